Source: an optimization exercise on an open RTL-to-GDS flow (aim: small area). Production flows keep margins and buffers that such runs may drop.
Where RTL was checked, it was by simulation tests only, not by an equivalence proof against the original.
The runs stand in the order in which they began. Some may have run side by side, so a run need not build on the results above it, and the first need not be the original design.
Not every run is shown, and edits may drop behaviour that the tests do not exercise.
Only the layout flow was run in runs 2 to 4; the RTL was not checked for function there.
The clock cells of runs 4 to 10 come from the design's own scripts or RTL, not from TritonCTS.
The flow treats the clock pin as an ideal source. Dropping or thinning the clock tree relies on that and would not hold on a real chip.
Power is estimated from default activity; no workload was simulated.

**flow/run.sh**
```bash
#!/bin/bash
# synth_recipe.tcl (not shown) runs the flow's synth.tcl, then flattens the netlist and writes it again
# the make line also repeats each setting of config.mk as NAME=value (left out here)
make -C /OpenROAD-flow-scripts/flow DESIGN_CONFIG=/design/flow/config.mk WORK_HOME=/design/flow/orfs CLKGATE_MAP_FILE= SYNTH_SCRIPT=/design/flow/synth_recipe.tcl finish
```
**flow/config.mk**
```make
export PLATFORM = sky130hd
export DESIGN_NAME = keypad_entry
export DESIGN_NICKNAME = keypad_entry
export VERILOG_FILES = /design/flow/design.v
export SDC_FILE = /design/flow/constraint.sdc
export NUM_CORES = 4
export LEC_CHECK = 0
export CAP_MARGIN = 20
export CORE_MARGIN = 2
export CORE_UTILIZATION = 40
export SLEW_MARGIN = 20
```
**flow/constraint.sdc**
```tcl
create_clock -name core_clock -period 10.0 [get_ports {clk}]
set_input_delay 2.0000 -clock core_clock [delete_from_list [all_inputs] [get_ports {clk}]]
set_output_delay 2.0000 -clock core_clock [all_outputs]
set_load 0.01 [all_outputs]
```
**flow/design.v**
```verilog
module LFSR25000(
    input Clock,
    input Reset,
    output reg Out
);
    reg [8:0] counter;
    always @(posedge Clock or negedge Reset) begin
        if (Reset == 0) begin
            Out <= 0;
            counter <= 9'd0;
        end else begin
            if (counter == 9'd249) begin
                Out <= 1;
                counter <= 9'd0;
            end else begin
                Out <= 0;
                counter <= counter + 1'b1;
            end
        end
    end
endmodule
module KeyPadScanner(
input Reset,
input Clock, 
input [3:0] RowIn, 
output [3:0] ColOut, 
output reg LFSRReset, 
input LFSRFlg, 
output reg [3:0] RowColVector, 
output reg KeyRdy, 
input KeyRd
);
parameter Scan=2'b00, Calculate=2'b01, Analyize=2'b10, WaitForRead=2'b11;
reg [1:0] State;
reg [2:0] Counter;
reg [15:0] Data;
reg [3:0] Col;
reg [3:0] Sum;
reg ZeroChecker;
reg waitbit;
assign ColOut = Col;
always @(posedge Clock, negedge Reset) begin
	if (Reset == 0) begin
		State <= Scan;
		Col <= 4'b0111;
		LFSRReset <= 0;
		KeyRdy <= 0;
		RowColVector <= 4'b1101;
		Counter <= 0;
		Data <= 16'hFFFF;
		Sum <= 0;
		ZeroChecker <= 0;
		waitbit <= 0;
	end
	else begin
		case(State)
			Scan: begin
				if(LFSRFlg == 1) begin
					case(Col)
						4'b0111: begin 
							if(waitbit == 1) begin
								Data[15:12] <= RowIn;
								Col <= 4'b1011;
								waitbit <= 0;
							end
							else waitbit <= 1;
						end
						4'b1011: begin
							if(waitbit == 1) begin
								Data[11:8] <= RowIn;
								Col <= 4'b1101;
								waitbit <= 0;
							end
							else waitbit <= 1;
						end
						4'b1101: begin
							if(waitbit == 1) begin
								Data[7:4] <= RowIn;
								Col <= 4'b1110;
								waitbit <= 0;
							end
							else waitbit <= 1;
						end
						4'b1110: begin
							if(waitbit == 1) begin
								Data[3:0] <= RowIn;
								Col <= 4'b0111;
								State <= Calculate;	
								waitbit <= 0;
							end
							else waitbit <= 1;
						end
						default: begin
							Col <= 4'b1110;
							Counter <= 0;
						end
					endcase
					LFSRReset <= 0;
				end
				else begin
					LFSRReset <= 1;
				end
			end
			Calculate: begin
				Sum <= ~Data[0] + ~Data[1] + ~Data[2] + ~Data[3]
					 + ~Data[4] + ~Data[5] + ~Data[6] + ~Data[7]
					 + ~Data[8] + ~Data[9] + ~Data[10] + ~Data[11]
					 + ~Data[12] + ~Data[13] + ~Data[14] + ~Data[15]; 
				State <= Analyize;
			end
			Analyize: begin
				if (ZeroChecker== 1'b1) begin
					if(Sum == 4'b0001) begin
						Counter <= Counter + 1'b1;
						if(Counter == 3'b100) begin
							case(Data)
								16'hFFFE : RowColVector <= 4'b0000; 
								16'hFFFD : RowColVector <= 4'b0100; 
								16'hFFFB : RowColVector <= 4'b1000; 
								16'hFFF7 : RowColVector <= 4'b1100; 
								16'hFFEF : RowColVector <= 4'b0001; 
								16'hFFDF : RowColVector <= 4'b0101; 
								16'hFFBF : RowColVector <= 4'b1001; 
								16'hFF7F : RowColVector <= 4'b1101; 
								16'hFEFF : RowColVector <= 4'b0010; 
								16'hFDFF : RowColVector <= 4'b0110; 
								16'hFBFF : RowColVector <= 4'b1010; 
								16'hF7FF : RowColVector <= 4'b1110; 
								16'hEFFF : RowColVector <= 4'b0011; 
								16'hDFFF : RowColVector <= 4'b0111; 
								16'hBFFF : RowColVector <= 4'b1011; 
								16'h7FFF : RowColVector <= 4'b1111; 
								default  : RowColVector <= 4'b0000; 
							endcase
							KeyRdy <= 1;
							State <= WaitForRead;
							Counter <= 0;
							ZeroChecker <= 0;
						end
					end
					else if (Sum == 4'b0000) begin 
						Counter <= 0;
						State <= Scan;
					end
					else begin 
						ZeroChecker <= 1'b0; 
						Counter <= 0; 
						State <= Scan;
					end
				end
				else if (Sum == 4'b0000) begin
					ZeroChecker <= 1'b1;
					State <= Scan;
				end
				else State <= Scan;
			end
			WaitForRead: begin
				if(KeyRd == 1) begin
					KeyRdy <= 0;
					LFSRReset <= 0;
					State <= Scan;
				end
			end 
			default: begin 
				State <= Scan;
				Col <= 4'b1110;
				LFSRReset <= 0;
				KeyRdy <= 1;
				RowColVector <= 4'b1111;
				Counter <= 0;
				Data <= 16'hFFFF;
				Sum <= 0;
			end
		endcase
	end
end
endmodule
module PulseCounter(
input Reset,
input Clock,
input In, 
output [3:0] Out
);
reg [3:0] Counter;
reg toggle;
always @(posedge Clock, negedge Reset) begin
	if ( Reset == 0 ) 
		Counter <= 4'b0000;
	else begin
		if ((In==1) & (toggle==0)) begin
			Counter <= Counter + 1'b1;
			toggle <= 1;
	    end
		else if (In==0) begin
			toggle <= 0;
		end
	end
end
assign Out = Counter;
endmodule
module KeyPadDecoder(
input [3:0] In, 
output reg [3:0] Out
);
always @(In) begin
	case (In)
		4'b0000: Out = 4'h1;
		4'b0001: Out = 4'h2;
		4'b0010: Out = 4'h3;
		4'b0011: Out = 4'hA;
		4'b0100: Out = 4'h4;
		4'b0101: Out = 4'h5;
		4'b0110: Out = 4'h6;
		4'b0111: Out = 4'hB;
		4'b1000: Out = 4'h7;
		4'b1001: Out = 4'h8;
		4'b1010: Out = 4'h9;
		4'b1011: Out = 4'hC;
		4'b1100: Out = 4'hF;
		4'b1101: Out = 4'h0;
		4'b1110: Out = 4'hE;
		4'b1111: Out = 4'hD;
     default: Out = 4'h1;
	endcase
end
endmodule
module KeyPadInterpreter(
    input  Clock, 
    input  ResetButton,
    input  KeyRead, 			
    input  [3:0] RowDataIn,
    output KeyReady,			
    output [3:0] DataOut,
    output [3:0] ColDataOut,
    output [3:0] PressCount
);
    wire [3:0] KeyCode;
    wire LFSRRst;
    wire LFSRFlg;
    LFSR25000       LFSR     (Clock, LFSRRst, LFSRFlg);
    KeyPadScanner   Scanner  (ResetButton, Clock, RowDataIn, ColDataOut, LFSRRst, LFSRFlg, KeyCode, KeyReady, KeyRead);
    PulseCounter    Count    (ResetButton, Clock, KeyReady, PressCount);
    KeyPadDecoder   Decoder  (KeyCode, DataOut);
endmodule
module mod_lecturaTeclado (
    input        Clock,
    input        Reset_n,
    input  [3:0] KeyData,
    input        KeyReady,
    output reg   KeyRead,
    output reg [9:0] Num1_value,
    output reg [9:0] Num2_value,
    output reg        Num1_done,
    output reg        Num2_done,
    output reg        Sum_ready,
    output reg [3:0] disp_hundreds,
    output reg [3:0] disp_tens,
    output reg [3:0] disp_units,
    output reg [1:0] active_field
);
    localparam S_IDLE=3'd0, S_INPUT1=3'd1, S_INPUT2=3'd2, S_DONE=3'd3;
    reg [2:0] state;
    reg [3:0] n1_d2,n1_d1,n1_d0,n2_d2,n2_d1,n2_d0;
    reg keyready_q;
    wire keyready_rise = (KeyReady && !keyready_q);
    always @(posedge Clock or negedge Reset_n) begin
        if (!Reset_n) begin
            state<=S_IDLE; keyready_q<=0; KeyRead<=0;
            n1_d2<=0; n1_d1<=0; n1_d0<=0; n2_d2<=0; n2_d1<=0; n2_d0<=0;
            Num1_value<=0; Num2_value<=0;
            Num1_done<=0; Num2_done<=0; Sum_ready<=0;
            disp_hundreds<=0; disp_tens<=0; disp_units<=0;
            active_field<=0;
        end else begin
            keyready_q<=KeyReady;
            KeyRead<=0;
            case(state)
                S_IDLE: begin
                    Num1_done<=0; Num2_done<=0; Sum_ready<=0;
                    n1_d2<=0; n1_d1<=0; n1_d0<=0;
                    n2_d2<=0; n2_d1<=0; n2_d0<=0;
                    active_field<=2'd1;
                    state<=S_INPUT1;
                end
                S_INPUT1: if (keyready_rise) begin
                    if (KeyData<=4'h9) begin
                        n1_d2<=n1_d1; n1_d1<=n1_d0; n1_d0<=KeyData;
                        disp_hundreds<=n1_d1; disp_tens<=n1_d0; disp_units<=KeyData;
                        KeyRead<=1;
                    end else if (KeyData==4'hF) begin
                        Num1_done<=1; Num1_value<=(n1_d2*100)+(n1_d1*10)+n1_d0;
                        KeyRead<=1; active_field<=2'd2; state<=S_INPUT2;
                    end else KeyRead<=1;
                end
                S_INPUT2: if (keyready_rise) begin
                    if (KeyData<=4'h9) begin
                        n2_d2<=n2_d1; n2_d1<=n2_d0; n2_d0<=KeyData;
                        disp_hundreds<=n2_d1; disp_tens<=n2_d0; disp_units<=KeyData;
                        KeyRead<=1;
                    end else if (KeyData==4'hE) begin
                        Num2_done<=1; Num2_value<=(n2_d2*100)+(n2_d1*10)+n2_d0;
                        KeyRead<=1; active_field<=2'd3; state<=S_DONE;
                    end else KeyRead<=1;
                end
                S_DONE: Sum_ready<=(Num1_done & Num2_done);
            endcase
        end
    end
endmodule
module keypad_entry (
    input        clk,
    input        rst_n,
    input  [3:0] row,
    output [3:0] col,
    output       key_ready,
    output [3:0] key_data,
    output [3:0] press_count,
    output       key_read,
    output [9:0] num1,
    output [9:0] num2,
    output       num1_done,
    output       num2_done,
    output       sum_ready,
    output [3:0] disp_hundreds,
    output [3:0] disp_tens,
    output [3:0] disp_units,
    output [1:0] active_field
);
    KeyPadInterpreter u_keypad (
        .Clock(clk),
        .ResetButton(rst_n),
        .KeyRead(key_read),
        .RowDataIn(row),
        .KeyReady(key_ready),
        .DataOut(key_data),
        .ColDataOut(col),
        .PressCount(press_count)
    );
    mod_lecturaTeclado u_lectura (
        .Clock(clk),
        .Reset_n(rst_n),
        .KeyData(key_data),
        .KeyReady(key_ready),
        .KeyRead(key_read),
        .Num1_value(num1),
        .Num2_value(num2),
        .Num1_done(num1_done),
        .Num2_done(num2_done),
        .Sum_ready(sum_ready),
        .disp_hundreds(disp_hundreds),
        .disp_tens(disp_tens),
        .disp_units(disp_units),
        .active_field(active_field)
    );
endmodule
```
==> results.json, run 1 <==
{
  "rsz0062_at_grt": "false",
  "via_per_inst": 5.229,
  "num_io_pins": 57,
  "cts_hold_buf": 0,
  "arrival_ns": 2.59,
  "die_area_sq_mm": 0.01930,
  "drc": 0,
  "hold_viol": 0,
  "critPathLaunchType": "flop",
  "synthArstFlopShare": 0.9913,
  "synth_area_sq_mm": 0.007282,
  "slew_violations": 0,
  "fin_crit_ns": 4.589,
  "synth_area_per_cell_sq_um": 10.21,
  "setup_violations": 0,
  "firstDrtPassIters": 5,
  "antenna_found_initial": 0,
  "grt_max_degree": 61,
  "cp.required_ns": 8.00,
  "drtIter0Drc": 291,
  "slew-limit-headroom": 0.3458,
  "start_util": 0.4068,
  "grt_overflow": 0,
  "numCtsBuffers": 17,
  "core_sq_mm": 0.01790,
  "placementRows": 49,
  "clock_sinks": 115,
  "setup_slack_ns": 5.411,
  "clock_skew_ns": 0.007850,
  "syn2layout_area_growth_pct": 18.06,
  "preCtsSetupSlack_ns": 5.816,
  "grt_pass1_vias": 5351,
  "p_per_area_mw_per_mm2": 134.8,
  "leakagePower_nw": 4.064,
  "drv_cap": 0,
  "fmax_mhz": 217.9,
  "placed_area_sq_mm": 0.008000,
  "worst-slew-pin-transition_ns": 0.9802,
  "yosysWarnings": 5,
  "grt_use_total": 0.1643,
  "cts_tree": "built",
  "ys_seq_area_frac": 0.3997,
  "crit_fanout": 6,
  "period_share": 0.4589,
  "routabilityCongestion": 0.8634,
  "hp-class": "reg -> async",
  "die_w_um": 138.9,
  "status": "complete, no violations",
  "antenna_cells": 0,
  "cts.clk_slew.worst_paths_ns": 0.05,
  "postRouteAntennaNets": 0,
  "clock_path_buffers": 2,
  "peakVddDrop_mv": 0.1142,
  "dp_hpwl_um": 11130,
  "root_buffer": "clkbuf_16",
  "postRouteWirelength_um": 15020,
  "synth_edf_count": 1,
  "htree_levels": 4,
  "synth_nets": 808,
  "cp-end-kind": "primary output",
  "reg2regPathDepth": 12,
  "finish.instance_area_sq_mm": 0.008597,
  "final.setup.tns_ns": 0,
  "ctsResizeCount": 0,
  "die_y_um": 138.9,
  "clkLatencyLatePin_ns": 0.42,
  "ys_types": 61,
  "dr_total_vias": 5255,
  "wl_per_cell_um": 14.94,
  "portBuffers": 56,
  "cts_setup_buffers": 0,
  "layout-drive-gt1-share": 0.1263,
  "synth_cells": 713,
  "ys.flop_type": "dfrtp_1",
  "ys_seq_elements": 115,
  "nets": 858,
  "critPathKind": "reg -> out",
  "grt_pass1_wl_um": 26100
}
[layer usage]
layer	wire length, um	global-route usage	up-vias
li1	-	-	2550
met1	6729	0.2079	2583
met2	7455	0.2805	99
met3	528	0.03591	23
met4	305	0.05369	0
met5	0	0	-
[cells in the final DEF, fill, tap and decap left out, types with 6 or more instances in the layout]
master / netlist / final
o31ai_1: 9 / 9
o21ai_0: 35 / 35
mux2_2: 32 / 32
a31oi_1: 6 / 6
inv_1: 75 / 75
nor2b_1: 11 / 11
nor3_1: 12 / 12
nand4_1: 6 / 6
dfstp_2: 22 / 22
clkdlybuf4s50_1: 0 / 55
xnor2_1: 21 / 21
nand2_1: 67 / 67
nor2_1: 34 / 34
nand2b_1: 11 / 11
clkbuf_8: 0 / 6
dfrtp_1: 92 / 92
clkbuf_16: 0 / 17
nand3_1: 35 / 35
o221ai_1: 6 / 6
xor2_1: 13 / 13
mux2_1: 9 / 9
mux2i_1: 11 / 11
a21oi_1: 29 / 29
ha_1: 69 / 69
fa_1: 20 / 20
[Yosys cell counts, types with 2 or more instances]
cell       number  area [sq um]
and2_1          4         25.02
dfrtp_1        92          2302
fa_1           20         400.4
o41ai_1         2         17.52
mux2i_1        11         110.1
xnor2_1        21         183.9
ha_1           69         863.3
o211ai_1        2         15.01
and3_1          5         31.28
nor4_1          2         12.51
buf_2           2         10.01
buf_6           5         56.30
nor2_1         34         127.6
a21oi_1        29         145.1
o2111ai_1       3         26.28
nand2_1        67         251.5
a32o_1          2         20.02
o21a_1          5         37.54
nand3_1        35         175.2
o21bai_1        2         15.01
mux2_2         32         360.4
nor3_1         12         60.06
mux2_4          3         45.04
nand2b_1       11         68.82
clkbuf_1       19         71.32
nor2b_1        11         68.82
o21ai_0        35         175.2
inv_1          75         281.5
nand4b_1        2         17.52
a31oi_1         6         37.54
mux2_1          9         101.4
a21o_1          2         15.01
o311ai_0        2         17.52
nor3b_1         2         15.01
dfstp_2        22         578.1
o31ai_1         9         67.56
a21boi_0        2         15.01
xor2_1         13         113.9
o221ai_1        6         52.55
nand4_1         6         37.54
or3_1           2         12.51
[critical path, cell delays in order, from the launching register on]
cell	delay (ns)
dfstp_2	0.57
inv_1	0.09
ha_1	0.31
nand2b_1	0.17
a31o_2	0.29
inv_1	0.17
clkdlybuf4s50_1	0.58
[layout make-up]
class                      count  area [sq um]
clock buffer                  28         526.8
clock inverter                 4         70.07
fill                        1655          9305
inverter                      75         281.5
multi-input combinational    495          3941
sequential                   115          2910
tap                          229         286.5
timing repair buffer          59         580.6
[path summary, 6_finish.rpt]
path	startpoint	slack, ns	end
min in group core_clock	u_keypad.Count.Counter[3]	0.47	u_keypad.Count.Counter[3]
max in group asynchronous	rst_n	7.17	u_lectura.n2_d0[3]
worst min register to register	u_keypad.Scanner.LFSRReset	0.19	u_keypad.LFSR.counter[7]
worst max register to register	u_keypad.Scanner.Data[14]	6.27	u_keypad.Scanner.Sum[3]
worst min-delay path	u_keypad.Scanner.LFSRReset	0.19	u_keypad.LFSR.counter[7]
worst max-delay path	u_keypad.Scanner.RowColVector[0]	5.41	key_data[0]
[logic make-up after synthesis]
kind of cell | synth area share
simple gates | 0.1351
compound gates | 0.1070
flops | 0.3997
buf+inv | 0.05911
fa+ha+maj | 0.1735
mux | 0.08471
xor+xnor | 0.04089
[power by group]
| group | internal (mW) | total, mW | switching (mW) |
|---|---|---|---|
| combinational | 0.0295 | 0.0698 | 0.0403 |
| sequential | 0.471 | 0.476 | 0.00438 |
| clock | 0.406 | 0.613 | 0.207 |
| total | 0.907 | 1.16 | 0.252 |
[sequential cells by signal, indices dropped and copies added, names as in the netlist, 2 cells and up]
name / flops
u_lectura.Num1_value: 10
u_keypad.Scanner.Sum: 4
u_keypad.Scanner.RowColVector: 4
u_lectura.n1_d2: 4
u_keypad.LFSR.counter: 9
u_lectura.n2_d2: 4
u_keypad.Scanner.State: 2
u_keypad.Scanner.Counter: 3
u_keypad.Count.Counter: 4
u_keypad.Scanner.Data: 16
u_lectura.state: 2
u_lectura.disp_hundreds: 4
u_lectura.disp_tens: 4
u_keypad.Scanner.Col: 4
u_lectura.n1_d1: 4
u_lectura.disp_units: 4
u_lectura.n2_d1: 4
u_lectura.Num2_value: 10
u_lectura.n1_d0: 4
u_lectura.n2_d0: 4
[through the flow]
step | hold WS [ns] | power, mW | util | std cells
detailed placement | 0.1953 | 0.5524 | 0.4469 | 973
floorplan | 0.1382 | 0.5283 | - | 713
global route | 0.2461 | 1.207 | 0.4802 | 1005
finish | 0.1855 | 1.159 | 0.4802 | 1005
global placement | 0.1772 | 0.5481 | 0.4469 | 973
CTS | 0.2064 | 1.174 | 0.4802 | 1005
==> inputs of run 2 (changes only) <==
==> flow/design.v (replaced) <==
module keypad_entry (
    input        clk,
    input        rst_n,
    input  [3:0] row,
    output [3:0] col,
    output       key_ready,
    output [3:0] key_data,
    output [3:0] press_count,
    output       key_read,
    output [9:0] num1,
    output [9:0] num2,
    output       num1_done,
    output       num2_done,
    output       sum_ready,
    output [3:0] disp_hundreds,
    output [3:0] disp_tens,
    output [3:0] disp_units,
    output [1:0] active_field
);
    reg [7:0] t;
    reg [2:0] k;
    reg       zc;        
    reg [4:0] tr;        
    reg [3:0] kd;
    reg [3:0] pc;
    reg [1:0] af;
    reg       f2dig;     
    reg       sr;
    reg [3:0] dh, dt, du;
    reg [9:0] n1;
    wire scan  = |t[7:2];
    wire tmax  = &t;
    wire [2:0] n = {k[0], t[1:0]};
    wire an0   = ~scan & (n == 3'd1);
    wire an4   = ~scan & (n == 3'd5);
    wire rise  = ~scan & (n == 3'd6);
    wire wait2 = ~scan & (n == 3'd7);
    assign key_ready = ~scan & k[0] & t[1];
    assign key_read  = wait2 & ~sr;
    wire [1:0] idx = k[2:1];
    assign col = {idx != 2'd0, idx != 2'd1, idx != 2'd2, idx != 2'd3};
    function [3:0] code_of(input [1:0] ci, input [3:0] r);
        reg [1:0] ri;
        begin
            ri = ~r[0] ? 2'd0 : ~r[1] ? 2'd1 : ~r[2] ? 2'd2 : 2'd3;
            case ({ri, ci})
                4'b00_00: code_of = 4'hA; 4'b00_01: code_of = 4'h3;
                4'b00_10: code_of = 4'h2; 4'b00_11: code_of = 4'h1;
                4'b01_00: code_of = 4'hB; 4'b01_01: code_of = 4'h6;
                4'b01_10: code_of = 4'h5; 4'b01_11: code_of = 4'h4;
                4'b10_00: code_of = 4'hC; 4'b10_01: code_of = 4'h9;
                4'b10_10: code_of = 4'h8; 4'b10_11: code_of = 4'h7;
                4'b11_00: code_of = 4'hD; 4'b11_01: code_of = 4'hE;
                4'b11_10: code_of = 4'h0; default:  code_of = 4'hF;
            endcase
        end
    endfunction
    wire [2:0] z = {2'b0, ~row[0]} + {2'b0, ~row[1]} + {2'b0, ~row[2]} + {2'b0, ~row[3]};
    wire [4:0] base = (idx == 2'd0) ? 5'b0_0000 : tr;
    reg  [4:0] tr_n;
    always @(*) begin
        if (base[4])
            tr_n = (z == 3'd0) ? base : 5'b0_0001;
        else if (base[1:0] == 2'b00) begin
            if (z == 3'd0)      tr_n = 5'b0_0000;
            else if (z == 3'd1) tr_n = {1'b1, code_of(idx, row)};
            else if (z == 3'd4 && idx == 2'd0) tr_n = 5'b0_0010;
            else                tr_n = 5'b0_0001;
        end else if (base[1:0] == 2'b10)
            tr_n = (z == 3'd4) ? 5'b0_0010 : 5'b0_0001;
        else
            tr_n = 5'b0_0001;
    end
    wire one     = tr[4];
    wire zero    = ~tr[4] & ~tr[0];
    wire go_scan = (an0 & ~(zc & one)) | (wait2 & key_read);
    wire hold    = wait2 & ~key_read;
    wire [2:0] n_inc = n + 3'd1;
    always @(posedge clk or negedge rst_n) begin
        if (!rst_n) begin
            t  <= 8'd4;
            k  <= 3'd0;
            zc <= 1'b0;
            tr <= 5'd0;
            kd <= 4'd0;
        end else begin
            if (scan) begin
                if (tmax) begin
                    k <= k + 3'd1;
                    t <= (k == 3'd7) ? 8'd0 : 8'd4;
                    if (k[0]) tr <= tr_n;
                end else
                    t <= t + 8'd1;
            end else if (go_scan) begin
                k <= 3'd0;
                t <= 8'd4;
            end else if (!hold) begin
                k[0] <= n_inc[2];
                t[1:0] <= n_inc[1:0];
            end
            if (an0) zc <= zero;
            if (an4) kd <= tr[3:0];
        end
    end
    assign key_data = kd;
    always @(posedge clk or negedge rst_n) begin
        if (!rst_n) pc <= 4'd0;
        else if (rise) pc <= pc + 4'd1;
    end
    assign press_count = pc;
    wire [9:0] conv = {dh, 6'b0} + {dh, 5'b0} + {dh, 2'b0} + {dt, 3'b0} + {dt, 1'b0} + du;
    wire is_digit = (kd <= 4'h9);
    wire keep = (af == 2'd1) | f2dig;      
    always @(posedge clk or negedge rst_n) begin
        if (!rst_n) begin
            af <= 2'd0; f2dig <= 1'b0; sr <= 1'b0;
            dh <= 4'd0; dt <= 4'd0; du <= 4'd0;
            n1 <= 10'd0;
        end else begin
            if (af == 2'd0) af <= 2'd1;
            if (af == 2'd3) sr <= 1'b1;
            if (rise & (af == 2'd1 || af == 2'd2)) begin
                if (is_digit) begin
                    dh <= keep ? dt : 4'd0;
                    dt <= keep ? du : 4'd0;
                    du <= kd;
                    if (af == 2'd2) f2dig <= 1'b1;
                end else if (af == 2'd1 && kd == 4'hF) begin
                    n1 <= conv;
                    af <= 2'd2;
                end else if (af == 2'd2 && kd == 4'hE) begin
                    af <= 2'd3;
                end
            end
        end
    end
    assign num1 = n1;
    assign num2 = conv & {10{(af == 2'd3) & f2dig}};
    assign num1_done = af[1];
    assign num2_done = af[1] & af[0];
    assign sum_ready = sr;
    assign disp_hundreds = dh;
    assign disp_tens = dt;
    assign disp_units = du;
    assign active_field = af;
endmodule
==> run 2 against run 1 <==
Still clean on timing, DRC and antenna. Combinational power fell by 74%. Cell area is 53% lower. Clock power down 77%. Via count down 53%. Hold slack improved by 0.28 ns.
==> results.json, run 2 <==
{
  "min_from": "pc[3]",
  "wl_met2_um": 3324,
  "placed_area_sq_mm": 0.003961,
  "grt_pass1_vias": 2444,
  "yosysMostFrequentCell": "dfrtp_1",
  "cts_hold_buf": 0,
  "ys_seq_area_frac": 0.3844,
  "fin_hold_ws_ns": 0.4694,
  "numCtsBuffers": 5,
  "fmax_mhz": 171.3,
  "crit-reg2reg-launch": "dh[1]",
  "critPathKind": "reg -> out",
  "dr_total_vias": 2468,
  "leakagePower_nw": 1.958,
  "clock_skew_ns": 0.01071,
  "crit_fanout": 4,
  "worst-slew-pin-transition_ns": 0.6841,
  "grt_overflow": 0,
  "htree_levels": 2,
  "cts.clk_slew.worst_paths_ns": 0.09,
  "portBuffers": 56,
  "cts_setup_buffers": 0,
  "drtIter0Drc": 71,
  "grt_use_total": 0.1615,
  "core_sq_mm": 0.008134,
  "final.setup.tns_ns": 0,
  "synth_nets": 384,
  "synth_area_leaders": "dfrtp_1, ha_1, fa_1, mux2_2, nand2_1",
  "antenna_found_initial": 0,
  "root_buffer": "clkbuf_8",
  "grt_max_degree": 52,
  "wl_per_cell_um": 13.58,
  "clock_path_buffers": 2,
  "clkPwrFrac": 0.386,
  "num_io_pins": 57,
  "die_area_sq_mm": 0.009054,
  "drc": 0,
  "via_per_inst": 4.976,
  "largest_register_ffs": 10,
  "fin_util": 0.5008,
  "ys_seq_elements": 51,
  "cpMostUsedCell": "fa_1",
  "synth_cells": 334,
  "antenna_cells": 0,
  "final.fill_count": 755,
  "ys_types": 54,
  "peakVddDrop_mv": 0.06020,
  "layout-drive-gt1-share": 0.1049,
  "p_comb_frac": 0.050,
  "cp_top_family": "adder cells",
  "p_per_area_mw_per_mm2": 89.87,
  "largest_register": "n1",
  "path_cells": "inv_1, fa_1, inv_1, fa_1, ha_1, fa_1, a211oi_1, o21bai_1, a21oi_1, xnor2_1, nor2_1, clkdlybuf4s50_1",
  "dp_hpwl_um": 5367,
  "clock_sinks": 51,
  "die_y_um": 95.15,
  "clkLatencyLatePin_ns": 0.30,
  "synth.cells.most_frequent": "dfrtp_1, nand2_1, ha_1, inv_1, o21ai_0",
  "postRouteWirelength_um": 6738,
  "arrival_ns": 3.84,
  "placementRows": 33,
  "cp-end-kind": "primary output",
  "nets": 440,
  "postRouteAntennaNets": 0,
  "die_w_um": 95.15,
  "synth_area_sq_mm": 0.003323,
  "drv_cap": 0,
  "fin_crit_ns": 5.836,
  "synthArstFlopShare": 1.000,
  "crit_path_top_delay_cell": "fa_1",
  "setup_slack_ns": 4.164,
  "yosys.area.top_type_share": 0.3765,
  "setup_violations": 0,
  "period_share": 0.5836,
  "rsz0062_at_grt": "false",
  "start_util": 0.4086,
  "instances_no_fill": 496,
  "final_common_cell": "clkdlybuf4s50_1",
  "detail_route.wirelength.met1_um": 3090,
  "firstDrtPassIters": 4,
  "top_regs": "n1: 10 flops, t: 8 flops, tr: 5 flops",
  "slowest_delay_ns": 0.54,
  "wl_met3_um": 261,
  "hold_viol": 0,
  "slew_violations": 0,
  "cts_tree": "built",
  "preCtsSetupSlack_ns": 4.528,
  "seqPwrFrac": 0.564,
  "dr.max_layer_used": "met4",
  "final_cell_mix": "clkdlybuf4s50_1, dfrtp_1, nand2_1",
  "synth_edf_count": 0,
  "grt_pass1_wl_um": 11630,
  "yosysWarnings": 1,
  "synth.largest_area_cell": "dfrtp_1",
  "syn2layout_area_growth_pct": 22.59,
  "power_switching_mw": 0.07825,
  "worstSetupStartpoint": "dh[1]",
  "finish.instance_area_sq_mm": 0.004074,
  "hp-class": "reg -> reg",
  "slew-limit-headroom": 0.5426,
  "switching_share": 0.2137,
  "intPower_mw": 0.2879,
  "cp.required_ns": 8.00,
  "ys.flop_type": "dfrtp_1",
  "routabilityCongestion": 0.8432,
  "ctsResizeCount": 0,
  "place_inst": 488,
  "critPathLaunchType": "flop",
  "total_power_mw": 0.3661,
  "synth_area_per_cell_sq_um": 9.950,
  "status": "complete, no violations",
  "crit_buf_inv": 3
}
==> run 2: area by class of cell <==
| class | instances | area, sq um | area share |
|---|---|---|---|
| Inverter | 36 | 135.1 | 0.03317 |
| Multi-Input combinational cell | 239 | 1854 | 0.4552 |
| Sequential cell | 51 | 1277 | 0.3136 |
| Clock buffer | 5 | 68.82 | 0.01689 |
| Clock inverter | 3 | 43.79 | 0.01075 |
| Timing Repair Buffer | 57 | 563.0 | 0.1382 |
| Tap cell | 105 | 131.4 | 0.03225 |
==> run 2: routing by layer <==
metal | track usage | vias up
met5 | 0 | -
met4 | 0.03623 | 0
met3 | 0.03083 | 7
met2 | 0.2870 | 46
met1 | 0.2031 | 1158
li1 | - | 1257
==> run 2: worst reg2reg max path, cell delays in order, from the launching register on <==
cell and delay (ns):
dfrtp_1 0.40, inv_1 0.11, fa_1 0.54, inv_1 0.05, fa_1 0.45, ha_1 0.25, fa_1 0.43, a211oi_1 0.28
o21bai_1 0.11, a21oi_1 0.18, xnor2_1 0.17, o21ai_1 0.10
==> run 2: path summary, 6_finish.rpt <==
check	endpoint	slack, ns	cells past startpoint
worst max-delay path	num2[9]	4.16	12
worst min-delay path	pc[3]	0.47	1
worst max register to register	n1[9]	6.82	11
worst min register to register	pc[3]	0.47	1
max in group asynchronous	t[4]	7.76	2
min in group asynchronous	n1[6]	1.78	2
==> run 2: power by group through the flow <==
stage	clock network, mW	logic [mW]	registers [mW]
finish	0.141	0.0183	0.206
global route	0.156	0.0216	0.207
CTS	0.147	0.0187	0.206
detailed placement	0	0.0186	0.211
global placement	0	0.0186	0.211
floorplan	0	0.00980	0.211
==> run 2: cell families after synthesis <==
family	Yosys count	share of synthesized area
mux	16	0.05723
fa+ha+maj	44	0.1837
compound gates	61	0.1111
buf+inv	44	0.05760
xor+xnor	14	0.03690
flops	51	0.3844
simple gates	104	0.1691
==> inputs of run 3 (changes only) <==
==> flow/flow/run.sh (new file) <==
#!/bin/bash
set -euo pipefail
bash standard.sh \
  BUFFER_PORTS_ARGS="-buffer_cell sky130_fd_sc_hd__buf_1" \
  CTS_ARGS="-sink_clustering_enable -repair_clock_nets -dont_use_dummy_load -buf_list {sky130_fd_sc_hd__clkbuf_2 sky130_fd_sc_hd__clkbuf_4 sky130_fd_sc_hd__clkbuf_8}" \
  finish > standard_flow.log 2>&1
==> flow/standard.sh (new file) <==
#!/bin/bash
# synth_recipe.tcl (not shown) runs the flow's synth.tcl, then flattens the netlist and writes it again
# the make line also repeats each setting of config.mk as NAME=value (left out here)
make -C /OpenROAD-flow-scripts/flow DESIGN_CONFIG=/design/flow/config.mk WORK_HOME=/design/flow/orfs CLKGATE_MAP_FILE= SYNTH_SCRIPT=/design/flow/synth_recipe.tcl "${@:-finish}"
removed: flow/run.sh
==> run 3 against run 2 <==
Non-clock buffer count unchanged. Global-route usage down 0.27 points. Fmax is 7.2% higher. Cell count is 0.60% lower. Clock power decreased by 25%. Count of clock-buffer cells in the layout did not move. Critical endpoint unchanged. Largest cell class unchanged.
==> results.json, run 3 <==
{
  "status": "complete, no violations",
  "detail_route.wirelength.met1_um": 3068,
  "start_util": 0.4086,
  "dp_hpwl_um": 5352,
  "portBuffers": 56,
  "rsz0062_at_grt": "false",
  "reg2reg_slack_ns": 6.83,
  "synth_compound_area_frac": 0.1111,
  "postRouteAntennaNets": 0,
  "wl_met2_um": 3332,
  "cts_setup_buffers": 0,
  "placementRows": 33,
  "yosysWarnings": 1,
  "largest_register_ffs": 10,
  "syn2layout_area_growth_pct": 10.92,
  "synth_cells": 334,
  "core_sq_mm": 0.008134,
  "postRouteWirelength_um": 6763,
  "crit_fanout": 4,
  "drtIter0Drc": 57,
  "synth_edf_count": 0,
  "synth_area_sq_mm": 0.003323,
  "clkLatencyLatePin_ns": 0.30,
  "setup_violations": 0,
  "grt_pass1_wl_um": 11470,
  "synth-simple-area-share": 0.1691,
  "root_buffer": "clkbuf_8",
  "firstDrtPassIters": 5,
  "routabilityCongestion": 0.8290,
  "clock_skew_ns": 0.02440,
  "final.fill_count": 830,
  "drc": 0,
  "synth_nets": 384,
  "cp-end-kind": "primary output",
  "dr.max_layer_used": "met4",
  "synth.cells.most_frequent": "dfrtp_1, nand2_1, ha_1, inv_1, o21ai_0",
  "die_w_um": 95.15,
  "synth_area_per_cell_sq_um": 9.950,
  "grt_pass1_vias": 2459,
  "finish.instance_area_sq_mm": 0.003686,
  "die_area_sq_mm": 0.009054,
  "dr_total_vias": 2473,
  "placed_area_sq_mm": 0.003617,
  "nets": 440,
  "cp.required_ns": 8.00,
  "p_per_area_mw_per_mm2": 89.53,
  "cts_tree": "built",
  "muxShareOfSynthArea": 0.05723,
  "grt_use_total": 0.1588,
  "drv_cap": 0,
  "num_io_pins": 57,
  "fin_util": 0.4532,
  "htree_levels": 2,
  "wl_per_cell_um": 13.72,
  "die_y_um": 95.15,
  "period_share": 0.5445,
  "synth_xor_area_frac": 0.03690,
  "synth_area_leaders": "dfrtp_1, ha_1, fa_1, mux2_2, nand2_1",
  "fmax_mhz": 183.7,
  "clock_sinks": 51,
  "hold_viol": 0,
  "total_power_mw": 0.3300,
  "hp-class": "reg -> reg",
  "ys_types": 54,
  "synthArstFlopShare": 1.000,
  "critPathLaunchType": "flop",
  "leakagePower_nw": 1.808,
  "clock_path_buffers": 2,
  "synth.largest_area_cell": "dfrtp_1",
  "critPathKind": "reg -> out",
  "worst-slew-pin-transition_ns": 0.6804,
  "ys_seq_elements": 51,
  "yosysMostFrequentCell": "dfrtp_1",
  "ys_seq_area_frac": 0.3844,
  "grt_max_degree": 52,
  "final.setup.tns_ns": 0,
  "cts.clk_slew.worst_paths_ns": 0.08,
  "ctsResizeCount": 0,
  "synth-adder-area-share": 0.1837,
  "largest_register": "n1",
  "slew_violations": 0,
  "antenna_cells": 0,
  "numCtsBuffers": 5,
  "top_regs": "n1: 10 flops, t: 8 flops, tr: 5 flops",
  "fin_crit_ns": 5.445,
  "peakVddDrop_mv": 0.04941,
  "grt_overflow": 0,
  "antenna_found_initial": 0,
  "cts_hold_buf": 0,
  "via_per_inst": 5.016,
  "final_cell_mix": "buf_1, dfrtp_1, nand2_1",
  "synth_top_family_by_area": "adder cells",
  "final_common_cell": "buf_1",
  "ys.flop_type": "dfrtp_1",
  "arrival_ns": 3.44,
  "yosys.area.top_type_share": 0.3765,
  "wl_met3_um": 293,
  "layout-drive-gt1-share": 0.09794,
  "slew-limit-headroom": 0.5451
}
run 3: cell counts after synthesis:
No cell type changed its count.
run 3: area by class of cell:
| cell class | instances | area (sq um) | share of cell area |
|---|---|---|---|
| sequential | 51 | 1277 | 0.3466 |
| clock buffer | 5 | 68.82 | 0.01867 |
| inverter | 36 | 135.1 | 0.03666 |
| tap | 105 | 131.4 | 0.03564 |
| multi-input combinational | 239 | 1854 | 0.5031 |
| timing repair buffer | 57 | 219.0 | 0.05940 |
run 3: cells by family (layout without fill, tap and decap cells):
kind of cell               Yosys count  count (layout)
AOI/OAI and AO/OA                   61              61
xor gates and xnor gates            14              14
adders and majority gates           44              44
muxes                               16              16
DFF                                 51              51
and+or+nand+nor                    104             104
buffers and inverters               44              98
run 3: worst max-delay path, cell delays in order (launching register included):
cell,delay [ns]
dfrtp_1,0.39
inv_1,0.11
fa_1,0.56
inv_1,0.06
fa_1,0.45
ha_1,0.25
fa_1,0.44
a211oi_1,0.27
o21bai_1,0.10
a21oi_1,0.18
xnor2_1,0.10
nor2_1,0.09
buf_1,0.15
run 3: power by group:
group / switching [mW] / total, mW / internal (mW)
Clock: 0.0609 / 0.106 / 0.0453
Sequential: 0.000235 / 0.206 / 0.206
Combinational: 0.0112 / 0.0174 / 0.00614
run 3: worst paths after layout:
path,endpoint,from,cells after the start
worst min register to register,pc[3],pc[3],1
worst min-delay path,pc[3],pc[3],1
min in group asynchronous,n1[5],rst_n,2
worst max-delay path,num2[9],dh[1],12
max in group asynchronous,pc[1],rst_n,2
worst max register to register,n1[9],dh[1],11
run 3: stage by stage:
| stage | hold slack, ns | worst slack, ns | instances |
|---|---|---|---|
| after global placement | 0.4602 | 4.953 | 488 |
| after floorplan | 0.4767 | 5.060 | 334 |
| final | 0.4707 | 4.555 | 493 |
| after detailed placement | 0.4626 | 4.888 | 488 |
| after global routing | 0.4895 | 4.312 | 493 |
| after CTS | 0.4771 | 4.536 | 493 |
run 3: routing by layer:
metal,GRT usage,up-vias
met3,0.03162,9
met4,0.03623,0
met1,0.1976,1173
li1,-,1246
met5,0,-
met2,0.2835,45
==> inputs of run 4 (changes only) <==
==> flow/flow/run.sh (replaced) <==
#!/bin/bash
# The standard layout with three changes:
#  1. the standard synthesis's combinational gates are re-mapped for area by
#     ABC (flow/resyn.ys, flow/resyn.abc); its flip-flops are kept as they are;
#  2. the ports are buffered with the smallest buffer (buf_1);
#  3. a hand-built one-level clock tree (flow/pre_cts.tcl) replaces TritonCTS.
# Each tool's output goes to a log file of its own in this folder.
set -euo pipefail
here=$(pwd)
R=$here/orfs/results/$FLOW_PLATFORM/keypad_entry/base
LIB=$FLOW_HOME/platforms/$FLOW_PLATFORM/lib/sky130_fd_sc_hd__tt_025C_1v80.lib
YOSYS=${YOSYS_EXE:-$FLOW_HOME/../tools/install/yosys/bin/yosys}
DONT_USE=$(sed -n '/DONT_USE_CELLS += /,/^#/p' $FLOW_HOME/platforms/$FLOW_PLATFORM/config.mk \
  | grep -o 'sky130_fd_sc_hd__[a-z0-9_]*' | sed 's/^/-dont_use /' | tr '\n' ' ')

bash standard.sh synth > standard_synth.log 2>&1

cp $R/1_2_yosys.v $here/standard_1_2_yosys.v
sed -e "s#{LIB}#$LIB#g" -e "s#{NETLIST}#$here/standard_1_2_yosys.v#" -e "s#{TOP}#$FLOW_TOP#g" \
    -e "s#{DONT_USE}#$DONT_USE#" -e "s#{ABC_SCRIPT}#$here/flow/resyn.abc#" -e "s#{OUT}#$R/1_2_yosys.v#" \
    flow/resyn.ys > resyn_run.ys
$YOSYS -s resyn_run.ys > resyn.log 2>&1
sed -e "s#{LIB}#$LIB#g" -e "s#{TOP}#$FLOW_TOP#g" -e "s#{OUT}#$R/1_2_yosys.v#" flow/check.ys > check_run.ys
$YOSYS -s check_run.ys > resyn_check.log 2>&1
rm -f $R/1_synth.odb

MY_CLKBUF=sky130_fd_sc_hd__clkbuf_8 bash standard.sh \
  BUFFER_PORTS_ARGS="-buffer_cell sky130_fd_sc_hd__buf_1" \
  PRE_CTS_TCL="$here/flow/pre_cts.tcl" \
  finish > standard_flow.log 2>&1
==> flow/flow/check.ys (new file) <==
# The re-mapped netlist must be made of library cells only.
read_liberty -lib {LIB}
read_verilog {OUT}
hierarchy -check -top {TOP}
check -assert -mapped
==> flow/flow/pre_cts.tcl (new file) <==
# Manual clock tree: the clock port drives NGRP clock buffers, each driving
# the clock pins of one group of nearby flip-flops (groups split at the
# median x, then at the median y).  TritonCTS is skipped.
set cbuf [expr {[info exists ::env(MY_CLKBUF)] ? $::env(MY_CLKBUF) : "sky130_fd_sc_hd__clkbuf_8"}]
set block [ord::get_db_block]
set master [[ord::get_db] findMaster $cbuf]
set clknet [$block findNet clk]
set sinks {}
foreach it [$clknet getITerms] {
  set loc [[$it getInst] getLocation]
  lappend sinks [list $it [lindex $loc 0] [lindex $loc 1]]
}
proc halves {lst idx} {
  set s [lsort -real -index $idx $lst]
  set h [expr {[llength $s] / 2}]
  return [list [lrange $s 0 [expr {$h - 1}]] [lrange $s $h end]]
}
set groups {}
foreach half [halves $sinks 1] {
  foreach q [halves $half 2] { lappend groups $q }
}
set g 0
foreach grp $groups {
  set inst [odb::dbInst_create $block $master clkbuf_leaf_$g]
  set net [odb::dbNet_create $block clknet_leaf_$g]
  $net setSigType CLOCK
  set sx 0.0; set sy 0.0
  foreach s $grp {
    set it [lindex $s 0]
    set sx [expr {$sx + [lindex $s 1]}]
    set sy [expr {$sy + [lindex $s 2]}]
    $it disconnect
    $it connect $net
  }
  [$inst findITerm A] connect $clknet
  [$inst findITerm X] connect $net
  $inst setLocation [expr {int($sx / [llength $grp])}] [expr {int($sy / [llength $grp])}]
  $inst setPlacementStatus PLACED
  puts "manual clock buffer $g: $cbuf drives [llength $grp] clock pins"
  incr g
}
rename clock_tree_synthesis tritoncts_unused
proc clock_tree_synthesis {args} { set_propagated_clock [all_clocks] }
==> flow/flow/resyn.abc (new file) <==
strash
&get -n
&deepsyn -T 60
&put
dch -f
amap
==> flow/flow/resyn.ys (new file) <==
# Re-map the combinational logic of the standard synthesis for area.  The
# flip-flops stay as the standard synthesis made them (same instances, names
# and cells); only the gates between them are re-optimised by ABC.
read_liberty -ignore_miss_func {LIB}
blackbox sky130_fd_sc_hd__df* sky130_fd_sc_hd__sdf* sky130_fd_sc_hd__edf* sky130_fd_sc_hd__dl* sky130_fd_sc_hd__sdl*
read_verilog {NETLIST}
hierarchy -top {TOP}
flatten -wb
opt -purge
abc -liberty {LIB} {DONT_USE} -script {ABC_SCRIPT}
opt_clean -purge
splitnets
opt_clean -purge
hilomap -singleton -hicell sky130_fd_sc_hd__conb_1 HI -locell sky130_fd_sc_hd__conb_1 LO
insbuf -buf sky130_fd_sc_hd__buf_4 A X
select {TOP}
stat -liberty {LIB}
write_verilog -noattr -nohex -nodec -selected {OUT}
==> run 4 against run 3 <==
Cell count down 2.8%. Worst setup slack got worse by 0.60 ns. Sequential power barely moved. Clock skew fell by 0.020 ns. Hold slack got worse by 0.0013 ns. Register-to-register slack got worse by 0.79 ns. Flip-flop and latch count unchanged. Critical endpoint unchanged. Still clean on timing, DRC and antenna.
==> results.json, run 4 <==
{
  "crit_fanout": 7,
  "postRouteAntennaNets": 0,
  "crit_path_top_delay_cell": "dfrtp_1",
  "grt_overflow": 0,
  "peakVddDrop_mv": 0.05466,
  "path_cells": "clkinv_1, o22ai_1, nor2_1, a21oi_1, nor2b_1, o21bai_1, nor2_1, o21a_1, nor2_1, nor2_1, o21ai_0, o21ai_0, nor2_1, nor2b_1, or2_0, o21a_1, o221ai_1, nor2b_1, nor2_1, nand2_1, clkinv_1, o32ai_1, nor2_1, buf_1",
  "finish.instance_area_sq_mm": 0.002974,
  "crit_buf_inv": 3,
  "placementRows": 30,
  "fmax_mhz": 165.4,
  "setup_slack_ns": 3.955,
  "largest_register": "n1",
  "fin_crit_ns": 6.045,
  "worst-slew-pin-transition_ns": 0.9009,
  "dp_hpwl_um": 4673,
  "crit-reg2reg-launch": "dh[1]",
  "cts.clk_slew.worst_paths_ns": 0.08,
  "rsz0062_at_grt": "false",
  "synth_nets": 360,
  "preCtsSetupSlack_ns": 4.158,
  "slowest_delay_ns": 0.42,
  "core_sq_mm": 0.006794,
  "firstDrtPassIters": 4,
  "critPathKind": "reg -> out",
  "placed_area_sq_mm": 0.002919,
  "synth_area_per_cell_sq_um": 7.967,
  "syn2layout_area_growth_pct": 5.457,
  "nets": 391,
  "worstHoldPathCells": 1,
  "layout-drive-gt1-share": 0.01828,
  "p_per_area_mw_per_mm2": 102.9,
  "portBuffers": 56,
  "cp.required_ns": 8.00,
  "min_to": "pc[3]",
  "largest_register_ffs": 10,
  "via_per_inst": 4.919,
  "slew-limit-headroom": 0.3930,
  "num_io_pins": 57,
  "leakagePower_nw": 1.225,
  "r2r_end": "n1[9]",
  "cts_hold_buf": 0,
  "die_area_sq_mm": 0.007738,
  "setup_violations": 0,
  "die_w_um": 87.97,
  "final_cell_mix": "nor2_1, buf_1, dfrtp_1",
  "final.fill_count": 704,
  "die_y_um": 87.97,
  "grt_use_total": 0.1584,
  "grt_max_degree": 52,
  "wl_per_cell_um": 12.34,
  "reg2regPathDepth": 23,
  "synth_area_sq_mm": 0.002820,
  "hp-class": "reg -> reg",
  "cp-end-kind": "primary output",
  "cp_top_family": "compound AO/OA/AOI/OAI gates",
  "arrival_ns": 4.04,
  "period_share": 0.6045,
  "final_common_cell": "nor2_1",
  "grt_pass1_vias": 2202,
  "synth_cells": 354,
  "antenna_found_initial": 0,
  "drv_cap": 0,
  "routabilityCongestion": 0.8620,
  "critPathLaunchType": "flop",
  "ctsResizeCount": 0,
  "dr_total_vias": 2356,
  "final.setup.tns_ns": 0,
  "cts_setup_buffers": 0,
  "reg2reg_slack_ns": 6.04,
  "hold_viol": 0,
  "cpMostUsedCell": "nor2_1",
  "top_regs": "n1: 10 flops, t: 8 flops, tr: 5 flops",
  "clock_skew_ns": 0.004550,
  "slew_violations": 0,
  "min_from": "pc[3]",
  "drc": 0,
  "status": "complete, no violations",
  "grt_pass1_wl_um": 10100,
  "yosysWarnings": 1,
  "total_power_mw": 0.3061,
  "antenna_cells": 0,
  "clkLatencyLatePin_ns": 0.14,
  "drtIter0Drc": 109,
  "postRouteWirelength_um": 5913,
  "start_util": 0.4151
}
[run 4: per-layer routing]
metal	global-route usage	vias up	share of wire	wire length, um
met3	0.01979	9	0.045	266
li1	-	1231	-	-
met1	0.2172	1073	0.46	2699
met4	0.02657	0	0.018	105
met2	0.2734	43	0.48	2842
met5	0	-	0	0
[run 4: metrics by stage]
stage,hold WS (ns),util,std cells
3_5_place_dp,0.4620,0.4297,475
6_report,0.4695,0.4378,479
4_1_cts,0.4720,0.4378,479
2_1_floorplan,0.4408,-,354
5_1_grt,0.5173,0.4378,479
3_3_place_gp,0.4519,0.4297,475
[run 4: how the worst max path moves through the flow]
stage | startpoint | endpoint | slack, ns | depth (start not counted)
after detailed placement | dh[1] | num2[9] | 4.16 | 24
final | dh[1] | num2[9] | 3.96 | 24
after floorplan | dh[1] | num2[9] | 4.66 | 23
after CTS | dh[1] | num2[9] | 3.96 | 24
after global placement | dh[1] | num2[9] | 4.28 | 24
after global routing | dh[1] | num2[9] | 3.31 | 24
[run 4: cell type report]
| class | instances | area, sq um | share of cell area |
|---|---|---|---|
| Sequential cell | 51 | 1277 | 0.4295 |
| Multi-Input combinational cell | 223 | 1122 | 0.3774 |
| Inverter | 48 | 180.2 | 0.06058 |
| Timing Repair Buffer | 57 | 219.0 | 0.07362 |
| Tap cell | 96 | 120.1 | 0.04039 |
| Buffer | 4 | 55.05 | 0.01851 |
[run 4: power by group]
group	total, mW	internal (mW)	switching (mW)
clock	0.0879	0.0367	0.0511
sequential	0.208	0.207	0.000961
combinational	0.00987	0.00250	0.00737
==> inputs of run 5 (changes only) <==
==> flow/design.v (replaced) <==
module keypad_entry (
    input        clk,
    input        rst_n,
    input  [3:0] row,
    output [3:0] col,
    output       key_ready,
    output [3:0] key_data,
    output [3:0] press_count,
    output       key_read,
    output [9:0] num1,
    output [9:0] num2,
    output       num1_done,
    output       num2_done,
    output       sum_ready,
    output [3:0] disp_hundreds,
    output [3:0] disp_tens,
    output [3:0] disp_units,
    output [1:0] active_field
);
    reg [7:0] t;
    reg [2:0] k;
    reg       zc;        
    reg [4:0] tr;        
    reg [3:0] kd;
    reg [3:0] pc;
    reg [1:0] af;
    reg       f2dig;     
    reg [3:0] dh, dt, du;
    reg [9:0] n1;
    wire scan  = |t[7:2];
    wire tmax  = &t;
    wire [2:0] n = {k[0], t[1:0]};
    wire an0   = ~scan & (n == 3'd1);
    wire an4   = ~scan & (n == 3'd5);
    wire rise  = ~scan & (n == 3'd6);
    wire wait2 = ~scan & (n == 3'd7) & ~k[1];
    wire stuck = ~scan & k[1];
    assign key_ready = ~scan & k[0] & t[1];
    assign key_read  = wait2;
    wire [1:0] idx = k[2:1];
    assign col = {scan & (idx != 2'd0), ~scan | (idx != 2'd1), idx != 2'd2, idx != 2'd3};
    function [3:0] code_of(input [3:0] pos);
        case (pos)
            4'b00_00: code_of = 4'hA; 4'b00_01: code_of = 4'hB;
            4'b00_10: code_of = 4'hC; 4'b00_11: code_of = 4'hD;
            4'b01_00: code_of = 4'h3; 4'b01_01: code_of = 4'h6;
            4'b01_10: code_of = 4'h9; 4'b01_11: code_of = 4'hE;
            4'b10_00: code_of = 4'h2; 4'b10_01: code_of = 4'h5;
            4'b10_10: code_of = 4'h8; 4'b10_11: code_of = 4'h0;
            4'b11_00: code_of = 4'h1; 4'b11_01: code_of = 4'h4;
            4'b11_10: code_of = 4'h7; default:  code_of = 4'hF;
        endcase
    endfunction
    wire c0 = &row;                                    
    wire c4 = ~|row;                                   
    wire c1 = (row == 4'b1110) | (row == 4'b1101) | (row == 4'b1011) | (row == 4'b0111);
    wire [1:0] ri = {~row[2] | ~row[3], ~row[1] | ~row[3]};
    wire [4:0] base = (idx == 2'd0) ? 5'b0_0000 : tr;
    reg  [4:0] tr_n;
    always @(*) begin
        if (base[4])
            tr_n = c0 ? base : 5'b0_0001;
        else if (base[1:0] == 2'b00) begin
            if (c0)      tr_n = 5'b0_0000;
            else if (c1) tr_n = {1'b1, idx, ri};
            else if (c4 && idx == 2'd0) tr_n = 5'b0_0010;
            else         tr_n = 5'b0_0001;
        end else if (base[1:0] == 2'b10)
            tr_n = c4 ? 5'b0_0010 : 5'b0_0001;
        else
            tr_n = 5'b0_0001;
    end
    wire one     = tr[4];
    wire zero    = ~tr[4] & ~tr[0];
    wire go_scan = (an0 & ~(zc & one)) | wait2;
    wire [2:0] n_inc = n + 3'd1;
    always @(posedge clk) begin
        if (scan & tmax & k[0]) tr <= tr_n;
    end
    always @(posedge clk or negedge rst_n) begin
        if (!rst_n) begin
            t  <= 8'd4;
            k  <= 3'd0;
            zc <= 1'b0;
            kd <= 4'd0;
        end else begin
            if (scan) begin
                if (tmax) begin
                    k <= k + 3'd1;
                    t <= (k == 3'd7) ? 8'd0 : 8'd4;
                end else
                    t <= t + 8'd1;
            end else if (go_scan) begin
                k <= 3'd0;
                t <= 8'd4;
            end else if (!stuck) begin
                k[0] <= n_inc[2];
                t[1:0] <= n_inc[1:0];
                if (rise && af == 2'd3) k[1] <= 1'b1;
            end
            if (an0) zc <= zero;
            if (an4) kd <= code_of(tr[3:0]);
        end
    end
    assign key_data = kd;
    always @(posedge clk or negedge rst_n) begin
        if (!rst_n) pc <= 4'd0;
        else if (rise) pc <= pc + 4'd1;
    end
    assign press_count = pc;
    wire [9:0] conv = {dh, 6'b0} + {dh, 5'b0} + {dh, 2'b0} + {dt, 3'b0} + {dt, 1'b0} + du;
    wire is_digit = (kd <= 4'h9);
    wire keep = (af == 2'd1) | f2dig;      
    always @(posedge clk or negedge rst_n) begin
        if (!rst_n) begin
            af <= 2'd0; f2dig <= 1'b0;
            dh <= 4'd0; dt <= 4'd0; du <= 4'd0;
            n1 <= 10'd0;
        end else begin
            if (af == 2'd0) af <= 2'd1;
            if (rise & (af == 2'd1 || af == 2'd2)) begin
                if (is_digit) begin
                    dh <= keep ? dt : 4'd0;
                    dt <= keep ? du : 4'd0;
                    du <= kd;
                    if (af == 2'd2) f2dig <= 1'b1;
                end else if (af == 2'd1 && kd == 4'hF) begin
                    n1 <= conv;
                    af <= 2'd2;
                end else if (af == 2'd2 && kd == 4'hE) begin
                    af <= 2'd3;
                end
            end
        end
    end
    assign num1 = n1;
    assign num2 = conv & {10{(af == 2'd3) & f2dig}};
    assign num1_done = af[1];
    assign num2_done = af[1] & af[0];
    assign sum_ready = (af == 2'd3) & ~wait2;
    assign disp_hundreds = dh;
    assign disp_tens = dt;
    assign disp_units = du;
    assign active_field = af;
endmodule
==> run 5 against run 4 <==
First-iteration DRC count decreased by 35%. Hold slack improved by 0.00063 ns. Via count increased by 0.30%. Critical endpoint is now num2[8]. Flip-flop and latch count decreased by 1. Power decreased by 1.5%. Combinational power decreased by 19%. Fmax increased by 8.7%. Wire length decreased by 3.9%.
==> results.json, run 5 <==
{
  "postRouteWirelength_um": 5681,
  "ctsResizeCount": 0,
  "start_util": 0.4140,
  "layout.area.seq_sq_mm": 0.001277,
  "synth_cells": 356,
  "multi_input_area_sq_mm": 0.001134,
  "worst-slew-pin-transition_ns": 0.9233,
  "setup_slack_ns": 4.439,
  "syn2layout_area_growth_pct": 5.738,
  "status": "complete, no violations",
  "nets": 394,
  "leakagePower_nw": 1.196,
  "die_area_sq_mm": 0.007719,
  "final_common_cell": "nor2_1",
  "synth_nets": 362,
  "preCtsSetupSlack_ns": 4.631,
  "peakVddDrop_mv": 0.06443,
  "firstDrtPassIters": 6,
  "place_inst": 478,
  "cts_setup_buffers": 0,
  "synth_area_sq_mm": 0.002813,
  "drv_cap": 0,
  "layout-drive-gt1-share": 0.02073,
  "drtIter0Drc": 71,
  "final_cell_mix": "nor2_1, buf_1, dfrtp_1",
  "critPathKind": "reg -> out",
  "yosysWarnings": 1,
  "via_per_inst": 4.902,
  "wl_per_cell_um": 11.79,
  "placementRows": 30,
  "cp.required_ns": 8.00,
  "clock_skew_ns": 0.004834,
  "final.fill_count": 727,
  "finish.instance_area_sq_mm": 0.002974,
  "grt_pass1_vias": 2123,
  "clkLatencyLatePin_ns": 0.14,
  "num_io_pins": 57,
  "routabilityCongestion": 0.8759,
  "fmax_mhz": 179.8,
  "critPathLaunchType": "flop",
  "core_sq_mm": 0.006794,
  "grt_max_degree": 46,
  "synth_area_per_cell_sq_um": 7.901,
  "hp-class": "reg -> reg",
  "antenna_cells": 0,
  "die_y_um": 87.86,
  "arrival_ns": 3.56,
  "setup_violations": 0,
  "antenna_found_initial": 0,
  "slew_violations": 0,
  "portBuffers": 56,
  "grt_pass1_wl_um": 9446,
  "postRouteAntennaNets": 0,
  "placed_area_sq_mm": 0.002919,
  "fin_crit_ns": 5.561,
  "p_per_area_mw_per_mm2": 101.4,
  "hold_viol": 0,
  "grt_use_total": 0.1475,
  "largest_register_ffs": 10,
  "rsz0062_at_grt": "false",
  "final.setup.tns_ns": 0,
  "instances_no_fill": 482,
  "period_share": 0.5561,
  "crit_fanout": 7,
  "top_regs": "n1: 10 flops, t: 8 flops, tr: 5 flops",
  "cts.clk_slew.worst_paths_ns": 0.08,
  "dp_hpwl_um": 4403,
  "largest_register": "n1",
  "cts_hold_buf": 0,
  "cp-end-kind": "primary output",
  "slew-limit-headroom": 0.3780,
  "drc": 0,
  "dr_total_vias": 2363,
  "grt_overflow": 0,
  "die_w_um": 87.86
}
[run 5: final timing paths]
| kind | startpoint | endpoint | slack [ns] | cells after the start |
|---|---|---|---|---|
| setup / recovery | dh[0] | num2[8] | 4.44 | 22 |
| setup reg to reg | t[3] | n1[3] | 6.57 | 13 |
| hold / removal | pc[3] | pc[3] | 0.47 | 1 |
| hold reg to reg | pc[3] | pc[3] | 0.47 | 1 |
| max in group asynchronous | rst_n | t[2] | 7.68 | 2 |
| min in group asynchronous | rst_n | n1[5] | 1.93 | 2 |
[run 5: worst max-delay path, stage by stage (launching register included)]
cell and delay [ns]:
dfrtp_1 0.45, clkinv_1 0.20, o22ai_1 0.21, nor2_1 0.08, a21oi_1 0.20, clkinv_1 0.11, a22oi_1 0.23, nand2_1 0.10
o21ai_0 0.10, o21ai_0 0.15, o21ai_0 0.21, nand2_1 0.09, nand2_1 0.09, nor2_1 0.05, a21oi_1 0.16, nor2_1 0.08
o22ai_1 0.19, nor2_1 0.10, a21oi_1 0.17, nand2_1 0.09, o21a_1 0.12, nor2_1 0.10, buf_1 0.16
[run 5: stage by stage]
stage	hold WS, ns	total power, mW	utilization
floorplan	0.4408	0.2117	-
global placement	0.4600	0.2172	0.4297
detailed placement	0.4664	0.2173	0.4297
CTS	0.4785	0.3060	0.4378
global route	0.4936	0.3136	0.4378
finish	0.4701	0.3015	0.4378
[run 5: metal layers]
metal / GRT usage / wire [um]
met1: 0.1937 / 2578
met2: 0.2741 / 2789
met3: 0.01320 / 266
met4: 0.01259 / 47
met5: 0 / 0
[run 5: layout make-up]
class / count / share of cell area
Buffer: 4 / 0.01851
Inverter: 43 / 0.05427
Multi-Input combinational cell: 231 / 0.3812
Sequential cell: 50 / 0.4295
Tap cell: 96 / 0.04039
Timing Repair Buffer: 58 / 0.07615
[run 5: where the power goes]
group	switching [mW]	internal (mW)
Clock	0.0520	0.0368
Combinational	0.00586	0.00211
Sequential	0	0.205
Total	0.0578	0.244
==> inputs of run 6 (changes only) <==
--- a/flow/design.v
+++ b/flow/design.v
@@ -108,7 +108,11 @@
         else if (rise) pc <= pc + 4'd1;
     end
     assign press_count = pc;
-    wire [9:0] conv = {dh, 6'b0} + {dh, 5'b0} + {dh, 2'b0} + {dt, 3'b0} + {dt, 1'b0} + du;
+    wire [3:0] cv_v   = dt + du[3:1];
+    wire [4:0] cv_q   = {dt, 1'b0} + cv_v[3:1];
+    wire [4:0] cv_h3  = dh[3] ? (dh[0] ? 5'd28 : 5'd25) : ({1'b0, dh[2:0], 1'b0} + {2'b0, dh[2:0]});
+    wire [7:0] cv_r   = {cv_h3, dh[2:0]} + cv_q;
+    wire [9:0] conv   = {cv_r, dt[0] ^ du[1], du[0]};
     wire is_digit = (kd <= 4'h9);
     wire keep = (af == 2'd1) | f2dig;      
     always @(posedge clk or negedge rst_n) begin
--- a/flow/flow/run.sh
+++ b/flow/flow/run.sh
@@ -3,7 +3,8 @@
 #  1. the standard synthesis's combinational gates are re-mapped for area by
 #     ABC (flow/resyn.ys, flow/resyn.abc); its flip-flops are kept as they are;
 #  2. the ports are buffered with the smallest buffer (buf_1);
-#  3. a hand-built one-level clock tree (flow/pre_cts.tcl) replaces TritonCTS.
+#  3. a hand-built one-level clock tree (flow/pre_cts.tcl): the clock port
+#     drives three clock buffers, each feeding a third of the flip-flops.
 # Each tool's output goes to a log file of its own in this folder.
 set -euo pipefail
 here=$(pwd)
@@ -24,7 +25,7 @@
 $YOSYS -s check_run.ys > resyn_check.log 2>&1
 rm -f $R/1_synth.odb
 
-MY_CLKBUF=sky130_fd_sc_hd__clkbuf_8 bash standard.sh \
+MY_CLKBUF=sky130_fd_sc_hd__clkbuf_8 MY_NX=3 MY_NY=1 bash standard.sh \
   BUFFER_PORTS_ARGS="-buffer_cell sky130_fd_sc_hd__buf_1" \
   PRE_CTS_TCL="$here/flow/pre_cts.tcl" \
   finish > standard_flow.log 2>&1
--- a/flow/flow/pre_cts.tcl
+++ b/flow/flow/pre_cts.tcl
@@ -10,14 +10,21 @@
   set loc [[$it getInst] getLocation]
   lappend sinks [list $it [lindex $loc 0] [lindex $loc 1]]
 }
-proc halves {lst idx} {
+# split lst into n nearly equal parts along coordinate idx
+proc parts {lst idx n} {
   set s [lsort -real -index $idx $lst]
-  set h [expr {[llength $s] / 2}]
-  return [list [lrange $s 0 [expr {$h - 1}]] [lrange $s $h end]]
+  set out {}
+  set len [llength $s]
+  for {set i 0} {$i < $n} {incr i} {
+    lappend out [lrange $s [expr {$i * $len / $n}] [expr {($i + 1) * $len / $n - 1}]]
+  }
+  return $out
 }
+set nx [expr {[info exists ::env(MY_NX)] ? $::env(MY_NX) : 2}]
+set ny [expr {[info exists ::env(MY_NY)] ? $::env(MY_NY) : 2}]
 set groups {}
-foreach half [halves $sinks 1] {
-  foreach q [halves $half 2] { lappend groups $q }
+foreach col [parts $sinks 1 $nx] {
+  foreach q [parts $col 2 $ny] { lappend groups $q }
 }
 set g 0
 foreach grp $groups {
==> flow/flow/resyn.abc (replaced) <==
strash
&get -n
&deepsyn -T 60
&put
dch -f
amap
strash
&get -n
&deepsyn -T 30
&put
dch -f
amap
==> run 6 against run 5 <==
Still clean. Cell count down 4.4%. Via count is 0.21% higher. Clock power fell by 6.4%. Power shrank 2.0%. Synthesized area fell by 2.4%. First-iteration DRC count up 9.9%. Critical path type unchanged. Critical endpoint is now num2[7]. Highest routed layer unchanged.
==> results.json, run 6 <==
{
  "dp_hpwl_um": 4691,
  "clkLatencyLatePin_ns": 0.17,
  "synth_cells": 352,
  "min_to": "pc[3]",
  "slew_violations": 0,
  "intPower_mw": 0.2346,
  "worstHoldPathCells": 1,
  "start_util": 0.4084,
  "p_comb_frac": 0.026,
  "reg2reg_slack_ns": 6.82,
  "seqPwrFrac": 0.693,
  "finish.instance_area_sq_mm": 0.002878,
  "grt_overflow": 0,
  "busiest_layer": "met2",
  "hp-class": "reg -> reg",
  "slew-limit-headroom": 0.3694,
  "fin_util": 0.4283,
  "p_per_area_mw_per_mm2": 102.7,
  "die_area_sq_mm": 0.007539,
  "layout-drive-gt1-share": 0.02100,
  "core_sq_mm": 0.006719,
  "crit-reg2reg-launch": "dt[1]",
  "placed_area_sq_mm": 0.002836,
  "cts_setup_buffers": 0,
  "reg2regPathDepth": 24,
  "clock_skew_ns": 0.01255,
  "syn2layout_area_growth_pct": 4.879,
  "nets": 389,
  "grt_max_degree": 46,
  "routabilityCongestion": 0.8413,
  "switching_share": 0.2061,
  "peakVddDrop_mv": 0.1063,
  "use_met1": 0.2068,
  "min_from": "pc[3]",
  "postRouteAntennaNets": 0,
  "critPathLaunchType": "flop",
  "cp-end-kind": "primary output",
  "clkPwrFrac": 0.281,
  "grt_pass1_vias": 2245,
  "worst-slew-pin-transition_ns": 0.9360,
  "grt_pass1_wl_um": 10230,
  "antenna_found_initial": 0,
  "setup_violations": 0,
  "largest_register_ffs": 10,
  "placementRows": 30,
  "cts.clk_slew.worst_paths_ns": 0.12,
  "gr-usage-met3": 0.01333,
  "drc": 0,
  "postRouteWirelength_um": 6080,
  "critPathKind": "reg -> out",
  "die_y_um": 86.83,
  "firstDrtPassIters": 5,
  "final.fill_count": 718,
  "final_cell_mix": "nor2_1, buf_1, dfrtp_1",
  "arrival_ns": 3.32,
  "crit_fanout": 5,
  "yosysWarnings": 1,
  "cp.required_ns": 8.00,
  "fmax_mhz": 188.0,
  "final.setup.tns_ns": 0,
  "dr_total_vias": 2368,
  "r2r_end": "n1[8]",
  "period_share": 0.5321,
  "synth_nets": 358,
  "cts_hold_buf": 0,
  "antenna_cells": 0,
  "rsz0062_at_grt": "false",
  "ctsResizeCount": 0,
  "top_regs": "n1: 10 flops, t: 8 flops, tr: 5 flops",
  "final_common_cell": "nor2_1",
  "grt_use_met2": 0.3040,
  "num_io_pins": 57,
  "power_switching_mw": 0.06091,
  "drtIter0Drc": 78,
  "synth_area_sq_mm": 0.002744,
  "leakagePower_nw": 1.156,
  "die_w_um": 86.83,
  "fin_crit_ns": 5.321,
  "via_per_inst": 5.137,
  "wl_per_cell_um": 13.19,
  "portBuffers": 56,
  "drv_cap": 0,
  "grt_use_total": 0.1628,
  "synth_area_per_cell_sq_um": 7.795,
  "hold_viol": 0,
  "largest_register": "n1",
  "status": "complete, no violations"
}
[run 6: cell types whose count changed in the layout (fill, tap and decap cells not counted), sizes merged, moves of 3 or more]
cell / delta
a21oi: +5
o22ai: -5
nand4: +3
nand2: +5
or2: -4
[run 6: final cells by class]
| cell class | count | area (sq um) | share of cell area |
|---|---|---|---|
| flip-flops and latches | 50 | 1277 | 0.4439 |
| multi-input cells | 229 | 1079 | 0.3748 |
| repair buffers | 58 | 226.5 | 0.07870 |
| inverters | 41 | 153.9 | 0.05348 |
| well taps | 80 | 100.1 | 0.03478 |
| plain buffers | 3 | 41.29 | 0.01435 |
[run 6: power groups by stage]
stage,logic (mW),registers (mW),clock network [mW]
finish,0.00766,0.205,0.0830
global route,0.00893,0.205,0.0912
CTS,0.00807,0.205,0.0867
floorplan,0.00221,0.209,0
detailed placement,0.00800,0.209,0
global placement,0.00778,0.209,0
[run 6: layer usage]
metal  up-vias  part of all wire
met3        11             0.037
met1      1084              0.45
met5         -                 0
met2        59              0.50
met4         0             0.020
li1       1214                 -
[run 6: through the flow]
stage	setup WS (ns)	cells	power (mW)	hold WS [ns]
after floorplan	5.403	352	0.2111	0.4408
after global placement	5.107	458	0.2166	0.4554
after detailed placement	4.951	458	0.2168	0.4582
after CTS	4.732	461	0.2996	0.4743
after global routing	4.046	461	0.3050	0.5252
final	4.679	461	0.2955	0.4716
[run 6: worst max path at each step]
stage / startpoint / to / slack, ns
3_5_place_dp: dt[1] / num2[7] / 4.95
6_report: dt[1] / num2[7] / 4.68
2_1_floorplan: dt[1] / num2[8] / 5.40
5_1_grt: dt[1] / num2[7] / 4.05
3_3_place_gp: dt[1] / num2[7] / 5.11
4_1_cts: dt[1] / num2[7] / 4.73
[run 6: worst max-delay path, stage by stage (launching register included)]
cell and delay (ns):
dfrtp_1 0.42, clkinv_1 0.17, nor2_1 0.19, nor2_1 0.06
a21oi_1 0.15, nand2_1 0.08, o21ai_0 0.11, nor2_1 0.06
a21oi_1 0.20, nor2_1 0.06, a21oi_1 0.14, nand2_1 0.08
o21ai_0 0.10, nor2_1 0.10, a21oi_1 0.19, nand2_1 0.10
o21a_1 0.12, nand2_1 0.07, nand2_1 0.06, nand2_1 0.07
nand2_1 0.08, nand2_1 0.12, o21ai_0 0.16, nor2_1 0.11
buf_1 0.16
==> inputs of run 7 (changes only) <==
--- a/flow/design.v
+++ b/flow/design.v
@@ -20,7 +20,6 @@
     reg [7:0] t;
     reg [2:0] k;
     reg       zc;        
-    reg [4:0] tr;        
     reg [3:0] kd;
     reg [3:0] pc;
     reg [1:0] af;
@@ -55,27 +54,27 @@
     wire c4 = ~|row;                                   
     wire c1 = (row == 4'b1110) | (row == 4'b1101) | (row == 4'b1011) | (row == 4'b0111);
     wire [1:0] ri = {~row[2] | ~row[3], ~row[1] | ~row[3]};
-    wire [4:0] base = (idx == 2'd0) ? 5'b0_0000 : tr;
-    reg  [4:0] tr_n;
+    reg [1:0] ts;        
+    reg [3:0] tp;        
+    wire [1:0] bs = (idx == 2'd0) ? 2'b00 : ts;
+    reg  [1:0] ts_n;
     always @(*) begin
-        if (base[4])
-            tr_n = c0 ? base : 5'b0_0001;
-        else if (base[1:0] == 2'b00) begin
-            if (c0)      tr_n = 5'b0_0000;
-            else if (c1) tr_n = {1'b1, idx, ri};
-            else if (c4 && idx == 2'd0) tr_n = 5'b0_0010;
-            else         tr_n = 5'b0_0001;
-        end else if (base[1:0] == 2'b10)
-            tr_n = c4 ? 5'b0_0010 : 5'b0_0001;
-        else
-            tr_n = 5'b0_0001;
+        case (bs)
+            2'b00: ts_n = c0 ? 2'b00 : c1 ? 2'b01 : (c4 && idx == 2'd0) ? 2'b11 : 2'b10;
+            2'b01: ts_n = c0 ? 2'b01 : 2'b10;
+            2'b10: ts_n = 2'b10;
+            default: ts_n = c4 ? 2'b11 : 2'b10;
+        endcase
     end
-    wire one     = tr[4];
-    wire zero    = ~tr[4] & ~tr[0];
+    wire one  = (ts == 2'b01);
+    wire zero = (ts == 2'b00) | (ts == 2'b11);
     wire go_scan = (an0 & ~(zc & one)) | wait2;
     wire [2:0] n_inc = n + 3'd1;
     always @(posedge clk) begin
-        if (scan & tmax & k[0]) tr <= tr_n;
+        if (scan & tmax & k[0]) begin
+            ts <= ts_n;
+            if (bs == 2'b00 && c1) tp <= {idx, ri};
+        end
     end
     always @(posedge clk or negedge rst_n) begin
         if (!rst_n) begin
@@ -99,7 +98,7 @@
                 if (rise && af == 2'd3) k[1] <= 1'b1;
             end
             if (an0) zc <= zero;
-            if (an4) kd <= code_of(tr[3:0]);
+            if (an4) kd <= code_of(tp);
         end
     end
     assign key_data = kd;
--- a/flow/flow/pre_cts.tcl
+++ b/flow/flow/pre_cts.tcl
@@ -1,6 +1,7 @@
-# Manual clock tree: the clock port drives NGRP clock buffers, each driving
-# the clock pins of one group of nearby flip-flops (groups split at the
-# median x, then at the median y).  TritonCTS is skipped.
+# Manual clock tree: the clock port drives MY_NX * MY_NY clock buffers, each
+# driving the clock pins of one group of nearby flip-flops (the flip-flops
+# sorted by x are cut into MY_NX equal parts, each part sorted by y into
+# MY_NY).  Each buffer sits at its group's centre.  TritonCTS is skipped.
 set cbuf [expr {[info exists ::env(MY_CLKBUF)] ? $::env(MY_CLKBUF) : "sky130_fd_sc_hd__clkbuf_8"}]
 set block [ord::get_db_block]
 set master [[ord::get_db] findMaster $cbuf]
==> run 7 against run 6 <==
Worst setup slack worse by 1.1 ns. Synthesized area up 0.55%. Wire length down 6.0%. Cell area up 0.30%. Register-to-register slack worse by 1.1 ns. Global-route usage down 1.6 points. Cell count down 3.9%. Die area up 0.52%. Core utilization up 0.13 points. Flip-flop and latch count up 1. Clock skew down 0.0056 ns.
==> results.json, run 7 <==
{
  "status": "complete, no violations",
  "layout-drive-gt1-share": 0.01928,
  "cp.required_ns": 8.00,
  "start_util": 0.4106,
  "die_w_um": 87.05,
  "cp-end-kind": "primary output",
  "final_cell_mix": "nor2_1, buf_1, dfrtp_1",
  "cts_setup_buffers": 0,
  "slew-limit-headroom": 0.3815,
  "cp_top_family": "compound AO/OA/AOI/OAI gates",
  "hold_viol": 0,
  "final.setup.tns_ns": 0,
  "cts.clk_slew.worst_paths_ns": 0.10,
  "dr_total_vias": 2283,
  "top_regs": "n1: 10 flops, t: 8 flops",
  "postRouteWirelength_um": 5717,
  "grt_max_degree": 46,
  "critical_path_cell_count": 27,
  "synth_nets": 340,
  "firstDrtPassIters": 4,
  "drc": 0,
  "place_inst": 440,
  "clock_skew_ns": 0.006992,
  "drv_cap": 0,
  "fmax_mhz": 155.4,
  "arrival_ns": 4.44,
  "worstHoldPathCells": 1,
  "grt_use_met2": 0.2700,
  "dp_hpwl_um": 4373,
  "die_y_um": 87.05,
  "die_area_sq_mm": 0.007578,
  "grt_use_total": 0.1472,
  "crit_path_top_delay_cell": "dfrtp_1",
  "routabilityCongestion": 0.8320,
  "nets": 371,
  "gr-usage-met3": 0.01232,
  "worst-slew-pin-transition_ns": 0.9180,
  "grt_overflow": 0,
  "largest_register_ffs": 10,
  "reg2regPathDepth": 28,
  "slowest_delay_ns": 0.42,
  "crit-reg2reg-launch": "dt[1]",
  "use_met1": 0.1978,
  "preCtsSetupSlack_ns": 3.838,
  "cpMostUsedCell": "nor2_1",
  "fin_crit_ns": 6.436,
  "num_io_pins": 57,
  "fin_hold_ws_ns": 0.4751,
  "final_common_cell": "nor2_1",
  "critPathKind": "reg -> out",
  "setup_violations": 0,
  "grt_pass1_wl_um": 9273,
  "postRouteAntennaNets": 0,
  "hp-class": "reg -> reg",
  "wl_per_cell_um": 12.91,
  "busiest_layer": "met2",
  "clkLatencyLatePin_ns": 0.16,
  "core_sq_mm": 0.006719,
  "instances_no_fill": 443,
  "period_share": 0.6436,
  "drtIter0Drc": 92,
  "crit_buf_inv": 5,
  "cts_hold_buf": 0,
  "crit_fanout": 5,
  "portBuffers": 56,
  "grt_pass1_vias": 2064,
  "yosysWarnings": 1,
  "reg2reg_slack_ns": 5.71,
  "ctsResizeCount": 0,
  "min_to": "pc[3]",
  "rsz0062_at_grt": "false",
  "antenna_found_initial": 0,
  "setup_slack_ns": 3.564,
  "largest_register": "n1",
  "slew_violations": 0,
  "antenna_cells": 0,
  "synth_area_sq_mm": 0.002759,
  "min_from": "pc[3]",
  "critPathLaunchType": "flop",
  "r2r_end": "n1[7]",
  "placementRows": 30,
  "synth_cells": 334,
  "synth_area_per_cell_sq_um": 8.260,
  "via_per_inst": 5.153,
  "syn2layout_area_growth_pct": 4.626
}
run 7: through the flow:
stage	utilization	area, sq um
after global routing	0.4296	2887
after global placement	0.4235	2845
after detailed placement	0.4235	2845
final	0.4296	2887
after floorplan	-	2759
after CTS	0.4296	2887
run 7: worst max path at each step:
| stage | from | to | slack (ns) |
|---|---|---|---|
| floorplan | dt[1] | num2[7] | 4.44 |
| global placement | dt[1] | num2[8] | 3.94 |
| detailed placement | dt[1] | num2[7] | 3.84 |
| CTS | dt[1] | num2[7] | 3.60 |
| global route | dt[1] | num2[7] | 2.87 |
| finish | dt[1] | num2[8] | 3.56 |
run 7: cell type report:
type | count | area (sq um)
multi-input combinational | 213 | 1069
sequential | 51 | 1308
timing repair buffer | 58 | 226.5
inverter | 38 | 142.6
fill | 706 | 3832
tap | 80 | 100.1
buffer | 3 | 41.29
run 7: layer usage:
layer	wire, um	vias up
li1	-	1177
met1	2702	1059
met2	2767	43
met3	205	4
met4	42	0
met5	0	-
Power of run 7 is not shown: the default activity estimate is doubtful for this run.
==> inputs of run 8 (changes only) <==
--- a/flow/flow/run.sh
+++ b/flow/flow/run.sh
@@ -1,7 +1,8 @@
 #!/bin/bash
 # The standard layout with three changes:
 #  1. the standard synthesis's combinational gates are re-mapped for area by
-#     ABC (flow/resyn.ys, flow/resyn.abc); its flip-flops are kept as they are;
+#     ABC (flow/resyn.ys, flow/resyn.abc; the best of three seeds is kept);
+#     its flip-flops are kept as they are;
 #  2. the ports are buffered with the smallest buffer (buf_1);
 #  3. a hand-built one-level clock tree (flow/pre_cts.tcl): the clock port
 #     drives three clock buffers, each feeding a third of the flip-flops.
@@ -17,10 +18,21 @@
 bash standard.sh synth > standard_synth.log 2>&1
 
 cp $R/1_2_yosys.v $here/standard_1_2_yosys.v
-sed -e "s#{LIB}#$LIB#g" -e "s#{NETLIST}#$here/standard_1_2_yosys.v#" -e "s#{TOP}#$FLOW_TOP#g" \
-    -e "s#{DONT_USE}#$DONT_USE#" -e "s#{ABC_SCRIPT}#$here/flow/resyn.abc#" -e "s#{OUT}#$R/1_2_yosys.v#" \
-    flow/resyn.ys > resyn_run.ys
-$YOSYS -s resyn_run.ys > resyn.log 2>&1
+# three ABC runs with different random seeds; the smallest netlist is kept
+for seed in 1 2 3; do
+  sed "s/{SEED}/$seed/" flow/resyn.abc > resyn_$seed.abc
+  sed -e "s#{LIB}#$LIB#g" -e "s#{NETLIST}#$here/standard_1_2_yosys.v#" -e "s#{TOP}#$FLOW_TOP#g" \
+      -e "s#{DONT_USE}#$DONT_USE#" -e "s#{ABC_SCRIPT}#$here/resyn_$seed.abc#" -e "s#{OUT}#$here/resyn_$seed.v#" \
+      flow/resyn.ys > resyn_run_$seed.ys
+  $YOSYS -s resyn_run_$seed.ys > resyn_$seed.log 2>&1 &
+done
+wait
+best=$(for seed in 1 2 3; do
+  a=$(grep 'Chip area' resyn_$seed.log | tail -1 | awk '{print $NF}')
+  if [[ -n "$a" && -s resyn_$seed.v ]]; then echo "$a $seed"; fi
+done | sort -g | head -1 | awk '{print $2}')
+echo "kept ABC run $best" > resyn_choice.log
+cp resyn_$best.v $R/1_2_yosys.v
 sed -e "s#{LIB}#$LIB#g" -e "s#{TOP}#$FLOW_TOP#g" -e "s#{OUT}#$R/1_2_yosys.v#" flow/check.ys > check_run.ys
 $YOSYS -s check_run.ys > resyn_check.log 2>&1
 rm -f $R/1_synth.odb
==> flow/flow/resyn.abc (replaced) <==
strash
&get -n
&deepsyn -T 60 -S {SEED}
&put
dch -f
amap
strash
&get -n
&deepsyn -T 30 -S {SEED}
&put
dch -f
amap
--- a/flow/config.mk
+++ b/flow/config.mk
@@ -5,7 +5,7 @@
 export SDC_FILE = /design/flow/constraint.sdc
 export NUM_CORES = 4
 export LEC_CHECK = 0
-export CAP_MARGIN = 20
+export CAP_MARGIN = 0
 export CORE_MARGIN = 2
 export CORE_UTILIZATION = 40
-export SLEW_MARGIN = 20
+export SLEW_MARGIN = 0
==> run 8 against run 7 <==
Critical endpoint unchanged. Die area down 0.52%. First-iteration DRC count up 8.7%. Wire length up 3.5%. Synthesized cell count up 1.2%. Sequential share of layout area up 0.14 points. Critical path type unchanged. Flip-flop and latch count unchanged. Synthesized area down 0.54%. Fmax up 13%.
==> results.json, run 8 <==
{
  "grt_pass1_vias": 2161,
  "postRouteWirelength_um": 5916,
  "fin_crit_ns": 5.711,
  "largest_register_ffs": 10,
  "drc": 0,
  "crit_fanout": 6,
  "synth_cells": 338,
  "top_regs": "n1: 10 flops, t: 8 flops",
  "cts_hold_buf": 0,
  "dp_hpwl_um": 4614,
  "die_area_sq_mm": 0.007539,
  "worstHoldPathCells": 1,
  "hold_viol": 0,
  "min_to": "pc[3]",
  "placementRows": 30,
  "reg2reg_slack_ns": 6.42,
  "crit-reg2reg-launch": "t[3]",
  "yosysWarnings": 1,
  "die_w_um": 86.83,
  "clkLatencyLatePin_ns": 0.16,
  "grt_use_total": 0.1539,
  "num_io_pins": 57,
  "ctsResizeCount": 0,
  "portBuffers": 56,
  "fmax_mhz": 175.1,
  "syn2layout_area_growth_pct": 4.879,
  "grt_pass1_wl_um": 9680,
  "drv_cap": 0,
  "synth_nets": 344,
  "arrival_ns": 3.71,
  "synth_area_per_cell_sq_um": 8.118,
  "critPathLaunchType": "flop",
  "cts_setup_buffers": 0,
  "antenna_cells": 0,
  "wl_per_cell_um": 13.23,
  "start_util": 0.4084,
  "dr_total_vias": 2320,
  "final.setup.tns_ns": 0,
  "drtIter0Drc": 100,
  "setup_violations": 0,
  "slew_violations": 0,
  "final.fill_count": 699,
  "synth_area_sq_mm": 0.002744,
  "r2r_end": "dh[3]",
  "layout-drive-gt1-share": 0.02180,
  "core_sq_mm": 0.006719,
  "grt_overflow": 0,
  "slew-limit-headroom": 0.3538,
  "cp.required_ns": 8.00,
  "clock_skew_ns": 0.006669,
  "routabilityCongestion": 0.8243,
  "critPathKind": "reg -> out",
  "firstDrtPassIters": 4,
  "period_share": 0.5711,
  "worst-slew-pin-transition_ns": 0.9592,
  "cp-end-kind": "primary output",
  "antenna_found_initial": 0,
  "grt_max_degree": 46,
  "largest_register": "n1",
  "status": "complete, no violations",
  "rsz0062_at_grt": "false",
  "nets": 375,
  "postRouteAntennaNets": 0,
  "min_from": "pc[3]",
  "reg2regPathDepth": 10,
  "hp-class": "reg -> reg",
  "via_per_inst": 5.190,
  "die_y_um": 86.83,
  "cts.clk_slew.worst_paths_ns": 0.10,
  "final_common_cell": "nor2_1",
  "final_cell_mix": "nor2_1, buf_1, dfrtp_1"
}
run 8: stage by stage:
stage | hold slack (ns) | cells | worst slack [ns] | util | area (sq um)
floorplan | 0.4408 | 338 | 5.047 | - | 2744
global placement | 0.4534 | 444 | 4.693 | 0.4222 | 2836
detailed placement | 0.4579 | 444 | 4.541 | 0.4222 | 2836
CTS | 0.4723 | 447 | 4.311 | 0.4283 | 2878
global route | 0.4941 | 447 | 3.617 | 0.4283 | 2878
finish | 0.4689 | 447 | 4.289 | 0.4283 | 2878
run 8: layout make-up:
class / count / area [sq um] / area share
Inverter: 41 / 153.9 / 0.05348
Sequential cell: 51 / 1308 / 0.4543
Tap cell: 80 / 100.1 / 0.03478
Timing Repair Buffer: 58 / 226.5 / 0.07870
Multi-Input combinational cell: 214 / 1049 / 0.3643
Buffer: 3 / 41.29 / 0.01435
run 8: how the worst max path moves through the flow:
stage | startpoint | depth (start not counted) | to
after detailed placement | dt[1] | 24 | num2[8]
after floorplan | dt[1] | 23 | num2[8]
after global routing | dt[1] | 24 | num2[8]
final | dt[1] | 24 | num2[8]
after global placement | dt[1] | 24 | num2[8]
after CTS | dt[1] | 24 | num2[8]
run 8: worst max-delay path, stage by stage (launching register included):
cell and delay, ns:
dfrtp_1 0.39, clkinv_1 0.16, nor2_1 0.18, clkinv_1 0.13, nand2_1 0.09, a32oi_1 0.11
o21ai_0 0.39, nor2_1 0.07, a21oi_1 0.18, nand2_1 0.09, o21ai_0 0.13, nor2_1 0.07
a21oi_1 0.15, nand2_1 0.08, o21ai_0 0.11, nor2_1 0.08, a21oi_1 0.16, nand2_1 0.08
o21ai_0 0.12, clkinv_1 0.17, nor2_1 0.16, nor3_1 0.07, a31oi_1 0.17, nor2_1 0.07
buf_1 0.13
run 8: layer usage:
metal | global-route usage | up-vias | share of wire
li1 | - | 1175 | -
met2 | 0.2894 | 59 | 0.50
met4 | 0.01563 | 0 | 0.011
met1 | 0.1973 | 1079 | 0.44
met3 | 0.01333 | 7 | 0.050
met5 | 0 | - | 0
Power of run 8 is not shown: the default activity estimate is doubtful for this run.
==> inputs of run 9 (changes only) <==
--- a/flow/design.v
+++ b/flow/design.v
@@ -17,7 +17,8 @@
     output [3:0] disp_units,
     output [1:0] active_field
 );
-    reg [7:0] t;
+    reg [5:0] lf;
+    reg [1:0] lo;
     reg [2:0] k;
     reg       zc;        
     reg [3:0] kd;
@@ -26,15 +27,15 @@
     reg       f2dig;     
     reg [3:0] dh, dt, du;
     reg [9:0] n1;
-    wire scan  = |t[7:2];
-    wire tmax  = &t;
-    wire [2:0] n = {k[0], t[1:0]};
+    wire scan  = |lf;
+    wire tmax  = (lo == 2'd3) & (lf == 6'b100000);    
+    wire [2:0] n = {k[0], lo};
     wire an0   = ~scan & (n == 3'd1);
     wire an4   = ~scan & (n == 3'd5);
     wire rise  = ~scan & (n == 3'd6);
     wire wait2 = ~scan & (n == 3'd7) & ~k[1];
     wire stuck = ~scan & k[1];
-    assign key_ready = ~scan & k[0] & t[1];
+    assign key_ready = ~scan & k[0] & lo[1];
     assign key_read  = wait2;
     wire [1:0] idx = k[2:1];
     assign col = {scan & (idx != 2'd0), ~scan | (idx != 2'd1), idx != 2'd2, idx != 2'd3};
@@ -69,32 +70,28 @@
     wire one  = (ts == 2'b01);
     wire zero = (ts == 2'b00) | (ts == 2'b11);
     wire go_scan = (an0 & ~(zc & one)) | wait2;
-    wire [2:0] n_inc = n + 3'd1;
     always @(posedge clk) begin
         if (scan & tmax & k[0]) begin
             ts <= ts_n;
             if (bs == 2'b00 && c1) tp <= {idx, ri};
         end
     end
+    wire last = scan & tmax & (k == 3'd7);            
     always @(posedge clk or negedge rst_n) begin
         if (!rst_n) begin
-            t  <= 8'd4;
+            lf <= 6'b000001;
+            lo <= 2'd0;
             k  <= 3'd0;
             zc <= 1'b0;
             kd <= 4'd0;
         end else begin
+            lf <= last ? 6'b000000 : {lf[4:0], (lf[5] ^ lf[4]) | go_scan};
             if (scan) begin
-                if (tmax) begin
-                    k <= k + 3'd1;
-                    t <= (k == 3'd7) ? 8'd0 : 8'd4;
-                end else
-                    t <= t + 8'd1;
-            end else if (go_scan) begin
-                k <= 3'd0;
-                t <= 8'd4;
+                lo <= lo + 2'd1;
+                if (tmax) k <= k + 3'd1;
             end else if (!stuck) begin
-                k[0] <= n_inc[2];
-                t[1:0] <= n_inc[1:0];
+                lo <= (an0 & go_scan) ? 2'd0 : lo + 2'd1;
+                k[0] <= k[0] ^ (lo == 2'd3);
                 if (rise && af == 2'd3) k[1] <= 1'b1;
             end
             if (an0) zc <= zero;
==> run 9 against run 8 <==
Still clean on timing, DRC and antenna. Critical path type unchanged. Register-to-register slack worse by 1.2 ns. Highest routed layer unchanged. Die area shrank 2.7%. Largest cell class unchanged. Cell count fell by 5.8%. First-iteration DRC count is 58% lower. Cell area down 3.4%. Sequential share of layout area rose by 1.6 points. Clock skew is essentially flat.
==> results.json, run 9 <==
{
  "status": "complete, no violations",
  "slowest_delay_ns": 0.38,
  "antenna_cells": 0,
  "cts.clk_slew.worst_paths_ns": 0.10,
  "hold_viol": 0,
  "cpMostUsedCell": "nand2_1",
  "crit_path_top_delay_cell": "dfrtp_1",
  "largest_register_ffs": 10,
  "final_cell_mix": "nor2_1, buf_1, dfrtp_1",
  "grt_overflow": 0,
  "synth_area_per_cell_sq_um": 8.411,
  "clock_skew_ns": 0.006373,
  "antenna_found_initial": 0,
  "crit_buf_inv": 4,
  "cts_hold_buf": 0,
  "synth_area_sq_mm": 0.002666,
  "postRouteWirelength_um": 5468,
  "routabilityCongestion": 0.8336,
  "placementRows": 29,
  "fin_util": 0.4351,
  "largest_register": "n1",
  "nets": 352,
  "layout-drive-gt1-share": 0.01744,
  "ctsResizeCount": 0,
  "drtIter0Drc": 42,
  "top_regs": "n1: 10 flops, lf: 6 flops",
  "dr_total_vias": 2162,
  "drv_cap": 0,
  "grt_use_total": 0.1502,
  "firstDrtPassIters": 4,
  "cp-end-kind": "primary output",
  "yosysWarnings": 1,
  "setup_violations": 0,
  "cp_top_family": "compound AO/OA/AOI/OAI gates",
  "slew_violations": 0,
  "crit_fanout": 7,
  "dp_hpwl_um": 4359,
  "grt_pass1_wl_um": 9363,
  "critPathLaunchType": "flop",
  "grt_pass1_vias": 2042,
  "core_sq_mm": 0.006386,
  "worst-slew-pin-transition_ns": 1.000,
  "critPathKind": "reg -> out",
  "synth_nets": 323,
  "rsz0062_at_grt": "false",
  "fin_crit_ns": 5.700,
  "via_per_inst": 5.135,
  "period_share": 0.5700,
  "synth_cells": 317,
  "hp-class": "reg -> reg",
  "die_w_um": 85.65,
  "postRouteAntennaNets": 0,
  "fin_hold_ws_ns": 0.3756,
  "die_area_sq_mm": 0.007335,
  "final.setup.tns_ns": 0,
  "drc": 0,
  "cts_setup_buffers": 0,
  "slew-limit-headroom": 0.3279,
  "die_y_um": 85.65,
  "num_io_pins": 57,
  "arrival_ns": 3.70,
  "start_util": 0.4175,
  "cp.required_ns": 8.00,
  "portBuffers": 56,
  "wl_per_cell_um": 12.99,
  "grt_max_degree": 46,
  "clkLatencyLatePin_ns": 0.16,
  "fmax_mhz": 175.4,
  "syn2layout_area_growth_pct": 4.224
}
## run 9: final cells by class
type | count | area [sq um]
inverter | 38 | 142.6
multi-input combinational | 195 | 972.2
timing repair buffer | 57 | 219.0
sequential | 51 | 1308
tap | 77 | 96.34
buffer | 3 | 41.29
fill | 655 | 3607
## run 9: metrics by stage
step | instances | worst slack, ns | area [sq um]
floorplan | 317 | 4.966 | 2666
global placement | 418 | 4.618 | 2738
detailed placement | 418 | 4.511 | 2738
CTS | 421 | 4.306 | 2779
global route | 421 | 3.682 | 2779
finish | 421 | 4.300 | 2779
## run 9: layer usage
| metal | part of all wire | global-route usage | routed length, um |
|---|---|---|---|
| met2 | 0.50 | 0.2862 | 2744 |
| met4 | 0.0044 | 0.007215 | 24 |
| met1 | 0.44 | 0.1912 | 2398 |
| met3 | 0.055 | 0.01829 | 301 |
| met5 | 0 | 0 | 0 |
## run 9: worst reg2reg max path: cells and delay by family (launching register included)
| kind | cells | cell delay (ns) |
|---|---|---|
| simple gates | 6 | 2.71 |
| buf+inv | 4 | 1.06 |
| compound gates | 2 | 0.54 |
| flops | 1 | 0.38 |
## run 9: worst paths after layout
| kind | slack [ns] | from | endpoint | depth (start not counted) |
|---|---|---|---|---|
| min reg2reg | 0.38 | lf[2] | lf[3] | 0 |
| max reg2reg | 5.24 | lf[2] | n1[9] | 12 |
| max | 4.30 | dt[1] | num2[9] | 28 |
| min in group asynchronous | 1.90 | rst_n | dh[2] | 2 |
| min | 0.38 | lf[2] | lf[3] | 0 |
| max in group asynchronous | 7.71 | rst_n | lf[0] | 2 |
Power of run 9 is not shown: the default activity estimate is doubtful for this run.
==> inputs of run 10 (changes only) <==
--- a/flow/design.v
+++ b/flow/design.v
@@ -28,27 +28,27 @@
     reg [3:0] dh, dt, du;
     reg [9:0] n1;
     wire scan  = |lf;
-    wire tmax  = (lo == 2'd3) & (lf == 6'b100000);    
-    wire [2:0] n = {k[0], lo};
-    wire an0   = ~scan & (n == 3'd1);
-    wire an4   = ~scan & (n == 3'd5);
-    wire rise  = ~scan & (n == 3'd6);
-    wire wait2 = ~scan & (n == 3'd7) & ~k[1];
+    wire tmax  = (lo == 2'b10) & (lf == 6'b100000);   
+    wire [1:0] lo_n = {lo[0], ~lo[1]};                 
+    wire an0   = ~scan & ~k[0] & (lo == 2'b01);
+    wire an4   = ~scan & k[0] & (lo == 2'b01);
+    wire rise  = ~scan & k[0] & (lo == 2'b11);
+    wire wait2 = ~scan & k[0] & (lo == 2'b10) & ~k[1];
     wire stuck = ~scan & k[1];
     assign key_ready = ~scan & k[0] & lo[1];
     assign key_read  = wait2;
     wire [1:0] idx = k[2:1];
-    assign col = {scan & (idx != 2'd0), ~scan | (idx != 2'd1), idx != 2'd2, idx != 2'd3};
+    assign col = {scan & (idx != 2'b00), ~scan | (idx != 2'b01), idx != 2'b11, idx != 2'b10};
     function [3:0] code_of(input [3:0] pos);
         case (pos)
             4'b00_00: code_of = 4'hA; 4'b00_01: code_of = 4'hB;
             4'b00_10: code_of = 4'hC; 4'b00_11: code_of = 4'hD;
             4'b01_00: code_of = 4'h3; 4'b01_01: code_of = 4'h6;
             4'b01_10: code_of = 4'h9; 4'b01_11: code_of = 4'hE;
-            4'b10_00: code_of = 4'h2; 4'b10_01: code_of = 4'h5;
-            4'b10_10: code_of = 4'h8; 4'b10_11: code_of = 4'h0;
-            4'b11_00: code_of = 4'h1; 4'b11_01: code_of = 4'h4;
-            4'b11_10: code_of = 4'h7; default:  code_of = 4'hF;
+            4'b11_00: code_of = 4'h2; 4'b11_01: code_of = 4'h5;
+            4'b11_10: code_of = 4'h8; 4'b11_11: code_of = 4'h0;
+            4'b10_00: code_of = 4'h1; 4'b10_01: code_of = 4'h4;
+            4'b10_10: code_of = 4'h7; default:  code_of = 4'hF;
         endcase
     endfunction
     wire c0 = &row;                                    
@@ -76,7 +76,7 @@
             if (bs == 2'b00 && c1) tp <= {idx, ri};
         end
     end
-    wire last = scan & tmax & (k == 3'd7);            
+    wire last = scan & tmax & (k == 3'b101);            
     always @(posedge clk or negedge rst_n) begin
         if (!rst_n) begin
             lf <= 6'b000001;
@@ -87,11 +87,14 @@
         end else begin
             lf <= last ? 6'b000000 : {lf[4:0], (lf[5] ^ lf[4]) | go_scan};
             if (scan) begin
-                lo <= lo + 2'd1;
-                if (tmax) k <= k + 3'd1;
+                lo <= lo_n;
+                if (tmax) begin
+                    k[0] <= ~k[0];
+                    if (k[0]) k[2:1] <= {k[1], ~k[2]};
+                end
             end else if (!stuck) begin
-                lo <= (an0 & go_scan) ? 2'd0 : lo + 2'd1;
-                k[0] <= k[0] ^ (lo == 2'd3);
+                lo <= (an0 & go_scan) ? 2'b00 : lo_n;
+                k[0] <= k[0] ^ (lo == 2'b10);
                 if (rise && af == 2'd3) k[1] <= 1'b1;
             end
             if (an0) zc <= zero;
==> run 10 against run 9 <==
First-iteration DRC count increased by 9.5%. Still clean. Via count is 3.6% lower. Synthesized cell count fell by 1.6%.
==> results.json, run 10 <==
{
  "status": "complete, no violations",
  "worst-slew-pin-transition_ns": 0.9110,
  "start_util": 0.4146,
  "cp-end-kind": "primary output",
  "slew-limit-headroom": 0.3863,
  "drtIter0Drc": 46,
  "grt_overflow": 0,
  "postRouteAntennaNets": 0,
  "final_common_cell": "buf_1",
  "crit_fanout": 7,
  "ctsResizeCount": 0,
  "postRouteWirelength_um": 5311,
  "antenna_cells": 0,
  "setup_slack_ns": 4.452,
  "layout-drive-gt1-share": 0.01770,
  "grt_pass1_wl_um": 8838,
  "synth_cells": 312,
  "arrival_ns": 3.55,
  "drc": 0,
  "antenna_found_initial": 0,
  "fin_crit_ns": 5.548,
  "cp.required_ns": 8.00,
  "cts_hold_buf": 0,
  "hp-class": "reg -> reg",
  "dp_hpwl_um": 4038,
  "via_per_inst": 5.012,
  "synth_area_sq_mm": 0.002633,
  "reg2reg_slack_ns": 5.54,
  "slew_violations": 0,
  "wl_met3_um": 226,
  "clkLatencyLatePin_ns": 0.17,
  "largest_register": "n1",
  "synth_area_per_cell_sq_um": 8.438,
  "portBuffers": 56,
  "die_y_um": 85.13,
  "final.fill_count": 644,
  "wl_met2_um": 2560,
  "drv_cap": 0,
  "placementRows": 29,
  "period_share": 0.5548,
  "synth_nets": 318,
  "critPathKind": "reg -> out",
  "firstDrtPassIters": 4,
  "cts.clk_slew.worst_paths_ns": 0.11,
  "routabilityCongestion": 0.8699,
  "fmax_mhz": 180.2,
  "crit_path_top_delay_cell": "dfrtp_1",
  "die_area_sq_mm": 0.007246,
  "cts_setup_buffers": 0,
  "syn2layout_area_growth_pct": 4.277,
  "rsz0062_at_grt": "false",
  "grt_max_degree": 46,
  "largest_register_ffs": 10,
  "clock_skew_ns": 0.01303,
  "slowest_delay_ns": 0.47,
  "final_cell_mix": "buf_1, nor2_1, dfrtp_1",
  "preCtsSetupSlack_ns": 4.721,
  "fin_hold_ws_ns": 0.3766,
  "dr_total_vias": 2085,
  "path_cells": "clkinv_1, a22oi_1, nand2_1, o21ai_0, nand2_1, o21ai_0, nor2_1, a21oi_1, o21ai_0, o21ai_0, nor2_1, a21oi_1, o21ai_0, nor2_1, a21oi_1, a21oi_1, nand2_1, nor2_1, o22ai_1, nor2_1, buf_1",
  "num_io_pins": 57,
  "core_sq_mm": 0.006350,
  "top_regs": "n1: 10 flops, lf: 6 flops",
  "nets": 347,
  "detail_route.wirelength.met1_um": 2445,
  "hold_viol": 0,
  "critPathLaunchType": "flop",
  "setup_violations": 0,
  "final.setup.tns_ns": 0,
  "yosysWarnings": 1,
  "grt_use_total": 0.1435,
  "dr.max_layer_used": "met4",
  "die_w_um": 85.13,
  "grt_pass1_vias": 1963,
  "wl_per_cell_um": 12.77
}
==> run 10: path summary, 6_finish.rpt <==
kind                       start  endpoint  depth (start not counted)
max in group asynchronous  rst_n      k[1]                          2
min in group asynchronous  rst_n     n1[2]                          2
setup reg to reg           lf[3]     n1[3]                         12
setup / recovery           dt[1]   num2[9]                         21
hold / removal             lf[2]     lf[3]                          0
hold reg to reg            lf[2]     lf[3]                          0
==> run 10: critical path, delay by kind of cell, from the launching register on <==
kind	cells	cell delay, ns
compound gates	11	1.71
buf+inv	2	0.31
flops	1	0.47
simple gates	8	0.91
==> run 10: layout make-up <==
cell class | count | area (sq um) | share of cell area
buffer | 3 | 41.29 | 0.01504
tap | 77 | 96.34 | 0.03510
multi-input combinational | 190 | 938.4 | 0.3418
sequential | 51 | 1308 | 0.4763
inverter | 38 | 142.6 | 0.05196
timing repair buffer | 57 | 219.0 | 0.07976
==> run 10: stage by stage <==
stage | util | std cells | cell area (sq um)
floorplan | - | 312 | 2633
global placement | 0.4258 | 413 | 2704
detailed placement | 0.4258 | 413 | 2704
CTS | 0.4323 | 416 | 2745
global route | 0.4323 | 416 | 2745
finish | 0.4323 | 416 | 2745
==> run 10: layer usage <==
layer / vias to the layer above / global-route usage
li1: 1087 / -
met1: 943 / 0.1883
met2: 47 / 0.2607
met3: 8 / 0.01167
met4: 0 / 0.02742
met5: - / 0
Power of run 10 is not shown: the default activity estimate is doubtful for this run.

-- re-timing with driven ports --
No port has a modelled driver above. Below, the same layouts with a new extraction and two added sets of constraints. Step 1, drivers: a clkbuf_16 drives clk and a buf_2 each remaining input, both assumed. Step 2 also shifts input and output timing later by t, the mid clock arrival at the registers, as if the neighbouring blocks saw the same clock. a / b / c = no drivers / after step 1 / after step 2; a / b = the first two.
run	t (ns)	setup WS [ns]	worst data-port slew with drivers (ns)
run 1	0.450	5.411 / 5.372 / 5.822	0.03
run 2	0.326	4.164 / 4.136 / 4.461	0.03
run 3	0.316	4.555 / 4.528 / 4.843	0.03
run 4	0.198	3.955 / 3.900 / 4.098	0.03
run 5	0.200	4.439 / 4.381 / 4.581	0.03
run 6	0.210	4.679 / 4.632 / 4.842	0.03
run 7	0.207	3.564 / 3.516 / 3.723	0.03
run 8	0.208	4.289 / 4.241 / 4.450	0.03
run 9	0.201	4.300 / 4.254 / 4.455	0.03
run 10	0.205	4.452 / 4.406 / 4.611	0.03
After both steps every run listed still meets setup and hold.
